What follows belongs to an exercise in optimizing a design on an open flow for small area; a production flow would make more cautious choices.
RTL that was checked went through simulation tests only; none was proved equivalent to the original.
Runs are listed by start time; runs that overlapped did not see each other's results, and the first one shown may already differ from the original design.
Some runs may be left out. An edit can pass the tests and still lose a function that they never use.
No functional check of the RTL was part of runs 1 to 7.
No activity file was given, so power comes from the tool's default toggle rates.

`design.v`:
```
module alu #(
    parameter INT_W  = 3,
    parameter FRAC_W = 5,
    parameter INST_W = 3,
    parameter DATA_W = INT_W + FRAC_W
)(
    input                     i_clk,
    input                     i_rst_n,
    input                     i_valid,
    input signed [DATA_W-1:0] i_data_a,
    input signed [DATA_W-1:0] i_data_b,
    input        [INST_W-1:0] i_inst,
    output                    o_valid,
    output signed      [DATA_W-1:0] o_data
);
   parameter OP_ADD 	= 3'd0,
			 OP_SUB 	= 3'd1,
			 OP_MULT 	= 3'd2,
			 OP_NAND 	= 3'd3,
			 OP_XNOR	= 3'd4,
			 OP_SIGMOID = 3'd5,
			 OP_SHIFT 	= 3'd6,
			 OP_MIN 	= 3'd7;
integer i;
reg signed [DATA_W:0] o_data_w, o_data_r;
reg             o_valid_w, o_valid_r;
wire [DATA_W-2:0]	upper_limit;
wire [DATA_W-2:0]	bottom_limit;
wire signed [DATA_W*2-1:0] mult;
wire signed [DATA_W-1:0] signed_sigmoid;
wire signed [DATA_W-1:0] compare_positive;
wire signed [DATA_W-1:0] compare_negtive;
wire [DATA_W-1:0] 	unsigned_idatab;
wire [DATA_W-1:0] 	amount_shift;
wire [DATA_W-1:0] 	shift0, shift1, shift2, shift3, shift4, shift5, shift6, shift7;
assign o_valid = o_valid_r;
assign o_data = o_data_r;
assign upper_limit = ~i_data_a[6:0];
assign bottom_limit = i_data_a[6:0];
assign mult = i_data_a * i_data_b;
assign signed_sigmoid = (i_data_a >>> 2);
assign compare_positive = 8'b01100000 ;
assign compare_negtive = 8'b11000000 ;
assign unsigned_idatab = i_data_b;
assign amount_shift = unsigned_idatab % 8;
assign shift0 = i_data_a;
assign shift1 = {i_data_a[0],i_data_a[7:1]};
assign shift2 = {i_data_a[1:0],i_data_a[7:2]};
assign shift3 = {i_data_a[2:0],i_data_a[7:3]};
assign shift4 = {i_data_a[3:0],i_data_a[7:4]};
assign shift5 = {i_data_a[4:0],i_data_a[7:5]};
assign shift6 = {i_data_a[5:0],i_data_a[7:6]};
assign shift7 = {i_data_a[6:0],i_data_a[7]};
always@(*) o_valid_w = i_valid;
always@(*) begin	
	if( i_valid ) begin
		case( i_inst )
		OP_ADD : begin
			if( i_data_a[7] ) begin
				if( i_data_b[7] == 0 ) o_data_w = i_data_a + i_data_b;	
				else if( -i_data_b > bottom_limit ) o_data_w = -128;
				else o_data_w = i_data_a + i_data_b;	
			end
			else begin
				if( i_data_b[7] ) o_data_w = i_data_a + i_data_b;	
				else if( i_data_b > upper_limit ) o_data_w = 127;
				else o_data_w = i_data_a + i_data_b;	
			end
		end
		OP_SUB : begin
			if( i_data_a[7] ) begin
				if( i_data_b[7] ) o_data_w = i_data_a - i_data_b;	
				else if( i_data_b > bottom_limit ) o_data_w = -128;
				else o_data_w = i_data_a - i_data_b;	
			end
			else begin
				if( i_data_b[7] == 0 ) o_data_w = i_data_a - i_data_b;	
				else if( -i_data_b > upper_limit ) o_data_w = 127;
				else o_data_w = i_data_a - i_data_b;	
			end
		end
		OP_MULT : begin
			if( mult[15] == 0 ) begin
				if( mult[14:10] > 3 ) o_data_w = 127;
				else o_data_w = ( mult[4] )? mult[12:5] + 1 : mult[12:5];
			end
			else begin
				if( mult[14:10] < 5'b11100 ) o_data_w = -128;
				else o_data_w = ( mult[4] )? {1'b1,mult[11:5]+1'b1}: {1'b1,mult[11:5]};
			end
		end
		OP_NAND : o_data_w = ~(i_data_a & i_data_b);	
		OP_XNOR	: o_data_w = ~(i_data_a ^ i_data_b);
		OP_SIGMOID : begin 
			if( i_data_a >= compare_positive ) o_data_w = 8'b00100000;
			else if( i_data_a <= compare_negtive ) o_data_w = 0;
			else o_data_w = 8'b00010000 + signed_sigmoid;
		end
		OP_SHIFT : begin 
			case(amount_shift)
			0: o_data_w = shift0;	
			1: o_data_w = shift1;	
			2: o_data_w = shift2;	
			3: o_data_w = shift3;	
			4: o_data_w = shift4;	
			5: o_data_w = shift5;	
			6: o_data_w = shift6;	
			7: o_data_w = shift7;	
			default: o_data_w = shift0;
			endcase
		end
		OP_MIN : begin 
			if( i_data_a > i_data_b ) o_data_w = i_data_b;
			else o_data_w = i_data_a;
		end
		endcase
	end
	else 	o_data_w = 0;
end
always@(posedge i_clk or negedge i_rst_n) begin
    if(!i_rst_n) begin
        o_data_r  <= 0;
        o_valid_r <= 0;
    end 
	else begin
        o_data_r  <= o_data_w;
        o_valid_r <= o_valid_w;
    end
end
endmodule
```
`run.sh`:
```
#!/bin/bash
# synth_recipe.tcl (not shown) runs the flow's synth.tcl, then flattens the netlist and writes it again
# the make line also repeats each setting of config.mk as NAME=value (left out here)
make -C /OpenROAD-flow-scripts/flow DESIGN_CONFIG=/design/flow/config.mk WORK_HOME=/design/flow/orfs CLKGATE_MAP_FILE= SYNTH_SCRIPT=/design/flow/synth_recipe.tcl finish
```
`config.mk`:
```
export PLATFORM = sky130hd
export DESIGN_NAME = alu
export DESIGN_NICKNAME = alu
export VERILOG_FILES = /design/flow/design.v
export SDC_FILE = /design/flow/constraint.sdc
export NUM_CORES = 4
export LEC_CHECK = 0
export CAP_MARGIN = 20
export CORE_MARGIN = 2
export CORE_UTILIZATION = 40
export SLEW_MARGIN = 20
```
`constraint.sdc`:
```
create_clock -name core_clock -period 7.0 [get_ports {i_clk}]
set_input_delay 1.4000 -clock core_clock [delete_from_list [all_inputs] [get_ports {i_clk}]]
set_output_delay 1.4000 -clock core_clock [all_outputs]
set_load 0.01 [all_outputs]
```
==> summary.txt, run 1 <==
Outcome
  • Status: finished clean

Layout
  • Most common cell after layout, fill and taps aside: inv_1
  • Fill cell count: ~1,400
  • Area of the multi-input gates: ~0.0048 mm²
  • Final #Nets: between 800 and 900
  • Ratio of cells with drive above 1 in the final layout: under 10%
  • Most frequent cells in the layout: 90 x inv_1, 72 x ha_1, 62 x nor2_1
  • Syn-to-layout area delta: 14.1%
  • Fin util: 46.9%
  • Non-Filler Instances: ~900
  • ANT cells: 0
  • Reg area: ~230 µm²

Placement
  • Detailed Place HPWL: around 17,000 µm
  • Cells after DPL: 904
  • Routability Congestion: 0.938
  • Number of I/O port buffers: 30

GRT
  • Largest net degree at the start of global routing: 16
  • Vias in the first global route: between 5,000 and 6,000
  • First-pass GRT wire length: 31,800 µm
  • All-layer global routing usage: between 20 and 30%
  • Initial antenna violation count: 0
  • Remaining global-route overflow: 0

CTS
  • CTS resizes: 0
  • Cts hold-fix bufs: 0
  • H-tree depth: 1
  • Clock transition at path regs: 0.04 ns
  • CTS sink cnt: 9
  • Cts bufs inserted: 3
  • Post-CTS Setup Inserts: 0
  • CTS tree: yes
  • CTS max path bufs: 2
  • Clock root cell: clkbuf_16

Synthesis
  • Count of different cell masters after synthesis: 71
  • Synth async-reset ratio: between 90% and 100%
  • Seq cells post-synth: 9
  • Syn. warnings: 1
  • Syn_area_per_cell: 7.97 µm²
  • Dominant cells by area after synthesis: fa_1 20%, ha_1 16%, inv_1 6.2%, nor2_1 4.2%, dfrtp_1 4.1%
  • Yosys top cell by area: fa_1
  • Main flop type after synthesis: dfrtp_1
  • Syn Inst Count: approximately 690
  • Post-synth design cell area: between 0.005 and 0.006 mm²
  • Register area share after synthesis: under 10%
  • Post-synth EDFFs: 0
  • Synth top area share: between 20 and 25%

Timing
  • Final setup TNS: 0 ns
  • Worst rel slew slack: 38.8%
  • Unrepaired setup endpoints after global routing: false
  • Final min period: roughly 6.7 ns
  • Final hold vios: 0
  • Max Clock Freq: between 100 and 150 MHz
  • Final setup vio count: 0
  • Measured slew at the worst slew-check pin: roughly 0.91 ns
  • Slew Limit Fails: 0
  • Ratio of final minimum period to clock period: a little over nine tenths

Die
  • Rows: 42
  • Initial Utilization: 41.1%
  • DIE WIDTH: approximately 120 µm
  • Die ar.: around 0.015 mm²
  • Die Height: roughly 120 µm
  • Core area: about 0.013 mm²
  • Num ports: 31

Critical path
  • WP data arrival: 6.81 ns
  • Max FO, Critical Path: 8
  • Kind of critical path: primary input to flop
  • Worst EP required: between 7 and 8 ns
  • CP startpoint kind: primary input
  • Worst Setup End Kind: flop

Detailed routing
  • Vias: roughly 5,500
  • Vias per cell: about 6.1
  • Post-route ant nets: 0
  • DRT Wirelength: between 20,000 and 25,000 µm
  • DR WL/cell: about 23 µm
  • Number of remaining DRC errors: 0
  • Drt pass-1 iters: 8
  • Drt initial violations: around 530

Power
  • Worst vdd ir: 0.278 mV
  • Pleak: between 2 and 3 nW
  • Power per cell area: approximately 310 mW/mm²

Hold path
  • Hold Path Class: primary input to async pin

Job
  • Max-cap check violation count: 0
==> worst max path at each step <==
stage	slack (ns)	cells past startpoint	start	end
2_1_floorplan	0.81	18	i_data_b[2]	o_data_r[0]
3_3_place_gp	0.09	17	i_data_b[6]	o_data_r[7]
3_5_place_dp	-0.05	17	i_data_b[6]	o_data_r[7]
4_1_cts	0.16	17	i_data_b[6]	o_data_r[7]
5_1_grt	0.01	17	i_data_a[7]	o_data_r[7]
6_report	0.27	17	i_data_b[2]	o_data_r[7]
==> stage by stage <==
stage / cell area [µm²] / power, W / hold slack, ns / worst slack, ns
2_1_floorplan: 5490 / 0.00135 / 1.10 / 0.805
4_1_cts: 6230 / 0.00187 / 1.47 / 0.165
3_5_place_dp: 6150 / 0.00176 / 1.71 / -0.0539
3_3_place_gp: 6150 / 0.00173 / 1.71 / 0.0926
6_report: 6260 / 0.00195 / 1.46 / 0.270
5_1_grt: 6260 / 0.00212 / 1.49 / 0.0141
==> flip-flops by register name, indices dropped and copies added, names as in the netlist <==
signal / count
o_data_r: 8
o_valid_r: 1
==> critical path, stage by stage <==
cell and delay (ns):
clkdlybuf4s50_1 0.73, nand2_1 0.22, fa_1 0.57, inv_1 0.10
fa_1 0.54, inv_1 0.05, fa_1 0.49, fa_1 0.54
inv_1 0.05, ha_1 0.38, a21o_1 0.21, or3_1 0.32
a31oi_1 0.20, o21ai_1 0.20, and3_1 0.22, a2111oi_1 0.41
a221oi_1 0.17
==> report_power, final <==
group	internal, W	switching (W)
clock	0.0000759	0.0000223
combinational	0.000715	0.00106
sequential	0.0000681	0.00000376
total	0.000859	0.00109
==> synthesized netlist by cell type, types with 6 or more instances <==
| library cell | number |
|---|---|
| nand2_1 | 48 |
| and2_1 | 6 |
| nand2b_1 | 6 |
| nor2_1 | 62 |
| a21o_1 | 8 |
| nor2b_1 | 14 |
| clkbuf_1 | 18 |
| clkinv_1 | 7 |
| ha_1 | 72 |
| inv_1 | 90 |
| dfrtp_1 | 9 |
| nor3_1 | 9 |
| nand3_1 | 11 |
| fa_1 | 56 |
| a211oi_1 | 12 |
| nor4_1 | 12 |
| xnor2_1 | 16 |
| a22oi_1 | 6 |
| and3_1 | 6 |
| o211ai_1 | 7 |
| a221oi_1 | 15 |
| o21a_1 | 10 |
| a31oi_1 | 8 |
| o21ai_0 | 41 |
| buf_2 | 7 |
| a21oi_1 | 26 |
| xor2_1 | 10 |
==> cell type report <==
type / instances / area share [%]
Multi-Input combinational cell: 554 / 76.4
Inverter: 98 / 5.87
Tap cell: 176 / 3.52
Sequential cell: 9 / 3.60
Clock buffer: 4 / 1.26
Timing Repair Buffer: 67 / 9.31
==> cells by family after synthesis <==
| group | share of synthesized area, % |
|---|---|
| compound gates | 25.9 |
| fa+ha+maj | 36.8 |
| flops | 4.10 |
| buf+inv | 9.18 |
| xor+xnor | 4.56 |
| mux | 1.73 |
| simple gates | 17.7 |
==> routing by layer <==
layer | global-route usage (%) | vias up | wire length [µm]
met1 | 39.4 | 2712 | 9040
met3 | 3.24 | 49 | 1230
li1 | - | 2517 | -
met5 | 0 | - | 0
met2 | 46.1 | 235 | 9490
met4 | 8.98 | 0 | 701
==> run 2, diff against run 1 <==
==> design.v (replaced) <==
module alu_fa(input x, input y, input z, output s, output c);
    assign s = x ^ y ^ z;
    assign c = (x & y) | (x & z) | (y & z);
endmodule
module alu_ha(input x, input y, output s, output c);
    assign s = x ^ y;
    assign c = x & y;
endmodule
module alu #(
    parameter INT_W  = 3,
    parameter FRAC_W = 5,
    parameter INST_W = 3,
    parameter DATA_W = INT_W + FRAC_W
)(
    input                     i_clk,
    input                     i_rst_n,
    input                     i_valid,
    input signed [DATA_W-1:0] i_data_a,
    input signed [DATA_W-1:0] i_data_b,
    input        [INST_W-1:0] i_inst,
    output                    o_valid,
    output signed      [DATA_W-1:0] o_data
);
wire [7:0] a = i_data_a;
wire [7:0] b = i_data_b;
wire       sub = i_inst[0];
wire [7:0] bx  = b ^ {8{sub}};
wire [8:0] ac;
wire [7:0] sum;
assign ac[0] = sub;
genvar gi;
generate for (gi = 0; gi < 8; gi = gi + 1) begin : g_add
    alu_fa u_fa (.x(a[gi]), .y(bx[gi]), .z(ac[gi]), .s(sum[gi]), .c(ac[gi+1]));
end endgenerate
wire       ovf    = ac[7] ^ ac[8];
wire [7:0] addsub = ovf ? {~sum[7], {7{sum[7]}}} : sum;
wire       a_lt_b = sum[7] ^ ovf;
wire [7:0] minv   = a_lt_b ? a : b;
wire [15:4] q;
wire pp01_1 = a[0] & b[1];
wire pp02_2 = a[0] & b[2];
wire pp03_3 = a[0] & b[3];
wire pp04_4 = a[0] & b[4];
wire pp05_5 = a[0] & b[5];
wire pp06_6 = a[0] & b[6];
wire pp07_7 = ~(a[0] & b[7]);
wire pp10_8 = a[1] & b[0];
wire pp11_9 = a[1] & b[1];
wire pp12_10 = a[1] & b[2];
wire pp13_11 = a[1] & b[3];
wire pp14_12 = a[1] & b[4];
wire pp15_13 = a[1] & b[5];
wire pp16_14 = a[1] & b[6];
wire pp17_15 = ~(a[1] & b[7]);
wire pp20_16 = a[2] & b[0];
wire pp21_17 = a[2] & b[1];
wire pp22_18 = a[2] & b[2];
wire pp23_19 = a[2] & b[3];
wire pp24_20 = a[2] & b[4];
wire pp25_21 = a[2] & b[5];
wire pp26_22 = a[2] & b[6];
wire pp27_23 = ~(a[2] & b[7]);
wire pp30_24 = a[3] & b[0];
wire pp31_25 = a[3] & b[1];
wire pp32_26 = a[3] & b[2];
wire pp33_27 = a[3] & b[3];
wire pp34_28 = a[3] & b[4];
wire pp35_29 = a[3] & b[5];
wire pp36_30 = a[3] & b[6];
wire pp37_31 = ~(a[3] & b[7]);
wire pp40_32 = a[4] & b[0];
wire pp41_33 = a[4] & b[1];
wire pp42_34 = a[4] & b[2];
wire pp43_35 = a[4] & b[3];
wire pp44_36 = a[4] & b[4];
wire pp45_37 = a[4] & b[5];
wire pp46_38 = a[4] & b[6];
wire pp47_39 = ~(a[4] & b[7]);
wire pp50_40 = a[5] & b[0];
wire pp51_41 = a[5] & b[1];
wire pp52_42 = a[5] & b[2];
wire pp53_43 = a[5] & b[3];
wire pp54_44 = a[5] & b[4];
wire pp55_45 = a[5] & b[5];
wire pp56_46 = a[5] & b[6];
wire pp57_47 = ~(a[5] & b[7]);
wire pp60_48 = a[6] & b[0];
wire pp61_49 = a[6] & b[1];
wire pp62_50 = a[6] & b[2];
wire pp63_51 = a[6] & b[3];
wire pp64_52 = a[6] & b[4];
wire pp65_53 = a[6] & b[5];
wire pp66_54 = a[6] & b[6];
wire pp67_55 = ~(a[6] & b[7]);
wire pp70_56 = ~(a[7] & b[0]);
wire pp71_57 = ~(a[7] & b[1]);
wire pp72_58 = ~(a[7] & b[2]);
wire pp73_59 = ~(a[7] & b[3]);
wire pp74_60 = ~(a[7] & b[4]);
wire pp75_61 = ~(a[7] & b[5]);
wire pp76_62 = ~(a[7] & b[6]);
wire pp77_63 = a[7] & b[7];
wire s64, c65;
wire s66, c67;
wire s68, c69;
wire s70 = ~(pp17_15 ^ pp26_22);
wire c71 = pp17_15 | pp26_22;
wire s72, c73;
wire s74, c75;
wire s76 = ~(pp04_4 ^ pp13_11);
wire c77 = pp04_4 | pp13_11;
wire s78, c79;
wire s80, c81;
wire s82, c83;
wire s84, c85;
wire s86, c87;
wire s88, c89;
wire s90, c91;
wire s92, c93;
wire s94, c95;
wire s96, c97;
wire s98, c99;
wire s100, c101;
wire s102, c103;
wire s104, c105;
wire s106, c107;
wire s108, c109;
wire s110, c111;
wire s112, c113;
wire s114, c115;
wire s116, c117;
wire s118, c119;
wire s120, c121;
wire s122, c123;
wire s124, c125;
wire s126, c127;
wire s128, c129;
wire s130, c131;
wire s132, c133;
wire s134, c135;
wire s136, c137;
wire s138, c139;
wire s140, c141;
wire s142, c143;
wire s144, c145;
wire s146, c147;
wire c148 = pp01_1 & pp10_8;
wire c149 = (pp20_16 & s124) | (pp20_16 & c148) | (s124 & c148);
wire c150 = (s126 & c125) | (s126 & c149) | (c125 & c149);
wire s151, c152;
wire s153, c154;
wire s155, c156;
wire s157, c158;
wire s159, c160;
wire s161, c162;
wire s163, c164;
wire s165, c166;
wire s167, c168;
wire s169, c170;
wire s171, c172;
wire s173 = ~c172;
assign q[4] = s151;
assign q[5] = s153;
assign q[6] = s155;
assign q[7] = s157;
assign q[8] = s159;
assign q[9] = s161;
assign q[10] = s163;
assign q[11] = s165;
assign q[12] = s167;
assign q[13] = s169;
assign q[14] = s171;
assign q[15] = s173;
alu_ha u_s64 (.x(pp06_6), .y(pp15_13), .s(s64), .c(c65));
alu_fa u_s66 (.x(pp07_7), .y(pp16_14), .z(pp25_21), .s(s66), .c(c67));
alu_ha u_s68 (.x(pp34_28), .y(pp43_35), .s(s68), .c(c69));
alu_fa u_s72 (.x(pp35_29), .y(pp44_36), .z(pp53_43), .s(s72), .c(c73));
alu_fa u_s74 (.x(pp27_23), .y(pp36_30), .z(pp45_37), .s(s74), .c(c75));
alu_fa u_s78 (.x(pp05_5), .y(pp14_12), .z(pp23_19), .s(s78), .c(c79));
alu_ha u_s80 (.x(pp32_26), .y(pp41_33), .s(s80), .c(c81));
alu_fa u_s82 (.x(pp24_20), .y(pp33_27), .z(pp42_34), .s(s82), .c(c83));
alu_fa u_s84 (.x(pp51_41), .y(pp60_48), .z(s64), .s(s84), .c(c85));
alu_fa u_s86 (.x(pp52_42), .y(pp61_49), .z(pp70_56), .s(s86), .c(c87));
alu_fa u_s88 (.x(s66), .y(s68), .z(c65), .s(s88), .c(c89));
alu_fa u_s90 (.x(pp62_50), .y(pp71_57), .z(s70), .s(s90), .c(c91));
alu_fa u_s92 (.x(s72), .y(c67), .z(c69), .s(s92), .c(c93));
alu_fa u_s94 (.x(pp54_44), .y(pp63_51), .z(pp72_58), .s(s94), .c(c95));
alu_fa u_s96 (.x(s74), .y(c71), .z(c73), .s(s96), .c(c97));
alu_fa u_s98 (.x(pp37_31), .y(pp46_38), .z(pp55_45), .s(s98), .c(c99));
alu_fa u_s100 (.x(pp64_52), .y(pp73_59), .z(c75), .s(s100), .c(c101));
alu_fa u_s102 (.x(pp47_39), .y(pp56_46), .z(pp65_53), .s(s102), .c(c103));
alu_ha u_s104 (.x(pp03_3), .y(pp12_10), .s(s104), .c(c105));
alu_fa u_s106 (.x(pp22_18), .y(pp31_25), .z(pp40_32), .s(s106), .c(c107));
alu_fa u_s108 (.x(pp50_40), .y(s78), .z(s80), .s(s108), .c(c109));
alu_fa u_s110 (.x(s82), .y(s84), .z(c79), .s(s110), .c(c111));
alu_fa u_s112 (.x(s86), .y(s88), .z(c83), .s(s112), .c(c113));
alu_fa u_s114 (.x(s90), .y(s92), .z(c87), .s(s114), .c(c115));
alu_fa u_s116 (.x(s94), .y(s96), .z(c91), .s(s116), .c(c117));
alu_fa u_s118 (.x(s98), .y(s100), .z(c95), .s(s118), .c(c119));
alu_fa u_s120 (.x(pp74_60), .y(s102), .z(c99), .s(s120), .c(c121));
alu_fa u_s122 (.x(pp57_47), .y(pp66_54), .z(pp75_61), .s(s122), .c(c123));
alu_ha u_s124 (.x(pp02_2), .y(pp11_9), .s(s124), .c(c125));
alu_fa u_s126 (.x(pp21_17), .y(pp30_24), .z(s104), .s(s126), .c(c127));
alu_fa u_s128 (.x(s76), .y(s106), .z(c105), .s(s128), .c(c129));
alu_fa u_s130 (.x(c77), .y(s108), .z(c107), .s(s130), .c(c131));
alu_fa u_s132 (.x(c81), .y(s110), .z(c109), .s(s132), .c(c133));
alu_fa u_s134 (.x(c85), .y(s112), .z(c111), .s(s134), .c(c135));
alu_fa u_s136 (.x(c89), .y(s114), .z(c113), .s(s136), .c(c137));
alu_fa u_s138 (.x(c93), .y(s116), .z(c115), .s(s138), .c(c139));
alu_fa u_s140 (.x(c97), .y(s118), .z(c117), .s(s140), .c(c141));
alu_fa u_s142 (.x(c101), .y(s120), .z(c119), .s(s142), .c(c143));
alu_fa u_s144 (.x(c103), .y(s122), .z(c121), .s(s144), .c(c145));
alu_fa u_s146 (.x(pp67_55), .y(pp76_62), .z(c123), .s(s146), .c(c147));
alu_fa u_s151 (.x(s128), .y(c127), .z(c150), .s(s151), .c(c152));
alu_fa u_s153 (.x(s130), .y(c129), .z(c152), .s(s153), .c(c154));
alu_fa u_s155 (.x(s132), .y(c131), .z(c154), .s(s155), .c(c156));
alu_fa u_s157 (.x(s134), .y(c133), .z(c156), .s(s157), .c(c158));
alu_fa u_s159 (.x(s136), .y(c135), .z(c158), .s(s159), .c(c160));
alu_fa u_s161 (.x(s138), .y(c137), .z(c160), .s(s161), .c(c162));
alu_fa u_s163 (.x(s140), .y(c139), .z(c162), .s(s163), .c(c164));
alu_fa u_s165 (.x(s142), .y(c141), .z(c164), .s(s165), .c(c166));
alu_fa u_s167 (.x(s144), .y(c143), .z(c166), .s(s167), .c(c168));
alu_fa u_s169 (.x(s146), .y(c145), .z(c168), .s(s169), .c(c170));
alu_fa u_s171 (.x(pp77_63), .y(c147), .z(c170), .s(s171), .c(c172));
wire       z    = ~|q[11:4];
wire       sat  = q[15] ? ~&q[14:12] : (|q[14:13] | (q[12] & ~z));
wire [7:0] mulv = sat ? {q[15], {7{~q[15]}}} : {q[15] | z, q[11:5]};
wire       sg_hi  = ~a[7] & a[6] & a[5];
wire       sg_lo  = a[7] & (~a[6] | ~|a[5:0]);
wire       sg_mid = ~sg_hi & ~sg_lo;
wire [7:0] sigv   = {2'b00, ~a[7] & a[6], sg_mid & ~a[7] & ~a[6], a[5:2] & {4{sg_mid}}};
wire [7:0] r1   = b[0] ? {a[0], a[7:1]} : a;
wire [7:0] r2   = b[1] ? {r1[1:0], r1[7:2]} : r1;
wire [7:0] rotv = b[2] ? {r2[3:0], r2[7:4]} : r2;
reg [7:0] res;
always @(*) begin
    case (i_inst)
    3'd0, 3'd1: res = addsub;
    3'd2:       res = mulv;
    3'd3:       res = ~(a & b);
    3'd4:       res = ~(a ^ b);
    3'd5:       res = sigv;
    3'd6:       res = rotv;
    default:    res = minv;
    endcase
end
reg [7:0] o_data_r;
reg       o_valid_r;
always @(posedge i_clk or negedge i_rst_n) begin
    if (!i_rst_n) begin
        o_data_r  <= 8'd0;
        o_valid_r <= 1'b0;
    end else begin
        o_data_r  <= i_valid ? res : 8'd0;
        o_valid_r <= i_valid;
    end
end
assign o_valid = o_valid_r;
assign o_data  = o_data_r;
endmodule
--- a/config.mk
+++ b/config.mk
@@ -11 +11,2 @@
 export SLEW_MARGIN = 20
+export SYNTH_HIERARCHICAL = 1
==> run 2 against run 1 <==
The layout now fails its checks (setup timing). Synthesized cell count fell by 57%. Final cell count fell by 50%. Sequential cell count did not move. Maximum frequency fell by 12%. Power fell by 45%. Core utilization rose by 7.6 points. Setup slack got worse by 0.88 ns. Design area fell by 36%. Critical endpoint is now o_data_r[3]. Largest cell class unchanged.
==> summary.txt, run 2 <==
Outcome
  • Status: finished with violations
  • Layout Check Failures: setup timing

Synthesis
  • Yosys top cell by area: fa_1
  • Syn Inst Count: 295 (-57%)
  • Main flop type after synthesis: dfrtp_1
  • Synth async-reset ratio: 100% (unchanged)
  • Syn_area_per_cell: 10.3 µm² (+29%)
  • Post-synth EDFFs: 0 (unchanged)
  • Dominant cells by area after synthesis: fa_1 36%, and2_1 8.0%, dfrtp_1 7.4%, ha_1 6.2%, mux4_2 5.9%
  • Synth top area share: 35.5% (+15 points)
  • Count of different cell masters after synthesis: 56 (-21%)
  • Seq cells post-synth: 9 (unchanged)
  • Post-synth design cell area: 0.00304 mm² (-45%)
  • Count leader, synth: fa_1
  • Syn. warnings: 7 (+6)
  • Synth top cells by count: 54 x fa_1, 39 x and2_1, 26 x clkbuf_1
  • Register area share after synthesis: 7.40% (+3.3 points)

Power
  • P_int: 0.000585 W (-32%)
  • Power per cell area: 269 mW/mm² (-14%)
  • Clock power frac: 5.7% (+0.7 points)
  • Worst vdd ir: 0.172 mV (-38%)
  • Sw Share: 45.2% (-11 points)
  • Combinational Power Share: 88.3% (-3.0 points)
  • NetSw: 0.000483 W (-56%)
  • Pleak: 1.66 nW (-42%)
  • Sequential share of power: 6.0% (+2.3 points)

Layout
  • Non-Filler Instances: 453 (-50%)
  • Max reg flops: 8 (unchanged)
  • Syn-to-layout area delta: 30.8%
  • Final #Nets: 446 (-49%)
  • Most common cell after layout, fill and taps aside: buf_4
  • Reg area: 225 µm² (unchanged)
  • Most frequent cells in the layout: 54 x buf_4, 44 x fa_1, 31 x and2_1
  • Biggest regs: o_data_r: 8 flops, o_valid_r: 1 flops
  • Fill cell count: 675 (-50%)
  • Top reg by flops: o_data_r
  • Fin util: 54.5% (+7.6 points)
  • Ratio of cells with drive above 1 in the final layout: 33.6% (+24 points)
  • Area of the multi-input gates: 0.00283 mm² (-41%)
  • ANT cells: 0 (unchanged)
  • Final instance area: 0.00398 mm² (-36%)

Die
  • Core area: 0.00729 mm² (-45%)
  • Initial Utilization: 41.7% (+0.57 points)
  • Die ar.: 0.00832 mm² (-43%)
  • Num ports: 31 (unchanged)
  • Die Height: 91.2 µm (-25%)
  • DIE WIDTH: 91.2 µm (-25%)
  • Rows: 31 (-26%)

Timing
  • Slew Limit Fails: 0 (unchanged)
  • Max Clock Freq: 131 MHz (-12%)
  • Final setup vio count: 8 (+8)
  • Final min period: 7.61 ns (+0.878 ns)
  • Final WS setup: -0.608 ns (-0.878 ns)
  • Measured slew at the worst slew-check pin: 0.940 ns (+0.0279 ns)
  • Worst rel slew slack: 37.2% (-1.7 points)
  • Ratio of final minimum period to clock period: 109% (+13 points)
  • Unrepaired setup endpoints after global routing: true
  • Final hold vios: 0 (unchanged)

Detailed routing
  • Post-route ant nets: 0 (unchanged)
  • Drt initial violations: 164 (-69%)
  • Vias per cell: 6.06 (-0.27%)
  • Drt pass-1 iters: 5 (-3)
  • Vias: 2,743 (-50%)
  • DRT Wirelength: 9600 µm (-53%)
  • DR WL/cell: 21.2 µm (-5.9%)
  • Number of remaining DRC errors: 0 (unchanged)

CTS
  • Clock root cell: clkbuf_8
  • CTS max path bufs: 2 (unchanged)
  • CTS tree: yes
  • CTS sink cnt: 9 (unchanged)
  • Clock transition at path regs: 0.05 ns (about the same)
  • H-tree depth: 1 (unchanged)
  • Cts bufs inserted: 3 (unchanged)

GRT
  • All-layer global routing usage: 23.8% (-4.5 points)
  • First-pass GRT wire length: 15,300 µm (-52%)
  • Remaining global-route overflow: 0 (unchanged)
  • GRT busiest layer: met2
  • Initial antenna violation count: 0 (unchanged)
  • Met3 Usage GRT: 2.82% (-0.42 points)
  • Largest net degree at the start of global routing: 23 (+7)
  • Vias in the first global route: 2,849 (-49%)
  • M2 GR Usage: 39.9% (-6.2 points)
  • Met1 Track Usage GR: 32.9% (-6.5 points)

Critical path
  • Crit path max-delay cell type: fa_1
  • Kind of critical path: primary input to flop
  • CP startpoint kind: primary input
  • Worst Path Buf+Inv: 1 (-3)
  • Max stage delay on crit path: 0.54 ns (-0.19 ns)
  • Worst Setup End Kind: flop
  • Worst EP required: 7.11 ns (+0.03 ns)
  • WP data arrival: 7.72 ns (+0.91 ns)
  • Critical-path cell list: buf_12, and2_4, fa_1, fa_1, fa_1, fa_2, fa_2, fa_2, fa_2, fa_2, fa_2, fa_2, fa_2, fa_2, fa_1, or2_4, o311a_4, o31a_1
  • Max FO, Critical Path: 8 (unchanged)
  • Most used cell, CP: fa_2
  • CP top delay family: adder cells

Placement
  • Routability Congestion: 0.858 (-8.5%)
  • Cells after DPL: 446 (-51%)
  • Detailed Place HPWL: 7650 µm (-55%)
  • Placed Area: 0.00380 mm² (-38%)
  • Number of I/O port buffers: 30 (unchanged)

Job
  • Max-cap check violation count: 0 (unchanged)

Hold path
  • Hold Path Class: primary input to async pin
## run 2: changes by cell type after synthesis, sizes merged, moves of 10 or more
cell,before,now
inv,91,6
xnor2,16,1
nor4,12,0
nor2,62,5
a211oi,13,1
a21oi,26,5
nand2,48,21
nand3,11,1
and2,7,39
o21ai,44,7
nor2b,14,2
a221oi,17,1
ha,72,15
## run 2: per-stage QoR
step           TNS (ns)  total power [W]  hold slack, ns  setup WS, ns
2_1_floorplan     -5.81         0.000636            1.10        -0.824
3_3_place_gp     -10.35         0.000952            1.73         -1.46
3_5_place_dp     -10.48         0.000954            1.72         -1.42
4_1_cts           -4.16          0.00103            1.47        -0.586
5_1_grt           -5.63          0.00116            1.49        -0.742
6_report          -4.53          0.00107            1.46        -0.608
## run 2: cell families (layout without fill, tap and decap cells)
| logic type | Yosys count | in the layout | synth area share [%] |
|---|---|---|---|
| AOI/OAI and AO/OA | 58 | 58 | 14.8 |
| xor gates and xnor gates | 10 | 10 | 3.33 |
| adders and majority gates | 70 | 70 | 42.0 |
| buffers and inverters | 37 | 96 | 4.65 |
| DFF | 9 | 9 | 7.40 |
| muxes | 23 | 23 | 11.0 |
| and+or+nand+nor | 88 | 88 | 16.8 |
## run 2: area by class of cell
| cell class | count | share of cell area, % |
|---|---|---|
| tap | 99 | 3.11 |
| sequential | 9 | 5.66 |
| inverter | 6 | 0.566 |
| multi-input combinational | 249 | 71.0 |
| timing repair buffer | 86 | 18.5 |
| clock buffer | 4 | 1.13 |
## run 2: power groups by stage
stage               logic, W  registers, W  clock network, W
finish              0.000943     0.0000636         0.0000613
global route         0.00103     0.0000642         0.0000649
CTS                 0.000903     0.0000636         0.0000611
detailed placement  0.000890     0.0000644                 0
global placement    0.000887     0.0000646                 0
floorplan           0.000568     0.0000680                 0
## run 2: modules after synthesis (local to each module, per instance)
module | times used | flops+latches | cell area [µm²] | cells
alu | 1 | 9 | 1900 | 236
alu_fa | 54 | 0 | 20.0 | 1
alu_ha | 5 | 0 | 12.5 | 1
## run 2: worst max-delay path by stage
| stage | from | depth (start not counted) | to | slack [ns] |
|---|---|---|---|---|
| final | i_data_a[1] | 18 | o_data_r[3] | -0.61 |
| after global routing | i_data_a[1] | 20 | o_data_r[6] | -0.74 |
| after CTS | i_data_a[1] | 18 | o_data_r[0] | -0.59 |
| after detailed placement | i_data_a[1] | 21 | o_data_r[2] | -1.42 |
| after global placement | i_data_b[1] | 19 | o_data_r[2] | -1.46 |
| after floorplan | i_data_b[0] | 20 | o_data_r[0] | -0.82 |
## run 2: metal layers
layer  wire length, µm  vias to the layer above
li1                  -                     1177
met1              4230                     1442
met2              4750                      104
met3               421                       20
met4               198                        0
met5                 0                        -
## run 2: what timing repair did
action	in CTS	in global routing
buffers inserted	1	2
hold buffers	0	0
pin swaps	13	5
gates resized for setup	81	6
endpoints found under the setup margin	8	8
==> run 3, diff against run 2 <==
--- a/design.v
+++ b/design.v
@@ -3,2 +3,5 @@
     assign c = (x & y) | (x & z) | (y & z);
+endmodule
+module alu_ao(input g, input p, input c, output o);
+    assign o = g | (p & c);
 endmodule
@@ -31,5 +34,8 @@
 genvar gi;
+wire [7:0] ag, ap;
 generate for (gi = 0; gi < 8; gi = gi + 1) begin : g_add
-    alu_fa u_fa (.x(a[gi]), .y(bx[gi]), .z(ac[gi]), .s(sum[gi]), .c(ac[gi+1]));
+    alu_ha u_ha (.x(a[gi]), .y(bx[gi]), .s(ap[gi]), .c(ag[gi]));
+    alu_ao u_ao (.g(ag[gi]), .p(ap[gi]), .c(ac[gi]), .o(ac[gi+1]));
 end endgenerate
+assign sum = ap ^ ac[7:0];
 wire       ovf    = ac[7] ^ ac[8];
@@ -150,25 +156,47 @@
 wire s151, c152;
-wire s153, c154;
+wire s153 = s151 ^ c150;
+wire c154;
 wire s155, c156;
-wire s157, c158;
+wire s157 = s155 ^ c154;
+wire c158;
 wire s159, c160;
-wire s161, c162;
+wire s161 = s159 ^ c158;
+wire c162;
 wire s163, c164;
-wire s165, c166;
+wire s165 = s163 ^ c162;
+wire c166;
 wire s167, c168;
-wire s169, c170;
+wire s169 = s167 ^ c166;
+wire c170;
 wire s171, c172;
-wire s173 = ~c172;
-assign q[4] = s151;
-assign q[5] = s153;
-assign q[6] = s155;
-assign q[7] = s157;
-assign q[8] = s159;
-assign q[9] = s161;
-assign q[10] = s163;
-assign q[11] = s165;
-assign q[12] = s167;
-assign q[13] = s169;
-assign q[14] = s171;
-assign q[15] = s173;
+wire s173 = s171 ^ c170;
+wire c174;
+wire s175, c176;
+wire s177 = s175 ^ c174;
+wire c178;
+wire s179, c180;
+wire s181 = s179 ^ c178;
+wire c182;
+wire s183, c184;
+wire s185 = s183 ^ c182;
+wire c186;
+wire s187, c188;
+wire s189 = s187 ^ c186;
+wire c190;
+wire s191, c192;
+wire s193 = s191 ^ c190;
+wire c194;
+wire s195 = 1'b1 ^ c194;
+assign q[4] = s153;
+assign q[5] = s157;
+assign q[6] = s161;
+assign q[7] = s165;
+assign q[8] = s169;
+assign q[9] = s173;
+assign q[10] = s177;
+assign q[11] = s181;
+assign q[12] = s185;
+assign q[13] = s189;
+assign q[14] = s193;
+assign q[15] = s195;
 alu_ha u_s64 (.x(pp06_6), .y(pp15_13), .s(s64), .c(c65));
@@ -213,13 +241,24 @@
 alu_fa u_s146 (.x(pp67_55), .y(pp76_62), .z(c123), .s(s146), .c(c147));
-alu_fa u_s151 (.x(s128), .y(c127), .z(c150), .s(s151), .c(c152));
-alu_fa u_s153 (.x(s130), .y(c129), .z(c152), .s(s153), .c(c154));
-alu_fa u_s155 (.x(s132), .y(c131), .z(c154), .s(s155), .c(c156));
-alu_fa u_s157 (.x(s134), .y(c133), .z(c156), .s(s157), .c(c158));
-alu_fa u_s159 (.x(s136), .y(c135), .z(c158), .s(s159), .c(c160));
-alu_fa u_s161 (.x(s138), .y(c137), .z(c160), .s(s161), .c(c162));
-alu_fa u_s163 (.x(s140), .y(c139), .z(c162), .s(s163), .c(c164));
-alu_fa u_s165 (.x(s142), .y(c141), .z(c164), .s(s165), .c(c166));
-alu_fa u_s167 (.x(s144), .y(c143), .z(c166), .s(s167), .c(c168));
-alu_fa u_s169 (.x(s146), .y(c145), .z(c168), .s(s169), .c(c170));
-alu_fa u_s171 (.x(pp77_63), .y(c147), .z(c170), .s(s171), .c(c172));
+alu_ha u_s151 (.x(s128), .y(c127), .s(s151), .c(c152));
+alu_ao u_c154 (.g(c152), .p(s151), .c(c150), .o(c154));
+alu_ha u_s155 (.x(s130), .y(c129), .s(s155), .c(c156));
+alu_ao u_c158 (.g(c156), .p(s155), .c(c154), .o(c158));
+alu_ha u_s159 (.x(s132), .y(c131), .s(s159), .c(c160));
+alu_ao u_c162 (.g(c160), .p(s159), .c(c158), .o(c162));
+alu_ha u_s163 (.x(s134), .y(c133), .s(s163), .c(c164));
+alu_ao u_c166 (.g(c164), .p(s163), .c(c162), .o(c166));
+alu_ha u_s167 (.x(s136), .y(c135), .s(s167), .c(c168));
+alu_ao u_c170 (.g(c168), .p(s167), .c(c166), .o(c170));
+alu_ha u_s171 (.x(s138), .y(c137), .s(s171), .c(c172));
+alu_ao u_c174 (.g(c172), .p(s171), .c(c170), .o(c174));
+alu_ha u_s175 (.x(s140), .y(c139), .s(s175), .c(c176));
+alu_ao u_c178 (.g(c176), .p(s175), .c(c174), .o(c178));
+alu_ha u_s179 (.x(s142), .y(c141), .s(s179), .c(c180));
+alu_ao u_c182 (.g(c180), .p(s179), .c(c178), .o(c182));
+alu_ha u_s183 (.x(s144), .y(c143), .s(s183), .c(c184));
+alu_ao u_c186 (.g(c184), .p(s183), .c(c182), .o(c186));
+alu_ha u_s187 (.x(s146), .y(c145), .s(s187), .c(c188));
+alu_ao u_c190 (.g(c188), .p(s187), .c(c186), .o(c190));
+alu_ha u_s191 (.x(pp77_63), .y(c147), .s(s191), .c(c192));
+alu_ao u_c194 (.g(c192), .p(s191), .c(c190), .o(c194));
 wire       z    = ~|q[11:4];
==> run 3 against run 2 <==
The run now finishes clean. Global-route usage is 1.5 points lower. Synthesized cell count up 9.2%. Via count shrank 3.6%. Hold slack got worse by 0.0053 ns. Critical path depth rose by 1. Power fell by 24%. Clock-buffer cell count unchanged. Core utilization decreased by 3.5 points. Wire length decreased by 8.2%. Clock power down 5.7%. Sequential cell count unchanged. Critical endpoint is now o_data_r[2].
==> summary.txt, run 3 <==
CTS
  • CTS tree: yes
  • CTS sink cnt: 9 (unchanged)
  • Clock root cell: clkbuf_8
  • Clock transition at path regs: 0.04 ns (about the same)
  • H-tree depth: 1 (unchanged)
  • Cts bufs inserted: 3 (unchanged)
  • CTS resizes: 0 (-100%)
  • Cts hold-fix bufs: 0 (unchanged)
  • Post-CTS Setup Inserts: 0 (-1)
  • CTS max path bufs: 2 (unchanged)

Critical path
  • CP top delay family: adder cells
  • Worst Path Buf+Inv: 1 (unchanged)
  • Max stage delay on crit path: 0.55 ns (about the same)
  • Critical-path cell list: clkdlybuf4s50_1, and2_1, fa_1, fa_1, fa_1, fa_1, ha_1, a21o_1, a21o_1, a21o_1, a21o_1, a21o_1, a21o_1, a21o_1, xor2_1, nor4b_2, nand4_1, o2111a_2, o311a_1
  • WP data arrival: 6.84 ns (-0.88 ns)
  • Kind of critical path: primary input to flop
  • Crit path max-delay cell type: fa_1
  • Most used cell, CP: a21o_1
  • Worst EP required: 7.11 ns (about the same)
  • CP startpoint kind: primary input
  • Max FO, Critical Path: 7 (-1)
  • Worst Setup End Kind: flop

Synthesis
  • Dominant cells by area after synthesis: fa_1 23%, ha_1 14%, and2_1 7.7%, dfrtp_1 7.5%, mux4_2 6.0%
  • Syn_area_per_cell: 9.37 µm² (-9.1%)
  • Yosys top cell by area: fa_1
  • Post-synth EDFFs: 0 (unchanged)
  • Post-synth design cell area: 0.00302 mm² (-0.78%)
  • Count leader, synth: and2_1
  • Seq cells post-synth: 9 (unchanged)
  • Synth top cells by count: 37 x and2_1, 35 x fa_1, 34 x ha_1
  • Syn Inst Count: 322 (+9.2%)
  • Synth top area share: 23.2% (-12 points)
  • Syn. warnings: 7 (unchanged)
  • Count of different cell masters after synthesis: 49 (-13%)
  • Synth async-reset ratio: 100% (unchanged)
  • Main flop type after synthesis: dfrtp_1
  • Register area share after synthesis: 7.46% (+0.058 points)

Layout
  • Non-Filler Instances: 472 (+4.2%)
  • Syn-to-layout area delta: 23.4%
  • Biggest regs: o_data_r: 8 flops, o_valid_r: 1 flops
  • Ratio of cells with drive above 1 in the final layout: 16.6% (-17 points)
  • Max reg flops: 8 (unchanged)
  • Top reg by flops: o_data_r
  • Most common cell after layout, fill and taps aside: buf_4
  • Most frequent cells in the layout: 43 x buf_4, 37 x and2_1, 35 x fa_1
  • Final #Nets: 465 (+4.3%)
  • ANT cells: 0 (unchanged)
  • Final instance area: 0.00372 mm² (-6.4%)

Detailed routing
  • Drt pass-1 iters: 4 (-1)
  • Number of remaining DRC errors: 0 (unchanged)
  • DR WL/cell: 18.7 µm (-12%)
  • Post-route ant nets: 0 (unchanged)
  • DRT Wirelength: 8820 µm (-8.2%)
  • Vias: 2,645 (-3.6%)
  • Vias per cell: 5.60 (-7.5%)
  • Drt initial violations: 137 (-16%)

Die
  • Core area: 0.00729 mm² (unchanged)
  • Num ports: 31 (unchanged)
  • DIE WIDTH: 90.9 µm (-0.37%)
  • Die ar.: 0.00826 mm² (-0.74%)
  • Die Height: 90.9 µm (-0.37%)
  • Initial Utilization: 41.4% (-0.33 points)
  • Rows: 31 (unchanged)

Timing
  • Measured slew at the worst slew-check pin: 0.755 ns (-0.186 ns)
  • Final min period: 6.74 ns (-0.872 ns)
  • Hold Slack: 1.45 ns (-0.00526 ns)
  • Final setup vio count: 0 (-8)
  • Worst rel slew slack: 49.0% (+12 points)
  • Slew Limit Fails: 0 (unchanged)
  • Final hold vios: 0 (unchanged)
  • Unrepaired setup endpoints after global routing: false
  • Final setup TNS: 0 ns (+4.53 ns)
  • Ratio of final minimum period to clock period: 96.2% (-12 points)
  • Max Clock Freq: 148 MHz (+13%)

GRT
  • Largest net degree at the start of global routing: 20 (-13%)
  • Vias in the first global route: 2,694 (-5.4%)
  • All-layer global routing usage: 22.4% (-1.5 points)
  • Initial antenna violation count: 0 (unchanged)
  • First-pass GRT wire length: 14,300 µm (-6.7%)
  • Remaining global-route overflow: 0 (unchanged)

Power
  • Worst vdd ir: 0.104 mV (-40%)
  • Power per cell area: 218 mW/mm² (-19%)
  • Pwr Total: 0.000811 W (-24%)
  • Pleak: 1.75 nW (+5.3%)

Placement
  • Cells after DPL: 468 (+4.9%)
  • Detailed Place HPWL: 7250 µm (-5.3%)
  • Routability Congestion: 0.902 (+5.2%)
  • Placed Area: 0.00366 mm² (-3.8%)
  • Number of I/O port buffers: 30 (unchanged)

Outcome
  • Status: finished clean

Hold path
  • Hold Path Class: primary input to async pin

Job
  • Max-cap check violation count: 0 (unchanged)
run 3: changes by cell type after synthesis, sizes merged, moves of 12 or more:
cell	change
a21o	+19
fa	-19
ha	+19
xor2	+12
run 3: area by class of cell:
class / instances / area (µm²)
fillers: 725 / 3570
inverters: 6 / 22.5
clock buffers: 4 / 45.0
well taps: 99 / 124
multi-input cells: 281 / 2680
repair buffers: 73 / 631
flip-flops and latches: 9 / 225
run 3: final timing paths:
| kind | start | endpoint | slack (ns) | cells past startpoint |
|---|---|---|---|---|
| worst max-delay path | i_data_b[6] | o_data_r[2] | 0.26 | 19 |
| max in group asynchronous | i_rst_n | o_data_r[4] | 5.28 | 1 |
| worst min-delay path | i_rst_n | o_data_r[2] | 1.45 | 1 |
| min in group core_clock | i_valid | o_valid_r | 1.87 | 1 |
run 3: metal layers:
metal	vias up	GRT usage, %	wire, µm
met3	24	4.09	579
met2	93	35.8	4200
met4	0	7.95	228
li1	1244	-	-
met5	-	0	0
met1	1284	30.4	3810
run 3: power by group:
| group | internal (W) | switching, W |
|---|---|---|
| logic | 0.000358 | 0.000332 |
| clock network | 0.0000395 | 0.0000183 |
| registers | 0.0000610 | 0.00000259 |
run 3: through the flow:
stage               setup WS (ns)  utilization [%]
floorplan                   0.281                -
global placement          -0.0403             50.2
detailed placement         -0.116             50.2
CTS                        0.0965             50.8
global route               0.0239             51.1
finish                      0.264             51.1
run 3: cells by family after synthesis:
logic type | count (synthesis) | share of synthesized area [%]
flip-flops | 9 | 7.46
XOR/XNOR | 28 | 8.13
buffers and inverters | 32 | 4.23
adder cells (fa/ha/maj) | 70 | 37.7
AO/OA/AOI/OAI | 72 | 16.9
multiplexers | 14 | 8.04
AND/OR/NAND/NOR | 97 | 17.5
run 3: Yosys stat by module (local to each module, per instance):
module,copies in the design,cell area [µm²],flip-flops and latches
alu,1,1870,9
alu_ha,24,12.5,0
alu_fa,35,20.0,0
alu_ao,19,7.51,0
==> run 4, diff against run 3 <==
--- a/config.mk
+++ b/config.mk
@@ -10,2 +10,3 @@
 export CORE_UTILIZATION = 40
+export GPL_TIMING_DRIVEN = 0
 export SLEW_MARGIN = 20
==> run 4 against run 3 <==
Global-route usage fell by 0.89 points. Clock-buffer cell count did not move. Maximum frequency rose by 0.30%. Sequential share of layout area rose by 0.093 points. Non-clock buffer count fell by 13. Final cell count fell by 2.8%. Sequential power fell by 1%. Design area fell by 1.5%. Synthesized cell count did not move. Via count fell by 1.7%. Largest cell class unchanged.
==> summary.txt, run 4 <==
Synthesis
  • Syn_area_per_cell: 9.37 µm² (unchanged)
  • Register area share after synthesis: 7.46% (unchanged)
  • Post-synth EDFFs: 0 (unchanged)
  • Synth top cells by count: 37 x and2_1, 35 x fa_1, 34 x ha_1
  • Syn. warnings: 7 (unchanged)
  • Synth top area share: 23.2% (unchanged)
  • Synth async-reset ratio: 100% (unchanged)
  • Count of different cell masters after synthesis: 49 (unchanged)
  • Dominant cells by area after synthesis: fa_1 23%, ha_1 14%, and2_1 7.7%, dfrtp_1 7.5%, mux4_2 6.0%
  • Main flop type after synthesis: dfrtp_1
  • Yosys top cell by area: fa_1
  • Count leader, synth: and2_1
  • Post-synth design cell area: 0.00302 mm² (unchanged)
  • Syn Inst Count: 322 (unchanged)
  • Seq cells post-synth: 9 (unchanged)

GRT
  • First-pass GRT wire length: 14,000 µm (-2.4%)
  • Initial antenna violation count: 0 (unchanged)
  • All-layer global routing usage: 21.5% (-0.89 points)
  • Vias in the first global route: 2,549 (-5.4%)
  • Remaining global-route overflow: 0 (unchanged)
  • GRT busiest layer: met2
  • Met1 Track Usage GR: 32.2% (+1.8 points)
  • M2 GR Usage: 34.9% (-0.87 points)
  • Largest net degree at the start of global routing: 18 (-10%)
  • Met3 Usage GRT: 1.67% (-2.4 points)

Layout
  • Reg area: 225 µm² (unchanged)
  • Fill cell count: 718 (-0.97%)
  • Max reg flops: 8 (unchanged)
  • Most common cell after layout, fill and taps aside: and2_1
  • ANT cells: 0 (unchanged)
  • Most frequent cells in the layout: 37 x and2_1, 35 x fa_1, 32 x ha_1
  • Ratio of cells with drive above 1 in the final layout: 13.9% (-2.7 points)
  • Biggest regs: o_data_r: 8 flops, o_valid_r: 1 flops
  • Area of the multi-input gates: 0.00271 mm² (+1.1%)
  • Final #Nets: 452 (-2.8%)
  • Final instance area: 0.00367 mm² (-1.5%)
  • Syn-to-layout area delta: 21.6%
  • Top reg by flops: o_data_r

Critical path
  • Kind of critical path: primary input to flop
  • Max stage delay on crit path: 0.53 ns (-0.02 ns)
  • Most used cell, CP: a21o_1
  • CP Depth: 20 (+1)
  • WP data arrival: 6.82 ns (-0.02 ns)
  • CP startpoint kind: primary input
  • CP top delay family: adder cells
  • Worst Path Buf+Inv: 2 (+1)
  • Worst Setup End Kind: flop
  • Max FO, Critical Path: 10 (+3)
  • Critical-path cell list: clkbuf_2, clkbuf_8, and2_1, fa_1, fa_1, fa_1, fa_1, ha_1, a21o_1, a21o_1, a21o_1, a21o_1, a21o_1, a21o_1, a21o_1, xor2_2, nor4b_2, nand4_1, o2111a_2, o31a_1
  • Crit path max-delay cell type: fa_1
  • Worst EP required: 7.11 ns (about the same)

CTS
  • CTS tree: yes
  • CTS sink cnt: 9 (unchanged)
  • Clock transition at path regs: 0.04 ns (about the same)
  • Clock root cell: clkbuf_8
  • Cts bufs inserted: 3 (unchanged)
  • CTS max path bufs: 2 (unchanged)
  • H-tree depth: 1 (unchanged)
  • Cts hold-fix bufs: 0 (unchanged)

Detailed routing
  • Drt initial violations: 236 (+72%)
  • Vias per cell: 5.66 (+1.0%)
  • DR WL/cell: 18.9 µm (+0.94%)
  • Post-route ant nets: 0 (unchanged)
  • DRT Wirelength: 8660 µm (-1.8%)
  • Drt pass-1 iters: 4 (unchanged)
  • Number of remaining DRC errors: 0 (unchanged)
  • Vias: 2,599 (-1.7%)

Power
  • Sequential share of power: 8.4% (+0.6 points)
  • Combinational Power Share: 83.9% (-1.1 points)
  • Sw Share: 47.9% (+4.4 points)
  • Power per cell area: 205 mW/mm² (-5.7%)
  • P_int: 0.000392 W (-14%)
  • Clock power frac: 7.8% (+0.7 points)
  • NetSw: 0.000360 W (+2.3%)
  • Pleak: 1.73 nW (-1.4%)
  • Worst vdd ir: 0.120 mV (+15%)

Die
  • Die Height: 90.9 µm (unchanged)
  • DIE WIDTH: 90.9 µm (unchanged)
  • Rows: 31 (unchanged)
  • Num ports: 31 (unchanged)
  • Core area: 0.00729 mm² (unchanged)
  • Initial Utilization: 41.4% (unchanged)
  • Die ar.: 0.00826 mm² (unchanged)

Placement
  • Detailed Place HPWL: 6760 µm (-6.7%)
  • Placed Area: 0.00343 mm² (-6.2%)
  • Number of I/O port buffers: 29 (-3.3%)
  • Routability Congestion: 0.892 (-1.1%)
  • Pre-CTS setup slack: -0.875 ns (-0.758 ns)

Timing
  • Final setup vio count: 0 (unchanged)
  • Worst rel slew slack: 46.5% (-2.5 points)
  • Unrepaired setup endpoints after global routing: false
  • Final setup TNS: 0 ns (unchanged)
  • Max Clock Freq: 149 MHz (+0.30%)
  • Measured slew at the worst slew-check pin: 0.796 ns (+0.0410 ns)
  • Slew Limit Fails: 0 (unchanged)
  • Final hold vios: 0 (unchanged)
  • Ratio of final minimum period to clock period: 95.9% (-0.29 points)
  • Final min period: 6.72 ns (-0.0204 ns)
  • Final WS setup: 0.284 ns (+0.0204 ns)

Outcome
  • Status: finished clean

Hold path
  • Hold Path Class: primary input to async pin

Job
  • Max-cap check violation count: 0 (unchanged)
## run 4: cell count changes in the layout (fill, tap and decap cells not counted), sizes merged
cell,delta
buf,-22
clkbuf,+15
clkdlybuf4s50,-11
dlymetal6s2s,+5
## run 4: final timing paths
path | slack (ns) | end | startpoint
setup / recovery | 0.28 | o_data_r[4] | i_data_a[2]
hold / removal | 1.44 | o_data_r[2] | i_rst_n
min in group core_clock | 1.66 | o_valid_r | i_valid
max in group asynchronous | 5.30 | o_valid_r | i_rst_n
## run 4: power groups by stage
stage,combinational [W],sequential (W),clock [W]
finish,0.000631,0.0000629,0.0000584
global route,0.000696,0.0000645,0.0000620
CTS,0.000609,0.0000631,0.0000600
detailed placement,0.000597,0.0000638,0
global placement,0.000592,0.0000635,0
floorplan,0.000427,0.0000690,0
## run 4: area by class of cell
type,count,area share [%]
Multi-Input combinational cell,281,73.8
Timing Repair Buffer,36,9.07
Sequential cell,9,6.14
Buffer,24,5.76
Tap cell,99,3.38
Clock buffer,4,1.23
Inverter,6,0.614
## run 4: stage by stage
step / hold slack (ns) / total power [W] / cells / util (%)
after floorplan: 1.10 / 0.000496 / 322 / -
after global placement: 1.70 / 0.000655 / 450 / 47.1
after detailed placement: 1.70 / 0.000661 / 450 / 47.1
after CTS: 1.45 / 0.000732 / 453 / 48.7
after global routing: 1.46 / 0.000822 / 459 / 50.3
final: 1.44 / 0.000753 / 459 / 50.3
## run 4: cell families (layout without fill, tap and decap cells)
kind of cell,after synthesis,after routing,share of synthesized area [%]
simple gates,97,97,17.5
xor+xnor,28,28,8.13
compound gates,72,72,16.9
mux,14,14,8.04
flops,9,9,7.46
buf+inv,32,70,4.23
fa+ha+maj,70,70,37.7
## run 4: timing repair
item | in CTS | in global routing
buffers inserted | 0 | 6
pin swaps | 5 | 20
setup endpoints to repair | 8 | 8
gates resized for setup | 37 | 51
gates cloned | 0 | 1
endpoints found under the hold margin | 0 | 0
## run 4: routing by layer
layer  vias up  share of wire (%)
met3         7                7.5
met1      1269                 45
met5         -                  0
met2       103                 46
met4         0               0.79
li1       1220                  -
## run 4: Yosys stat by module, one instance, submodules excluded
| module | times used | flops+latches | area [µm²] |
|---|---|---|---|
| alu_ao | 19 | 0 | 7.51 |
| alu_fa | 35 | 0 | 20.0 |
| alu | 1 | 9 | 1870 |
| alu_ha | 24 | 0 | 12.5 |
==> run 5, diff against run 4 <==
==> design.v (replaced) <==
module alu_fa(input x, input y, input z, output s, output c);
    assign s = x ^ y ^ z;
    assign c = (x & y) | (x & z) | (y & z);
endmodule
module alu_ha(input x, input y, output s, output c);
    assign s = x ^ y;
    assign c = x & y;
endmodule
module alu_ao(input g, input p, input c, output o);
    assign o = g | (p & c);
endmodule
module alu #(
    parameter INT_W  = 3,
    parameter FRAC_W = 5,
    parameter INST_W = 3,
    parameter DATA_W = INT_W + FRAC_W
)(
    input                     i_clk,
    input                     i_rst_n,
    input                     i_valid,
    input signed [DATA_W-1:0] i_data_a,
    input signed [DATA_W-1:0] i_data_b,
    input        [INST_W-1:0] i_inst,
    output                    o_valid,
    output signed      [DATA_W-1:0] o_data
);
wire [7:0] a = i_data_a;
wire [7:0] b = i_data_b;
wire [2:0] op = i_inst;
wire       t  = op[2] | (op[0] & ~op[1]);
wire [7:0] bx = b ^ {8{t}};
wire [7:0] ag, ap;
wire [8:0] ac;
assign ac[0] = t;
genvar gi;
generate for (gi = 0; gi < 8; gi = gi + 1) begin : g_add
    alu_ha u_ha (.x(a[gi]), .y(bx[gi]), .s(ap[gi]), .c(ag[gi]));
    alu_ao u_ao (.g(ag[gi]), .p(ap[gi]), .c(ac[gi]), .o(ac[gi+1]));
end endgenerate
wire [7:0] sum = ap ^ ac[7:0];
wire       ovf    = ac[7] ^ ac[8];
wire       a_lt_b = sum[7] ^ ovf;
wire [15:4] q;
wire pp01_1 = a[0] & b[1];
wire pp02_2 = a[0] & b[2];
wire pp03_3 = a[0] & b[3];
wire pp04_4 = a[0] & b[4];
wire pp05_5 = a[0] & b[5];
wire pp06_6 = a[0] & b[6];
wire pp07_7 = ~(a[0] & b[7]);
wire pp10_8 = a[1] & b[0];
wire pp11_9 = a[1] & b[1];
wire pp12_10 = a[1] & b[2];
wire pp13_11 = a[1] & b[3];
wire pp14_12 = a[1] & b[4];
wire pp15_13 = a[1] & b[5];
wire pp16_14 = a[1] & b[6];
wire pp17_15 = ~(a[1] & b[7]);
wire pp20_16 = a[2] & b[0];
wire pp21_17 = a[2] & b[1];
wire pp22_18 = a[2] & b[2];
wire pp23_19 = a[2] & b[3];
wire pp24_20 = a[2] & b[4];
wire pp25_21 = a[2] & b[5];
wire pp26_22 = a[2] & b[6];
wire pp27_23 = ~(a[2] & b[7]);
wire pp30_24 = a[3] & b[0];
wire pp31_25 = a[3] & b[1];
wire pp32_26 = a[3] & b[2];
wire pp33_27 = a[3] & b[3];
wire pp34_28 = a[3] & b[4];
wire pp35_29 = a[3] & b[5];
wire pp36_30 = a[3] & b[6];
wire pp37_31 = ~(a[3] & b[7]);
wire pp40_32 = a[4] & b[0];
wire pp41_33 = a[4] & b[1];
wire pp42_34 = a[4] & b[2];
wire pp43_35 = a[4] & b[3];
wire pp44_36 = a[4] & b[4];
wire pp45_37 = a[4] & b[5];
wire pp46_38 = a[4] & b[6];
wire pp47_39 = ~(a[4] & b[7]);
wire pp50_40 = a[5] & b[0];
wire pp51_41 = a[5] & b[1];
wire pp52_42 = a[5] & b[2];
wire pp53_43 = a[5] & b[3];
wire pp54_44 = a[5] & b[4];
wire pp55_45 = a[5] & b[5];
wire pp56_46 = a[5] & b[6];
wire pp57_47 = ~(a[5] & b[7]);
wire pp60_48 = a[6] & b[0];
wire pp61_49 = a[6] & b[1];
wire pp62_50 = a[6] & b[2];
wire pp63_51 = a[6] & b[3];
wire pp64_52 = a[6] & b[4];
wire pp65_53 = a[6] & b[5];
wire pp66_54 = a[6] & b[6];
wire pp67_55 = ~(a[6] & b[7]);
wire pp70_56 = ~(a[7] & b[0]);
wire pp71_57 = ~(a[7] & b[1]);
wire pp72_58 = ~(a[7] & b[2]);
wire pp73_59 = ~(a[7] & b[3]);
wire pp74_60 = ~(a[7] & b[4]);
wire pp75_61 = ~(a[7] & b[5]);
wire pp76_62 = ~(a[7] & b[6]);
wire pp77_63 = a[7] & b[7];
wire s64, c65;
wire s66, c67;
wire s68, c69;
wire s70 = ~(pp04_4 ^ pp13_11);
wire c71 = pp04_4 | pp13_11;
wire s72, c73;
wire s74, c75;
wire s76, c77;
wire s78, c79;
wire s80, c81;
wire s82, c83;
wire s84, c85;
wire s86, c87;
wire s88, c89;
wire s90, c91;
wire s92, c93;
wire s94, c95;
wire s96, c97;
wire s98, c99;
wire s100, c101;
wire s102, c103;
wire s104, c105;
wire s106 = ~(pp17_15 ^ pp26_22);
wire c107 = pp17_15 | pp26_22;
wire s108, c109;
wire s110, c111;
wire s112, c113;
wire s114, c115;
wire s116, c117;
wire s118, c119;
wire s120, c121;
wire s122, c123;
wire s124, c125;
wire s126, c127;
wire s128, c129;
wire s130, c131;
wire s132, c133;
wire s134, c135;
wire s136, c137;
wire s138, c139;
wire s140, c141;
wire s142, c143;
wire s144, c145;
wire s146, c147;
wire c148 = pp01_1 & pp10_8;
wire c149 = s64 & c148;
wire c150 = s68 & c149;
wire s151, c152;
wire s153 = s151 ^ c150;
wire c154;
wire s155, c156;
wire s157, c158;
wire s159, c160;
wire s161, c162;
wire s163 = s161 ^ c160;
wire c164;
wire s165, c166;
wire s167 = s165 ^ c164;
wire c168;
wire s169, c170;
wire s171 = s169 ^ c168;
wire c172;
wire s173, c174;
wire s175 = s173 ^ c172;
wire c176;
wire s177, c178;
wire s179 = s177 ^ c176;
wire c180;
wire s181, c182;
wire s183 = s181 ^ c180;
wire c184;
wire s185, c186;
wire s187 = s185 ^ c184;
wire c188;
wire s189 = ~c188;
assign q[4] = s153;
assign q[5] = s155;
assign q[6] = s157;
assign q[7] = s159;
assign q[8] = s163;
assign q[9] = s167;
assign q[10] = s171;
assign q[11] = s175;
assign q[12] = s179;
assign q[13] = s183;
assign q[14] = s187;
assign q[15] = s189;
alu_fa u_s64 (.x(pp02_2), .y(pp11_9), .z(pp20_16), .s(s64), .c(c65));
alu_fa u_s66 (.x(pp03_3), .y(pp12_10), .z(pp21_17), .s(s66), .c(c67));
alu_fa u_s68 (.x(pp30_24), .y(c65), .z(s66), .s(s68), .c(c69));
alu_fa u_s72 (.x(pp22_18), .y(pp31_25), .z(pp40_32), .s(s72), .c(c73));
alu_fa u_s74 (.x(s70), .y(c67), .z(s72), .s(s74), .c(c75));
alu_fa u_s76 (.x(pp05_5), .y(pp14_12), .z(pp23_19), .s(s76), .c(c77));
alu_fa u_s78 (.x(pp32_26), .y(pp41_33), .z(pp50_40), .s(s78), .c(c79));
alu_fa u_s80 (.x(c71), .y(c73), .z(s76), .s(s80), .c(c81));
alu_fa u_s82 (.x(s78), .y(c75), .z(s80), .s(s82), .c(c83));
alu_fa u_s84 (.x(pp06_6), .y(pp15_13), .z(pp24_20), .s(s84), .c(c85));
alu_fa u_s86 (.x(pp33_27), .y(pp42_34), .z(pp51_41), .s(s86), .c(c87));
alu_fa u_s88 (.x(pp60_48), .y(c77), .z(c79), .s(s88), .c(c89));
alu_fa u_s90 (.x(s84), .y(s86), .z(c81), .s(s90), .c(c91));
alu_fa u_s92 (.x(s88), .y(c83), .z(s90), .s(s92), .c(c93));
alu_fa u_s94 (.x(pp07_7), .y(pp16_14), .z(pp25_21), .s(s94), .c(c95));
alu_fa u_s96 (.x(pp34_28), .y(pp43_35), .z(pp52_42), .s(s96), .c(c97));
alu_fa u_s98 (.x(pp61_49), .y(pp70_56), .z(c85), .s(s98), .c(c99));
alu_fa u_s100 (.x(c87), .y(s94), .z(s96), .s(s100), .c(c101));
alu_fa u_s102 (.x(c89), .y(s98), .z(s100), .s(s102), .c(c103));
alu_fa u_s104 (.x(c91), .y(s102), .z(c93), .s(s104), .c(c105));
alu_fa u_s108 (.x(pp35_29), .y(pp44_36), .z(pp53_43), .s(s108), .c(c109));
alu_fa u_s110 (.x(pp62_50), .y(pp71_57), .z(s106), .s(s110), .c(c111));
alu_fa u_s112 (.x(c95), .y(c97), .z(s108), .s(s112), .c(c113));
alu_fa u_s114 (.x(s110), .y(c99), .z(c101), .s(s114), .c(c115));
alu_fa u_s116 (.x(s112), .y(c103), .z(s114), .s(s116), .c(c117));
alu_fa u_s118 (.x(pp27_23), .y(pp36_30), .z(pp45_37), .s(s118), .c(c119));
alu_fa u_s120 (.x(pp54_44), .y(pp63_51), .z(pp72_58), .s(s120), .c(c121));
alu_fa u_s122 (.x(c107), .y(c109), .z(s118), .s(s122), .c(c123));
alu_fa u_s124 (.x(s120), .y(c111), .z(c113), .s(s124), .c(c125));
alu_fa u_s126 (.x(s122), .y(c115), .z(s124), .s(s126), .c(c127));
alu_fa u_s128 (.x(pp37_31), .y(pp46_38), .z(pp55_45), .s(s128), .c(c129));
alu_fa u_s130 (.x(pp64_52), .y(pp73_59), .z(c119), .s(s130), .c(c131));
alu_fa u_s132 (.x(c121), .y(s128), .z(c123), .s(s132), .c(c133));
alu_fa u_s134 (.x(s130), .y(c125), .z(s132), .s(s134), .c(c135));
alu_fa u_s136 (.x(pp47_39), .y(pp56_46), .z(pp65_53), .s(s136), .c(c137));
alu_fa u_s138 (.x(pp74_60), .y(c129), .z(s136), .s(s138), .c(c139));
alu_fa u_s140 (.x(c131), .y(s138), .z(c133), .s(s140), .c(c141));
alu_fa u_s142 (.x(pp57_47), .y(pp66_54), .z(pp75_61), .s(s142), .c(c143));
alu_fa u_s144 (.x(c137), .y(s142), .z(c139), .s(s144), .c(c145));
alu_fa u_s146 (.x(pp67_55), .y(pp76_62), .z(c143), .s(s146), .c(c147));
alu_ha u_s151 (.x(c69), .y(s74), .s(s151), .c(c152));
alu_ao u_c154 (.g(c152), .p(s151), .c(c150), .o(c154));
alu_ha u_s155 (.x(s82), .y(c154), .s(s155), .c(c156));
alu_ha u_s157 (.x(s92), .y(c156), .s(s157), .c(c158));
alu_ha u_s159 (.x(s104), .y(c158), .s(s159), .c(c160));
alu_ha u_s161 (.x(c105), .y(s116), .s(s161), .c(c162));
alu_ao u_c164 (.g(c162), .p(s161), .c(c160), .o(c164));
alu_ha u_s165 (.x(c117), .y(s126), .s(s165), .c(c166));
alu_ao u_c168 (.g(c166), .p(s165), .c(c164), .o(c168));
alu_ha u_s169 (.x(c127), .y(s134), .s(s169), .c(c170));
alu_ao u_c172 (.g(c170), .p(s169), .c(c168), .o(c172));
alu_ha u_s173 (.x(c135), .y(s140), .s(s173), .c(c174));
alu_ao u_c176 (.g(c174), .p(s173), .c(c172), .o(c176));
alu_ha u_s177 (.x(c141), .y(s144), .s(s177), .c(c178));
alu_ao u_c180 (.g(c178), .p(s177), .c(c176), .o(c180));
alu_ha u_s181 (.x(c145), .y(s146), .s(s181), .c(c182));
alu_ao u_c184 (.g(c182), .p(s181), .c(c180), .o(c184));
alu_ha u_s185 (.x(pp77_63), .y(c147), .s(s185), .c(c186));
alu_ao u_c188 (.g(c186), .p(s185), .c(c184), .o(c188));
wire       z    = ~|q[11:4];
wire       msat = q[15] ? ~&q[14:12] : (|q[14:13] | (q[12] & ~z));
wire       sg_hi  = ~a[7] & a[6] & a[5];
wire       sg_lo  = a[7] & (~a[6] | ~|a[5:0]);
wire       sg_mid = ~sg_hi & ~sg_lo;
wire [7:0] sigv   = {2'b00, ~a[7] & a[6], sg_mid & ~a[7] & ~a[6], a[5:2] & {4{sg_mid}}};
wire [7:0] r1   = b[0] ? {a[0], a[7:1]} : a;
wire [7:0] r2   = b[1] ? {r1[1:0], r1[7:2]} : r1;
wire [7:0] rotv = b[2] ? {r2[3:0], r2[7:4]} : r2;
wire       is_as = ~op[2] & ~op[1];
wire       is_mul = ~op[2] & op[1] & ~op[0];
wire       sat = (is_as & ovf) | (is_mul & msat);
wire       sgn = is_as ? ~sum[7] : q[15];
reg [7:0] base;
always @(*) begin
    case (op)
    3'd0, 3'd1: base = sum;
    3'd2:       base = {q[15] | z, q[11:5]};
    3'd3:       base = ~ag;
    3'd4:       base = ap;
    3'd5:       base = sigv;
    3'd6:       base = rotv;
    default:    base = a_lt_b ? a : b;
    endcase
end
wire [7:0] res = sat ? {sgn, {7{~sgn}}} : base;
reg [7:0] o_data_r;
reg       o_valid_r;
always @(posedge i_clk or negedge i_rst_n) begin
    if (!i_rst_n) begin
        o_data_r  <= 8'd0;
        o_valid_r <= 1'b0;
    end else begin
        o_data_r  <= i_valid ? res : 8'd0;
        o_valid_r <= i_valid;
    end
end
assign o_valid = o_valid_r;
assign o_data  = o_data_r;
endmodule
==> run 5 against run 4 <==
Core utilization down 3.0 points. Power up 1.3%. Area after synthesis increased by 3.1%. Via count increased by 5.3%. Sequential power grew about 10%. Synthesized cell count up 11%. Largest cell class unchanged. Largest power group unchanged. Highest routed layer unchanged.
==> summary.txt, run 5 <==
Outcome
  • Status: finished clean

Detailed routing
  • DR WL/cell: 17.7 µm (-6.3%)
  • Vias: 2,737 (+5.3%)
  • Vias per cell: 5.65 (-0.13%)
  • Drt pass-1 iters: 4 (unchanged)
  • Drt initial violations: 209 (-11%)
  • DRT Wirelength: 8550 µm (-1.2%)
  • Number of remaining DRC errors: 0 (unchanged)
  • Post-route ant nets: 0 (unchanged)

CTS
  • CTS max path bufs: 2 (unchanged)
  • CTS tree: yes
  • CTS sink cnt: 9 (unchanged)
  • Cts bufs inserted: 3 (unchanged)
  • Clock root cell: clkbuf_8
  • Clock transition at path regs: 0.04 ns (about the same)
  • H-tree depth: 1 (unchanged)
  • Cts hold-fix bufs: 0 (unchanged)

Timing
  • Slew Limit Fails: 0 (unchanged)
  • Final hold vios: 0 (unchanged)
  • Measured slew at the worst slew-check pin: 0.739 ns (-0.0564 ns)
  • Ratio of final minimum period to clock period: 97.0% (+1.1 points)
  • Worst rel slew slack: 50.7% (+4.2 points)
  • Max Clock Freq: 147 MHz (-1.1%)
  • Final min period: 6.79 ns (+0.0772 ns)
  • Final setup vio count: 0 (unchanged)
  • Hold Slack: 1.48 ns (+0.0319 ns)

Layout
  • Final #Nets: 466 (+3.1%)
  • Area of the multi-input gates: 0.00275 mm² (+1.4%)
  • Final instance area: 0.00362 mm² (-1.4%)
  • Top reg by flops: o_data_r
  • Max reg flops: 8 (unchanged)
  • Fin util: 47.3% (-3.0 points)
  • Most frequent cells in the layout: 40 x and2_1, 37 x fa_1, 32 x nand2_1
  • Fill cell count: 746 (+3.9%)
  • Biggest regs: o_data_r: 8 flops, o_valid_r: 1 flops
  • Syn-to-layout area delta: 16.2%
  • Reg area: 225 µm² (unchanged)
  • Ratio of cells with drive above 1 in the final layout: 11.8% (-2.1 points)
  • Most common cell after layout, fill and taps aside: and2_1
  • ANT cells: 0 (unchanged)

Power
  • Pleak: 1.61 nW (-6.6%)
  • Pwr Total: 0.000762 W (+1.3%)
  • Worst vdd ir: 0.164 mV (+37%)
  • Power per cell area: 211 mW/mm² (+2.7%)

Placement
  • Detailed Place HPWL: 6920 µm (+2.4%)
  • Number of I/O port buffers: 21 (-28%)
  • Routability Congestion: 0.920 (+3.1%)
  • Placed Area: 0.00345 mm² (+0.51%)

GRT
  • Initial antenna violation count: 0 (unchanged)
  • Remaining global-route overflow: 0 (unchanged)
  • All-layer global routing usage: 21.0% (-0.48 points)
  • Vias in the first global route: 2,771 (+8.7%)
  • First-pass GRT wire length: 14,200 µm (+1.5%)
  • Largest net degree at the start of global routing: 20 (+2)

Synthesis
  • Syn_area_per_cell: 8.72 µm² (-7.0%)
  • Yosys top cell by area: fa_1
  • Synth async-reset ratio: 100% (unchanged)
  • Syn Inst Count: 357 (+11%)
  • Syn. warnings: 7 (unchanged)
  • Post-synth design cell area: 0.00311 mm² (+3.1%)
  • Count of different cell masters after synthesis: 47 (-4.1%)
  • Seq cells post-synth: 9 (unchanged)
  • Register area share after synthesis: 7.24% (-0.23 points)
  • Main flop type after synthesis: dfrtp_1
  • Synth top cells by count: 40 x and2_1, 40 x fa_1, 32 x nand2_1
  • Dominant cells by area after synthesis: fa_1 26%, ha_1 8.4%, and2_1 8.0%, dfrtp_1 7.2%, a21o_1 4.6%
  • Post-synth EDFFs: 0 (unchanged)
  • Synth top area share: 25.7% (+2.5 points)

Hold path
  • Hold Path Class: primary input to async pin

Critical path
  • Worst EP required: 7.14 ns (+0.03 ns)
  • Crit path max-delay cell type: fa_1
  • Critical-path cell list: clkdlybuf4s50_1, buf_6, and2_1, fa_1, fa_2, fa_2, fa_1, fa_2, ha_2, a21o_1, a21o_1, a21o_1, a21o_1, a21o_1, a21o_1, a21o_1, nor4_2, o22ai_1, a21oi_1, o21ai_2, buf_4, o31ai_2
  • Kind of critical path: primary input to flop
  • Max FO, Critical Path: 10 (unchanged)
  • Max stage delay on crit path: 0.51 ns (-0.02 ns)
  • CP startpoint kind: primary input
  • Most used cell, CP: a21o_1
  • Worst Setup End Kind: flop
  • WP data arrival: 6.93 ns (+0.11 ns)

Die
  • Die ar.: 0.00850 mm² (+3.0%)
  • Core area: 0.00765 mm² (+4.9%)
  • Rows: 32 (+3.2%)
  • Die Height: 92.2 µm (+1.5%)
  • DIE WIDTH: 92.2 µm (+1.5%)
  • Num ports: 31 (unchanged)
  • Initial Utilization: 40.7% (-0.70 points)

Job
  • Max-cap check violation count: 0 (unchanged)
[run 5: modules after synthesis, one instance, submodules excluded]
module  area (µm²)  flops+latches
alu_fa        20.0              0
alu           1950              9
alu_ao        7.51              0
alu_ha        12.5              0
[run 5: timing repair]
action,in CTS,in global routing
setup buffers,1,1
endpoints found under the setup margin,8,8
resized for setup,21,16
pin swaps,3,3
gates cloned,0,0
[run 5: power by group]
part	total [W]	internal, W	switching [W]
Combinational	0.000632	0.000292	0.000341
Sequential	0.0000695	0.0000657	0.00000376
Clock	0.0000604	0.0000397	0.0000207
[run 5: how the worst max path moves through the flow]
stage / end / slack (ns) / start
6_report: o_data_r[1] / 0.21 / i_data_a[0]
2_1_floorplan: o_data_r[4] / 0.36 / i_data_b[1]
3_3_place_gp: o_data_r[4] / -0.86 / i_data_b[2]
5_1_grt: o_data_r[2] / -0.04 / i_data_a[0]
3_5_place_dp: o_data_r[3] / -0.88 / i_data_b[2]
4_1_cts: o_data_r[1] / 0.05 / i_data_a[1]
[run 5: cell type report]
| type | count | area share [%] |
|---|---|---|
| Timing Repair Buffer | 23 | 6.33 |
| Buffer | 25 | 5.43 |
| Inverter | 13 | 1.35 |
| Tap cell | 102 | 3.53 |
| Sequential cell | 9 | 6.23 |
| Multi-Input combinational cell | 308 | 75.9 |
| Clock buffer | 4 | 1.25 |
[run 5: cell families after synthesis]
family	share of synthesized area [%]
muxes	5.51
buffers and inverters	6.27
DFF	7.24
AOI/OAI and AO/OA	20.3
adders and majority gates	34.2
xor gates and xnor gates	6.76
and+or+nand+nor	19.8
[run 5: metal layers]
layer  share of wire [%]  wire, µm  global-route usage [%]  up-vias
li1                    -         -                       -     1278
met1                  48      4080                    31.2     1375
met2                  46      3950                    34.1       78
met3                 5.0       430                    2.22        6
met4                 1.1        94                    2.49        0
met5                   0         0                       0        -
[run 5: worst max-delay path, delay by kind of cell]
family                     cells  cell delay (ns)
buffers and inverters          3             0.78
AOI/OAI and AO/OA             11             1.91
adders and majority gates      6             2.45
and+or+nand+nor                2             0.39
[run 5: per-stage QoR]
stage          setup WS, ns  setup TNS (ns)  std cells
2_1_floorplan         0.356               0        357
3_3_place_gp         -0.855           -6.61        480
3_5_place_dp         -0.877           -6.86        480
4_1_cts              0.0451               0        484
6_report              0.207               0        484
5_1_grt             -0.0357         -0.0471        484
==> run 6, diff against run 5 <==
--- a/config.mk
+++ b/config.mk
@@ -10,2 +10,3 @@
 export CORE_UTILIZATION = 40
+export CTS_BUF_LIST = sky130_fd_sc_hd__clkbuf_2
 export GPL_TIMING_DRIVEN = 0
==> run 6 against run 5 <==
Critical endpoint unchanged. Largest cell class unchanged. Global-route usage stayed put. Still clean on timing, DRC and antenna. Hold slack lost 0.016 ns. Design area shrank 0.62%. Power shrank 3.6%.
==> summary.txt, run 6 <==
Layout
  • Syn-to-layout area delta: 15.5%
  • Max reg flops: 8 (unchanged)
  • Top reg by flops: o_data_r
  • ANT cells: 0 (unchanged)
  • Final instance area: 0.00359 mm² (-0.62%)
  • Final #Nets: 466 (unchanged)
  • Area of the multi-input gates: 0.00275 mm² (about the same)
  • Biggest regs: o_data_r: 8 flops, o_valid_r: 1 flops
  • Most frequent cells in the layout: 40 x and2_1, 38 x fa_1, 32 x nand2_1
  • Ratio of cells with drive above 1 in the final layout: 12.0% (+0.26 points)
  • Non-Filler Instances: 484 (unchanged)
  • Fill cell count: 752 (+0.80%)
  • Reg area: 225 µm² (unchanged)
  • Most common cell after layout, fill and taps aside: and2_1

GRT
  • Remaining global-route overflow: 0 (unchanged)
  • Largest net degree at the start of global routing: 20 (unchanged)
  • Initial antenna violation count: 0 (unchanged)
  • Vias in the first global route: 2,783 (+0.43%)
  • First-pass GRT wire length: 14,200 µm (+0.30%)
  • All-layer global routing usage: 21.0% (unchanged)

Timing
  • Ratio of final minimum period to clock period: 97.7% (+0.66 points)
  • Final min period: 6.84 ns (+0.0465 ns)
  • Final setup vio count: 0 (unchanged)
  • Final WS setup: 0.160 ns (-0.0465 ns)
  • Final setup TNS: 0 ns (unchanged)
  • Worst rel slew slack: 50.4% (-0.36 points)
  • Slew Limit Fails: 0 (unchanged)
  • Max Clock Freq: 146 MHz (-0.68%)
  • Final hold vios: 0 (unchanged)
  • Measured slew at the worst slew-check pin: 0.745 ns (+0.00538 ns)

Placement
  • Pre-CTS setup slack: -0.877 ns (unchanged)
  • Cells after DPL: 480 (unchanged)
  • Detailed Place HPWL: 6920 µm (unchanged)
  • Number of I/O port buffers: 21 (unchanged)
  • Routability Congestion: 0.920 (unchanged)
  • Placed Area: 0.00345 mm² (unchanged)

Die
  • Initial Utilization: 40.7% (unchanged)
  • Core area: 0.00765 mm² (unchanged)
  • DIE WIDTH: 92.2 µm (unchanged)
  • Rows: 32 (unchanged)
  • Num ports: 31 (unchanged)
  • Die Height: 92.2 µm (unchanged)
  • Die ar.: 0.00850 mm² (unchanged)

Detailed routing
  • DR WL/cell: 17.7 µm (+0.41%)
  • Drt initial violations: 198 (-5.3%)
  • Drt pass-1 iters: 4 (unchanged)
  • DRT Wirelength: 8590 µm (+0.41%)
  • Vias: 2,753 (+0.58%)
  • Max layer used: met4
  • DR WL met3: 553 µm (+29%)
  • DR WL met2: 4040 µm (+2.4%)
  • Vias per cell: 5.69 (+0.58%)
  • Number of remaining DRC errors: 0 (unchanged)
  • Wl on met1: 3940 µm (-3.4%)
  • Post-route ant nets: 0 (unchanged)

Critical path
  • CP top delay family: adder cells
  • Worst EP required: 7.15 ns (about the same)
  • Kind of critical path: primary input to flop
  • WP data arrival: 6.99 ns (+0.06 ns)
  • Worst Path Buf+Inv: 3 (unchanged)
  • Crit path max-delay cell type: fa_1
  • CP startpoint kind: primary input
  • Max stage delay on crit path: 0.51 ns (about the same)
  • Most used cell, CP: a21o_1
  • Critical-path cell list: clkdlybuf4s50_1, buf_6, and2_1, fa_1, fa_2, fa_2, fa_1, fa_1, ha_4, a21o_1, a21o_1, a21o_1, a21o_1, a21o_1, a21o_1, a21o_1, nor4_2, o22ai_1, a21oi_1, o21ai_2, buf_4, o31ai_2
  • Worst Setup End Kind: flop
  • Max FO, Critical Path: 10 (unchanged)

Power
  • Sequential share of power: 9.4% (+0.3 points)
  • Combinational Power Share: 86.0% (+3.0 points)
  • Worst vdd ir: 0.162 mV (-1.4%)
  • P_int: 0.000372 W (-6.3%)
  • Power per cell area: 204 mW/mm² (-3.0%)
  • NetSw: 0.000363 W (-0.56%)
  • Sw Share: 49.4% (+1.5 points)
  • Clock power frac: 4.6% (-3.3 points)
  • Pleak: 1.61 nW (-0.18%)
  • Pwr Total: 0.000735 W (-3.6%)

Synthesis
  • Yosys top cell by area: fa_1
  • Count of different cell masters after synthesis: 47 (unchanged)
  • Syn. warnings: 7 (unchanged)
  • Register area share after synthesis: 7.24% (unchanged)
  • Synth async-reset ratio: 100% (unchanged)
  • Main flop type after synthesis: dfrtp_1
  • Dominant cells by area after synthesis: fa_1 26%, ha_1 8.4%, and2_1 8.0%, dfrtp_1 7.2%, a21o_1 4.6%
  • Seq cells post-synth: 9 (unchanged)
  • Synth top area share: 25.7% (unchanged)
  • Syn Inst Count: 357 (unchanged)
  • Post-synth EDFFs: 0 (unchanged)
  • Post-synth design cell area: 0.00311 mm² (unchanged)
  • Synth top cells by count: 40 x and2_1, 40 x fa_1, 32 x nand2_1
  • Syn_area_per_cell: 8.72 µm² (unchanged)

Job
  • Max-cap check violation count: 0 (unchanged)

CTS
  • CTS max path bufs: 2 (unchanged)
  • Clock root cell: clkbuf_2
  • H-tree depth: 1 (unchanged)
  • Clock transition at path regs: 0.10 ns (+0.06 ns)
  • CTS tree: yes
  • CTS sink cnt: 9 (unchanged)
  • Cts bufs inserted: 3 (unchanged)

Outcome
  • Status: finished clean

Hold path
  • Hold Path Class: primary input to async pin
-- run 6: final timing paths --
path,start,end,slack (ns),depth (start not counted)
max,i_data_a[0],o_data_r[1],0.16,22
min in group core_clock,i_data_b[0],o_data_r[0],1.71,4
max in group asynchronous,i_rst_n,o_data_r[4],5.23,1
min,i_rst_n,o_valid_r,1.46,1
-- run 6: per-layer routing --
metal | vias to the layer above | global-route usage, %
met5 | - | 0
met4 | 0 | 3.11
met3 | 4 | 1.97
met2 | 97 | 33.9
met1 | 1372 | 31.2
li1 | 1280 | -
-- run 6: logic make-up (layout without fill, tap and decap cells) --
group | Yosys count | count (layout) | synth area share, %
XOR/XNOR | 24 | 24 | 6.76
flip-flops | 9 | 9 | 7.24
buffers and inverters | 40 | 65 | 6.27
AO/OA/AOI/OAI | 87 | 87 | 20.3
multiplexers | 14 | 14 | 5.51
AND/OR/NAND/NOR | 122 | 122 | 19.8
adder cells (fa/ha/maj) | 61 | 61 | 34.2
-- run 6: cell type report --
| class | instances | area share, % |
|---|---|---|
| Clock buffer | 4 | 0.557 |
| Multi-Input combinational cell | 308 | 76.4 |
| Buffer | 25 | 5.46 |
| Timing Repair Buffer | 23 | 6.37 |
| Tap cell | 102 | 3.55 |
| Sequential cell | 9 | 6.27 |
| Inverter | 13 | 1.36 |
-- run 6: per-stage QoR --
step | utilization, % | hold WS (ns)
after CTS | 46.1 | 1.46
final | 47.0 | 1.46
after floorplan | - | 1.10
after global routing | 47.0 | 1.45
after detailed placement | 45.1 | 1.74
after global placement | 45.1 | 1.71
-- run 6: modules after synthesis (local to each module, per instance) --
module	copies in the design	cell area [µm²]
alu	1	1950
alu_fa	40	20.0
alu_ha	19	12.5
alu_ao	16	7.51
-- run 6: what timing repair did --
item                       CTS  global route
setup endpoints to repair    8             8
gates resized for setup     21            16
pin swaps                    1             3
hold buffers                 0             0
setup buffers                0             2
-- run 6: power by group through the flow --
stage	clock network (W)	logic, W	registers (W)
finish	0.0000339	0.000632	0.0000690
global route	0.0000397	0.000710	0.0000701
CTS	0.0000352	0.000604	0.0000692
detailed placement	0	0.000593	0.0000705
global placement	0	0.000589	0.0000694
floorplan	0	0.000438	0.0000776
==> run 7, diff against run 6 <==
--- a/design.v
+++ b/design.v
@@ -43,65 +43,65 @@
 wire [15:4] q;
-wire pp01_1 = a[0] & b[1];
-wire pp02_2 = a[0] & b[2];
-wire pp03_3 = a[0] & b[3];
-wire pp04_4 = a[0] & b[4];
-wire pp05_5 = a[0] & b[5];
-wire pp06_6 = a[0] & b[6];
-wire pp07_7 = ~(a[0] & b[7]);
-wire pp10_8 = a[1] & b[0];
-wire pp11_9 = a[1] & b[1];
-wire pp12_10 = a[1] & b[2];
-wire pp13_11 = a[1] & b[3];
-wire pp14_12 = a[1] & b[4];
-wire pp15_13 = a[1] & b[5];
-wire pp16_14 = a[1] & b[6];
-wire pp17_15 = ~(a[1] & b[7]);
-wire pp20_16 = a[2] & b[0];
-wire pp21_17 = a[2] & b[1];
-wire pp22_18 = a[2] & b[2];
-wire pp23_19 = a[2] & b[3];
-wire pp24_20 = a[2] & b[4];
-wire pp25_21 = a[2] & b[5];
-wire pp26_22 = a[2] & b[6];
-wire pp27_23 = ~(a[2] & b[7]);
-wire pp30_24 = a[3] & b[0];
-wire pp31_25 = a[3] & b[1];
-wire pp32_26 = a[3] & b[2];
-wire pp33_27 = a[3] & b[3];
-wire pp34_28 = a[3] & b[4];
-wire pp35_29 = a[3] & b[5];
-wire pp36_30 = a[3] & b[6];
-wire pp37_31 = ~(a[3] & b[7]);
-wire pp40_32 = a[4] & b[0];
-wire pp41_33 = a[4] & b[1];
-wire pp42_34 = a[4] & b[2];
-wire pp43_35 = a[4] & b[3];
-wire pp44_36 = a[4] & b[4];
-wire pp45_37 = a[4] & b[5];
-wire pp46_38 = a[4] & b[6];
-wire pp47_39 = ~(a[4] & b[7]);
-wire pp50_40 = a[5] & b[0];
-wire pp51_41 = a[5] & b[1];
-wire pp52_42 = a[5] & b[2];
-wire pp53_43 = a[5] & b[3];
-wire pp54_44 = a[5] & b[4];
-wire pp55_45 = a[5] & b[5];
-wire pp56_46 = a[5] & b[6];
-wire pp57_47 = ~(a[5] & b[7]);
-wire pp60_48 = a[6] & b[0];
-wire pp61_49 = a[6] & b[1];
-wire pp62_50 = a[6] & b[2];
-wire pp63_51 = a[6] & b[3];
-wire pp64_52 = a[6] & b[4];
-wire pp65_53 = a[6] & b[5];
-wire pp66_54 = a[6] & b[6];
-wire pp67_55 = ~(a[6] & b[7]);
-wire pp70_56 = ~(a[7] & b[0]);
-wire pp71_57 = ~(a[7] & b[1]);
-wire pp72_58 = ~(a[7] & b[2]);
-wire pp73_59 = ~(a[7] & b[3]);
-wire pp74_60 = ~(a[7] & b[4]);
-wire pp75_61 = ~(a[7] & b[5]);
-wire pp76_62 = ~(a[7] & b[6]);
-wire pp77_63 = a[7] & b[7];
+wire pp01_1 = ~(a[0] & b[1]);
+wire pp02_2 = ~(a[0] & b[2]);
+wire pp03_3 = ~(a[0] & b[3]);
+wire pp04_4 = ~(a[0] & b[4]);
+wire pp05_5 = ~(a[0] & b[5]);
+wire pp06_6 = ~(a[0] & b[6]);
+wire pp07_7 = a[0] & b[7];
+wire pp10_8 = ~(a[1] & b[0]);
+wire pp11_9 = ~(a[1] & b[1]);
+wire pp12_10 = ~(a[1] & b[2]);
+wire pp13_11 = ~(a[1] & b[3]);
+wire pp14_12 = ~(a[1] & b[4]);
+wire pp15_13 = ~(a[1] & b[5]);
+wire pp16_14 = ~(a[1] & b[6]);
+wire pp17_15 = a[1] & b[7];
+wire pp20_16 = ~(a[2] & b[0]);
+wire pp21_17 = ~(a[2] & b[1]);
+wire pp22_18 = ~(a[2] & b[2]);
+wire pp23_19 = ~(a[2] & b[3]);
+wire pp24_20 = ~(a[2] & b[4]);
+wire pp25_21 = ~(a[2] & b[5]);
+wire pp26_22 = ~(a[2] & b[6]);
+wire pp27_23 = a[2] & b[7];
+wire pp30_24 = ~(a[3] & b[0]);
+wire pp31_25 = ~(a[3] & b[1]);
+wire pp32_26 = ~(a[3] & b[2]);
+wire pp33_27 = ~(a[3] & b[3]);
+wire pp34_28 = ~(a[3] & b[4]);
+wire pp35_29 = ~(a[3] & b[5]);
+wire pp36_30 = ~(a[3] & b[6]);
+wire pp37_31 = a[3] & b[7];
+wire pp40_32 = ~(a[4] & b[0]);
+wire pp41_33 = ~(a[4] & b[1]);
+wire pp42_34 = ~(a[4] & b[2]);
+wire pp43_35 = ~(a[4] & b[3]);
+wire pp44_36 = ~(a[4] & b[4]);
+wire pp45_37 = ~(a[4] & b[5]);
+wire pp46_38 = ~(a[4] & b[6]);
+wire pp47_39 = a[4] & b[7];
+wire pp50_40 = ~(a[5] & b[0]);
+wire pp51_41 = ~(a[5] & b[1]);
+wire pp52_42 = ~(a[5] & b[2]);
+wire pp53_43 = ~(a[5] & b[3]);
+wire pp54_44 = ~(a[5] & b[4]);
+wire pp55_45 = ~(a[5] & b[5]);
+wire pp56_46 = ~(a[5] & b[6]);
+wire pp57_47 = a[5] & b[7];
+wire pp60_48 = ~(a[6] & b[0]);
+wire pp61_49 = ~(a[6] & b[1]);
+wire pp62_50 = ~(a[6] & b[2]);
+wire pp63_51 = ~(a[6] & b[3]);
+wire pp64_52 = ~(a[6] & b[4]);
+wire pp65_53 = ~(a[6] & b[5]);
+wire pp66_54 = ~(a[6] & b[6]);
+wire pp67_55 = a[6] & b[7];
+wire pp70_56 = a[7] & b[0];
+wire pp71_57 = a[7] & b[1];
+wire pp72_58 = a[7] & b[2];
+wire pp73_59 = a[7] & b[3];
+wire pp74_60 = a[7] & b[4];
+wire pp75_61 = a[7] & b[5];
+wire pp76_62 = a[7] & b[6];
+wire pp77_63 = ~(a[7] & b[7]);
 wire s64, c65;
@@ -109,4 +109,3 @@
 wire s68, c69;
-wire s70 = ~(pp04_4 ^ pp13_11);
-wire c71 = pp04_4 | pp13_11;
+wire s70, c71;
 wire s72, c73;
@@ -128,4 +127,3 @@
 wire s104, c105;
-wire s106 = ~(pp17_15 ^ pp26_22);
-wire c107 = pp17_15 | pp26_22;
+wire s106, c107;
 wire s108, c109;
@@ -150,5 +148,5 @@
 wire s146, c147;
-wire c148 = pp01_1 & pp10_8;
-wire c149 = s64 & c148;
-wire c150 = s68 & c149;
+wire c148 = pp01_1 | pp10_8;
+wire c149 = s64 | c148;
+wire c150 = s68 | c149;
 wire s151, c152;
@@ -156,5 +154,8 @@
 wire c154;
-wire s155, c156;
-wire s157, c158;
-wire s159, c160;
+wire s155 = ~(s82 ^ c154);
+wire c156 = s82 | c154;
+wire s157 = ~(s92 ^ c156);
+wire c158 = s92 | c156;
+wire s159 = ~(s104 ^ c158);
+wire c160 = s104 | c158;
 wire s161, c162;
@@ -181,14 +182,14 @@
 wire s189 = ~c188;
-assign q[4] = s153;
-assign q[5] = s155;
-assign q[6] = s157;
-assign q[7] = s159;
-assign q[8] = s163;
-assign q[9] = s167;
-assign q[10] = s171;
-assign q[11] = s175;
-assign q[12] = s179;
-assign q[13] = s183;
-assign q[14] = s187;
-assign q[15] = s189;
+assign q[4] = ~s153;
+assign q[5] = ~s155;
+assign q[6] = ~s157;
+assign q[7] = ~s159;
+assign q[8] = ~s163;
+assign q[9] = ~s167;
+assign q[10] = ~s171;
+assign q[11] = ~s175;
+assign q[12] = ~s179;
+assign q[13] = ~s183;
+assign q[14] = ~s187;
+assign q[15] = ~s189;
 alu_fa u_s64 (.x(pp02_2), .y(pp11_9), .z(pp20_16), .s(s64), .c(c65));
@@ -196,2 +197,3 @@
 alu_fa u_s68 (.x(pp30_24), .y(c65), .z(s66), .s(s68), .c(c69));
+alu_ha u_s70 (.x(pp04_4), .y(pp13_11), .s(s70), .c(c71));
 alu_fa u_s72 (.x(pp22_18), .y(pp31_25), .z(pp40_32), .s(s72), .c(c73));
@@ -213,2 +215,3 @@
 alu_fa u_s104 (.x(c91), .y(s102), .z(c93), .s(s104), .c(c105));
+alu_ha u_s106 (.x(pp17_15), .y(pp26_22), .s(s106), .c(c107));
 alu_fa u_s108 (.x(pp35_29), .y(pp44_36), .z(pp53_43), .s(s108), .c(c109));
@@ -235,5 +238,2 @@
 alu_ao u_c154 (.g(c152), .p(s151), .c(c150), .o(c154));
-alu_ha u_s155 (.x(s82), .y(c154), .s(s155), .c(c156));
-alu_ha u_s157 (.x(s92), .y(c156), .s(s157), .c(c158));
-alu_ha u_s159 (.x(s104), .y(c158), .s(s159), .c(c160));
 alu_ha u_s161 (.x(c105), .y(s116), .s(s161), .c(c162));
@@ -265,15 +265,21 @@
 wire       sgn = is_as ? ~sum[7] : q[15];
-reg [7:0] base;
-always @(*) begin
-    case (op)
-    3'd0, 3'd1: base = sum;
-    3'd2:       base = {q[15] | z, q[11:5]};
-    3'd3:       base = ~ag;
-    3'd4:       base = ap;
-    3'd5:       base = sigv;
-    3'd6:       base = rotv;
-    default:    base = a_lt_b ? a : b;
-    endcase
-end
-wire [7:0] res = sat ? {sgn, {7{~sgn}}} : base;
+wire       v      = i_valid;
+wire       e_as   = v & is_as & ~ovf;
+wire       e_mul  = v & is_mul & ~msat;
+wire       e_sat1 = v & ((is_as & ovf & ~sum[7]) | (is_mul & msat & q[15]));
+wire       e_sat0 = v & ((is_as & ovf & sum[7]) | (is_mul & msat & ~q[15]));
+wire       e_nand = v & (op == 3'd3);
+wire       e_xnor = v & (op == 3'd4);
+wire       e_sig  = v & (op == 3'd5);
+wire       e_rot  = v & (op == 3'd6);
+wire       e_min  = v & (op == 3'd7);
+wire       e_r0   = e_rot & ~b[2];
+wire       e_r1   = e_rot & b[2];
+wire       e_ma   = e_min & a_lt_b;
+wire       e_mb   = e_min & ~a_lt_b;
+wire [7:0] mulb   = {q[15] | z, q[11:5]};
+wire [7:0] res    = ({8{e_as}} & sum) | ({8{e_mul}} & mulb) | ({8{e_nand}} & ~ag) |
+                    ({8{e_xnor}} & ap) | ({8{e_sig}} & sigv) |
+                    ({8{e_r0}} & r2) | ({8{e_r1}} & {r2[3:0], r2[7:4]}) |
+                    ({8{e_ma}} & a) | ({8{e_mb}} & b) | {e_sat1, {7{e_sat0}}};
 reg [7:0] o_data_r;
@@ -285,3 +291,3 @@
     end else begin
-        o_data_r  <= i_valid ? res : 8'd0;
+        o_data_r  <= res;
         o_valid_r <= i_valid;
==> run 7 against run 6 <==
Core utilization up 2.1 points. Area after synthesis is 5.3% lower. Combinational power is 12% higher. Hold slack worse by 0.029 ns. Design area decreased by 2.0%. Die area shrank 5.1%. Synthesized cell count shrank 8.1%. Largest cell class unchanged. Clock-buffer cell count did not move.
==> summary.txt, run 7 <==
Outcome
  • Status: finished clean

Synthesis
  • Largest family of logic cells by synthesized area: adder cells
  • Synth async-reset ratio: 100% (unchanged)
  • Dominant cells by area after synthesis: fa_1 27%, ha_1 8.9%, dfrtp_1 7.6%, mux2i_1 7.1%, nand2_1 6.8%
  • Post-Synth XOR/XNOR Area: 5.90% (-0.85 points)
  • Post-synth EDFFs: 0 (unchanged)
  • Synthesized-area fraction occupied by adder cells: 36.1% (+1.9 points)
  • Post-synth design cell area: 0.00295 mm² (-5.3%)
  • Count of different cell masters after synthesis: 52 (+11%)
  • Syn. warnings: 7 (unchanged)
  • Syn_area_per_cell: 8.98 µm² (+3.0%)
  • Post-synthesis compound-gate area fraction: 15.8% (-4.4 points)
  • Count leader, synth: nand2_1
  • Synth top cells by count: 53 x nand2_1, 40 x fa_1, 21 x ha_1, 21 x mux2i_1
  • Syn Inst Count: 328 (-8.1%)
  • Synth top area share: 27.2% (+1.5 points)
  • Post-synthesis mux area share: 8.28% (+2.8 points)
  • Main flop type after synthesis: dfrtp_1
  • Simple-Gate Fraction of Synth Area: 20.5% (+0.69 points)
  • Seq cells post-synth: 9 (unchanged)
  • Yosys top cell by area: fa_1
  • Register area share after synthesis: 7.65% (+0.41 points)

Die
  • Core area: 0.00718 mm² (-6.2%)
  • Die ar.: 0.00807 mm² (-5.1%)
  • Rows: 31 (-3.1%)
  • Initial Utilization: 41.0% (+0.36 points)
  • DIE WIDTH: 89.8 µm (-2.6%)
  • Num ports: 31 (unchanged)
  • Die Height: 89.8 µm (-2.6%)

Detailed routing
  • DRT Wirelength: 8300 µm (-3.3%)
  • Drt initial violations: 130 (-34%)
  • Number of remaining DRC errors: 0 (unchanged)
  • Post-route ant nets: 0 (unchanged)
  • DR WL/cell: 18.0 µm (+1.3%)
  • Vias: 2,629 (-4.5%)
  • Drt pass-1 iters: 4 (unchanged)
  • Vias per cell: 5.69 (about the same)

Placement
  • Detailed Place HPWL: 6230 µm (-10%)
  • Routability Congestion: 0.931 (+1.1%)
  • Number of I/O port buffers: 22 (+4.8%)
  • Cells after DPL: 449 (-6.5%)

GRT
  • All-layer global routing usage: 20.4% (-0.60 points)
  • Remaining global-route overflow: 0 (unchanged)
  • Initial antenna violation count: 0 (unchanged)
  • Vias in the first global route: 2,610 (-6.2%)
  • Largest net degree at the start of global routing: 18 (-10%)
  • First-pass GRT wire length: 13,500 µm (-4.9%)

Timing
  • Worst rel slew slack: 42.6% (-7.8 points)
  • Final min period: 6.78 ns (-0.0590 ns)
  • Unrepaired setup endpoints after global routing: false
  • Max Clock Freq: 147 MHz (+0.87%)
  • Slew Limit Fails: 0 (unchanged)
  • Final hold vios: 0 (unchanged)
  • Measured slew at the worst slew-check pin: 0.850 ns (+0.105 ns)
  • Ratio of final minimum period to clock period: 96.9% (-0.84 points)
  • Final setup vio count: 0 (unchanged)

Layout
  • Final #Nets: 447 (-4.1%)
  • Most frequent cells in the layout: 53 x nand2_1, 37 x fa_1, 21 x mux2i_1
  • Most common cell after layout, fill and taps aside: nand2_1
  • Max reg flops: 8 (unchanged)
  • Top reg by flops: o_data_r
  • Syn-to-layout area delta: 19.6%
  • Ratio of cells with drive above 1 in the final layout: 15.2% (+3.1 points)
  • Biggest regs: o_data_r: 8 flops, o_valid_r: 1 flops
  • ANT cells: 0 (unchanged)
  • Non-Filler Instances: 462 (-4.5%)

Critical path
  • CP startpoint kind: primary input
  • Worst EP required: 7.17 ns (+0.02 ns)
  • Kind of critical path: primary input to flop
  • Max FO, Critical Path: 6 (-4)
  • WP data arrival: 6.95 ns (-0.04 ns)
  • Worst Setup End Kind: flop

Hold path
  • Hold Path Class: primary input to async pin

CTS
  • Cts bufs inserted: 3 (unchanged)
  • Cts hold-fix bufs: 0 (unchanged)
  • Clock root cell: clkbuf_2
  • CTS sink cnt: 9 (unchanged)
  • CTS tree: yes
  • CTS max path bufs: 2 (unchanged)
  • H-tree depth: 1 (unchanged)
  • Clock transition at path regs: 0.10 ns (about the same)

Power
  • Pleak: 1.49 nW (-7.1%)
  • Pwr Total: 0.000812 W (+11%)
  • Worst vdd ir: 0.177 mV (+9.4%)
  • Power per cell area: 231 mW/mm² (+13%)

Job
  • Max-cap check violation count: 0 (unchanged)
## run 7: kinds of logic (layout without fill, tap and decap cells)
family | Yosys count | count (layout)
and+or+nand+nor | 115 | 115
adders and majority gates | 61 | 61
muxes | 24 | 24
xor gates and xnor gates | 19 | 19
DFF | 9 | 9
buffers and inverters | 39 | 74
AOI/OAI and AO/OA | 61 | 61
## run 7: layer usage
metal	GRT usage [%]	part of all wire (%)	up-vias
li1	-	-	1221
met1	30.0	47	1343
met2	33.8	49	63
met3	2.26	4.3	2
met4	1.92	0.23	0
met5	0	0	-
## run 7: repair_timing
item	in CTS	in global routing
setup endpoints to repair	8	8
gates resized for setup	38	15
pin swaps	9	6
setup buffers	9	1
## run 7: Yosys stat by module, one instance, submodules excluded
module | flops+latches | cell area, µm²
alu_ha | 0 | 12.5
alu | 9 | 1800
alu_fa | 0 | 20.0
alu_ao | 0 | 7.51
## run 7: worst max-delay path, stage by stage
cell and delay (ns):
clkdlybuf4s15_1 0.28, clkbuf_8 0.17, nand2_1 0.07, fa_1 0.46, fa_1 0.53, fa_2 0.42
fa_2 0.39, fa_1 0.45, inv_1 0.07, ha_2 0.18, inv_1 0.04, a21o_1 0.16
a21o_1 0.18, a21o_1 0.18, a21o_1 0.18, a21o_1 0.18, a21o_1 0.18, a21o_1 0.21
or4_4 0.56, nor4_4 0.25, o21ai_4 0.15, o2111ai_2 0.25
## run 7: final cells by class
type	count	area, µm²
sequential	9	225
timing repair buffer	32	289
tap	99	124
buffer	24	176
fill	719	3650
inverter	14	52.6
clock buffer	4	20.0
multi-input combinational	280	2640
## run 7: worst paths after layout
path | from | endpoint | slack [ns] | depth (start not counted)
setup / recovery | i_data_a[3] | o_data_r[4] | 0.22 | 22
hold / removal | i_rst_n | o_data_r[3] | 1.43 | 1
max in group asynchronous | i_rst_n | o_data_r[2] | 5.27 | 1
min in group core_clock | i_valid | o_valid_r | 1.63 | 1
## run 7: stage by stage
step | util [%] | setup slack (ns) | TNS (ns) | hold slack [ns] | area, µm²
6_report | 49.1 | 0.219 | 0 | 1.43 | 3520
5_1_grt | 49.1 | 0.000202 | 0 | 1.43 | 3520
4_1_cts | 48.7 | 0.00226 | 0 | 1.43 | 3500
3_5_place_dp | 45.8 | -1.00 | -7.33 | 1.72 | 3290
3_3_place_gp | 45.8 | -0.987 | -7.23 | 1.71 | 3290
2_1_floorplan | - | 0.0638 | 0 | 1.10 | 2950
## run 7: where the power goes
part | internal [W] | switching [W] | total, W
registers | 0.0000660 | 0.00000339 | 0.0000694
logic | 0.000318 | 0.000390 | 0.000708
clock network | 0.0000152 | 0.0000196 | 0.0000347
total | 0.000399 | 0.000413 | 0.000812
==> run 8, diff against run 7 <==
--- a/design.v
+++ b/design.v
@@ -152,44 +152,42 @@
 wire s151, c152;
-wire s153 = s151 ^ c150;
-wire c154;
-wire s155 = ~(s82 ^ c154);
-wire c156 = s82 | c154;
-wire s157 = ~(s92 ^ c156);
-wire c158 = s92 | c156;
-wire s159 = ~(s104 ^ c158);
-wire c160 = s104 | c158;
-wire s161, c162;
-wire s163 = s161 ^ c160;
-wire c164;
-wire s165, c166;
-wire s167 = s165 ^ c164;
-wire c168;
-wire s169, c170;
-wire s171 = s169 ^ c168;
-wire c172;
-wire s173, c174;
-wire s175 = s173 ^ c172;
-wire c176;
-wire s177, c178;
-wire s179 = s177 ^ c176;
-wire c180;
-wire s181, c182;
-wire s183 = s181 ^ c180;
-wire c184;
-wire s185, c186;
-wire s187 = s185 ^ c184;
-wire c188;
-wire s189 = ~c188;
-assign q[4] = ~s153;
-assign q[5] = ~s155;
-assign q[6] = ~s157;
-assign q[7] = ~s159;
-assign q[8] = ~s163;
-assign q[9] = ~s167;
-assign q[10] = ~s171;
-assign q[11] = ~s175;
-assign q[12] = ~s179;
-assign q[13] = ~s183;
-assign q[14] = ~s187;
-assign q[15] = ~s189;
+wire s153 = ~(s82 ^ c152);
+wire c154 = s82 | c152;
+wire s155 = ~(s92 ^ c154);
+wire c156 = s92 | c154;
+wire s157 = ~(s104 ^ c156);
+wire c158 = s104 | c156;
+wire s159, c160;
+wire s161 = s159 ^ c158;
+wire c162;
+wire s163, c164;
+wire s165 = s163 ^ c162;
+wire c166;
+wire s167, c168;
+wire s169 = s167 ^ c166;
+wire c170;
+wire s171, c172;
+wire s173 = s171 ^ c170;
+wire c174;
+wire s175, c176;
+wire s177 = s175 ^ c174;
+wire c178;
+wire s179, c180;
+wire s181 = s179 ^ c178;
+wire c182;
+wire s183, c184;
+wire s185 = s183 ^ c182;
+wire c186;
+wire s187 = ~c186;
+assign q[4] = ~s151;
+assign q[5] = ~s153;
+assign q[6] = ~s155;
+assign q[7] = ~s157;
+assign q[8] = ~s161;
+assign q[9] = ~s165;
+assign q[10] = ~s169;
+assign q[11] = ~s173;
+assign q[12] = ~s177;
+assign q[13] = ~s181;
+assign q[14] = ~s185;
+assign q[15] = ~s187;
 alu_fa u_s64 (.x(pp02_2), .y(pp11_9), .z(pp20_16), .s(s64), .c(c65));
@@ -236,18 +234,17 @@
 alu_fa u_s146 (.x(pp67_55), .y(pp76_62), .z(c143), .s(s146), .c(c147));
-alu_ha u_s151 (.x(c69), .y(s74), .s(s151), .c(c152));
-alu_ao u_c154 (.g(c152), .p(s151), .c(c150), .o(c154));
-alu_ha u_s161 (.x(c105), .y(s116), .s(s161), .c(c162));
-alu_ao u_c164 (.g(c162), .p(s161), .c(c160), .o(c164));
-alu_ha u_s165 (.x(c117), .y(s126), .s(s165), .c(c166));
-alu_ao u_c168 (.g(c166), .p(s165), .c(c164), .o(c168));
-alu_ha u_s169 (.x(c127), .y(s134), .s(s169), .c(c170));
-alu_ao u_c172 (.g(c170), .p(s169), .c(c168), .o(c172));
-alu_ha u_s173 (.x(c135), .y(s140), .s(s173), .c(c174));
-alu_ao u_c176 (.g(c174), .p(s173), .c(c172), .o(c176));
-alu_ha u_s177 (.x(c141), .y(s144), .s(s177), .c(c178));
-alu_ao u_c180 (.g(c178), .p(s177), .c(c176), .o(c180));
-alu_ha u_s181 (.x(c145), .y(s146), .s(s181), .c(c182));
-alu_ao u_c184 (.g(c182), .p(s181), .c(c180), .o(c184));
-alu_ha u_s185 (.x(pp77_63), .y(c147), .s(s185), .c(c186));
-alu_ao u_c188 (.g(c186), .p(s185), .c(c184), .o(c188));
+alu_fa u_s151 (.x(c69), .y(s74), .z(c150), .s(s151), .c(c152));
+alu_ha u_s159 (.x(c105), .y(s116), .s(s159), .c(c160));
+alu_ao u_c162 (.g(c160), .p(s159), .c(c158), .o(c162));
+alu_ha u_s163 (.x(c117), .y(s126), .s(s163), .c(c164));
+alu_ao u_c166 (.g(c164), .p(s163), .c(c162), .o(c166));
+alu_ha u_s167 (.x(c127), .y(s134), .s(s167), .c(c168));
+alu_ao u_c170 (.g(c168), .p(s167), .c(c166), .o(c170));
+alu_ha u_s171 (.x(c135), .y(s140), .s(s171), .c(c172));
+alu_ao u_c174 (.g(c172), .p(s171), .c(c170), .o(c174));
+alu_ha u_s175 (.x(c141), .y(s144), .s(s175), .c(c176));
+alu_ao u_c178 (.g(c176), .p(s175), .c(c174), .o(c178));
+alu_ha u_s179 (.x(c145), .y(s146), .s(s179), .c(c180));
+alu_ao u_c182 (.g(c180), .p(s179), .c(c178), .o(c182));
+alu_ha u_s183 (.x(pp77_63), .y(c147), .s(s183), .c(c184));
+alu_ao u_c186 (.g(c184), .p(s183), .c(c182), .o(c186));
 wire       z    = ~|q[11:4];
==> run 8 against run 7 <==
Still clean. Wire length is 4.3% lower. Non-clock buffer count down 11. Critical path depth is 1 lower. Largest power group unchanged.
==> summary.txt, run 8 <==
Power
  • Worst vdd ir: 0.136 mV (-23%)
  • Combinational Power Share: 86.8% (-0.4 points)
  • Pleak: 1.46 nW (-2.5%)
  • Power per cell area: 218 mW/mm² (-5.5%)
  • Clock power frac: 4.2% (about the same)
  • NetSw: 0.000376 W (-8.9%)
  • Sw Share: 51.0% (+0.11 points)
  • P_int: 0.000362 W (-9.3%)
  • Pwr Total: 0.000738 W (-9.1%)
  • Sequential share of power: 8.9% (+0.4 points)

CTS
  • Cts hold-fix bufs: 0 (unchanged)
  • CTS tree: yes
  • CTS sink cnt: 9 (unchanged)
  • CTS max path bufs: 2 (unchanged)
  • Cts bufs inserted: 3 (unchanged)
  • Clock root cell: clkbuf_2
  • H-tree depth: 1 (unchanged)
  • Clock transition at path regs: 0.09 ns (about the same)

Critical path
  • Max FO, Critical Path: 10 (+4)
  • CP startpoint kind: primary input
  • Kind of critical path: primary input to flop
  • WP data arrival: 6.92 ns (-0.03 ns)
  • Worst Setup End Kind: flop
  • Worst EP required: 7.17 ns (about the same)

Die
  • DIE WIDTH: 90.0 µm (+0.16%)
  • Die ar.: 0.00809 mm² (+0.32%)
  • Die Height: 90.0 µm (+0.16%)
  • Rows: 31 (unchanged)
  • Core area: 0.00721 mm² (+0.54%)
  • Num ports: 31 (unchanged)
  • Initial Utilization: 41.0% (-0.082 points)

Synthesis
  • Syn Inst Count: 323 (-1.5%)
  • Synth async-reset ratio: 100% (unchanged)
  • Synth top cells by count: 53 x nand2_1, 41 x fa_1, 20 x ha_1
  • Seq cells post-synth: 9 (unchanged)
  • Post-Synth XOR/XNOR Area: 5.84% (-0.062 points)
  • Simple-Gate Fraction of Synth Area: 19.1% (-1.4 points)
  • Post-synth design cell area: 0.00296 mm² (+0.34%)
  • Dominant cells by area after synthesis: fa_1 28%, ha_1 8.5%, dfrtp_1 7.6%, nand2_1 6.7%, mux2i_1 4.4%
  • Yosys top cell by area: fa_1
  • Syn_area_per_cell: 9.15 µm² (+1.9%)
  • Synthesized-area fraction occupied by adder cells: 36.2% (+0.13 points)
  • Main flop type after synthesis: dfrtp_1
  • Count of different cell masters after synthesis: 57 (+9.6%)
  • Register area share after synthesis: 7.62% (-0.026 points)
  • Post-synth EDFFs: 0 (unchanged)
  • Count leader, synth: nand2_1
  • Synth top area share: 27.8% (+0.59 points)
  • Post-synthesis compound-gate area fraction: 15.0% (-0.82 points)
  • Largest family of logic cells by synthesized area: adder cells
  • Post-synthesis mux area share: 8.98% (+0.69 points)
  • Syn. warnings: 7 (unchanged)

Layout
  • ANT cells: 0 (unchanged)
  • Most common cell after layout, fill and taps aside: nand2_1
  • Syn-to-layout area delta: 14.7%
  • Max reg flops: 8 (unchanged)
  • Most frequent cells in the layout: 53 x nand2_1, 41 x fa_1, 19 x ha_1
  • Fill cell count: 740 (+2.9%)
  • Ratio of cells with drive above 1 in the final layout: 12.7% (-2.4 points)
  • Final instance area: 0.00339 mm² (-3.8%)
  • Biggest regs: o_data_r: 8 flops, o_valid_r: 1 flops
  • Fin util: 47.0% (-2.1 points)
  • Top reg by flops: o_data_r
  • Final #Nets: 430 (-3.8%)

Job
  • Max-cap check violation count: 0 (unchanged)

GRT
  • First-pass GRT wire length: 13,400 µm (-0.97%)
  • Largest net degree at the start of global routing: 11 (-7)
  • Vias in the first global route: 2,619 (+0.34%)
  • Initial antenna violation count: 0 (unchanged)
  • All-layer global routing usage: 20.3% (-0.057 points)
  • Remaining global-route overflow: 0 (unchanged)

Timing
  • Unrepaired setup endpoints after global routing: false
  • Max Clock Freq: 148 MHz (+0.42%)
  • Worst rel slew slack: 42.0% (-0.60 points)
  • Final hold vios: 0 (unchanged)
  • Hold Slack: 1.43 ns (+0.00244 ns)
  • Final WS setup: 0.248 ns (+0.0285 ns)
  • Slew Limit Fails: 0 (unchanged)
  • Final setup vio count: 0 (unchanged)
  • Ratio of final minimum period to clock period: 96.5% (-0.41 points)
  • Measured slew at the worst slew-check pin: 0.858 ns (+0.00848 ns)
  • Final min period: 6.75 ns (-0.0285 ns)

Detailed routing
  • DR WL/cell: 17.9 µm (-0.66%)
  • Drt pass-1 iters: 4 (unchanged)
  • DRT Wirelength: 7940 µm (-4.3%)
  • Drt initial violations: 181 (+39%)
  • Number of remaining DRC errors: 0 (unchanged)
  • Vias: 2,518 (-4.2%)
  • Vias per cell: 5.66 (-0.56%)
  • Post-route ant nets: 0 (unchanged)

Hold path
  • Hold Path Class: primary input to async pin

Placement
  • Detailed Place HPWL: 6270 µm (+0.71%)
  • Placed Area: 0.00328 mm² (-0.30%)
  • Routability Congestion: 0.930 (about the same)
  • Number of I/O port buffers: 20 (-9.1%)
  • Pre-CTS setup slack: -0.671 ns (+0.329 ns)

Outcome
  • Status: finished clean
-- run 8: cell types whose count changed after synthesis, sizes merged, moves of 3 or more --
cell,delta
mux2i,-8
mux4,+5
nor3,+5
o22ai,-5
xnor2,-5
a211oi,-4
xor2,+4
a221oi,-3
inv,+3
nand3,+3
-- run 8: how the worst max path moves through the flow --
stage / from / to / slack, ns / cells after the start
3_5_place_dp: i_data_a[3] / o_data_r[4] / -0.67 / 22
6_report: i_data_a[5] / o_data_r[3] / 0.25 / 21
5_1_grt: i_data_a[5] / o_data_r[3] / 0.03 / 21
3_3_place_gp: i_data_a[3] / o_data_r[6] / -0.70 / 22
2_1_floorplan: i_data_b[0] / o_data_r[3] / 0.39 / 20
4_1_cts: i_data_a[1] / o_data_r[4] / 0.001 / 22
-- run 8: power by group through the flow --
stage | logic (W) | clock network, W | registers (W)
detailed placement | 0.000611 | 0 | 0.0000672
CTS | 0.000638 | 0.0000327 | 0.0000661
global route | 0.000724 | 0.0000345 | 0.0000674
global placement | 0.000604 | 0 | 0.0000670
finish | 0.000641 | 0.0000314 | 0.0000659
floorplan | 0.000458 | 0 | 0.0000742
-- run 8: per-module statistics from Yosys (local to each module, per instance) --
module / copies in the design / flops+latches
alu: 1 / 9
alu_fa: 41 / 0
alu_ha: 17 / 0
alu_ao: 15 / 0
-- run 8: cell type report --
cell class / instances / area [µm²] / share of cell area (%)
Multi-Input combinational cell: 271 / 2550 / 75.3
Tap cell: 99 / 124 / 3.65
Sequential cell: 9 / 225 / 6.64
Inverter: 17 / 63.8 / 1.88
Clock buffer: 4 / 20.0 / 0.591
Timing Repair Buffer: 20 / 193 / 5.68
Buffer: 25 / 210 / 6.20
-- run 8: worst max-delay path, cell delays in order --
cell and delay, ns:
clkdlybuf4s50_1 0.62, clkbuf_4 0.29, nand2_1 0.10, fa_1 0.49, fa_1 0.56, fa_1 0.45, fa_1 0.50, inv_1 0.07
ha_2 0.21, inv_1 0.05, a21o_1 0.17, a21o_1 0.18, a21o_1 0.18, a21o_1 0.17, a21o_1 0.18, a21o_1 0.18
xor2_1 0.16, nand2_1 0.13, o2bb2ai_2 0.17, or4bb_1 0.52, nand4_1 0.13
-- run 8: logic make-up after synthesis --
kind of cell	Yosys count
compound gates	58
xor+xnor	18
fa+ha+maj	61
buf+inv	43
flops	9
mux	20
simple gates	114
-- run 8: layer usage --
metal	track usage, %	part of all wire, %	vias to the layer above
met3	1.51	5.3	6
met2	35.0	49	76
li1	-	-	1174
met4	2.82	0.45	0
met1	29.0	45	1262
met5	0	0	-
-- run 8: repair_timing --
action	4_1_cts	5_1_grt
setup endpoints to repair	8	8
gates resized for setup	25	19
setup buffers	0	0
pin swaps	0	2
endpoints found under the hold margin	0	0
-- run 8: stage by stage --
stage,std cells,TNS [ns]
floorplan,323,0
detailed placement,442,-4.68
global route,445,0
CTS,446,0
global placement,442,-4.86
finish,445,0
==> run 9, diff against run 8 <==
==> flow/run.sh (new file) <==
#!/bin/bash
# Own layout flow: the standard ORFS flow (standard.sh, which runs the
# standard synthesis unchanged), with three ORFS settings changed:
#   - port buffers are the smallest buffer cell (every port still gets one),
#   - the buffers ABC adds during synthesis are removed at floorplan,
#   - non-critical cells are downsized after global routing (ORFS's
#     power-recovery step).
# The make output goes to flow_make.log; ORFS writes each step's log under
# orfs/logs/.
set -euo pipefail
export BUFFER_PORTS_ARGS="-buffer_cell sky130_fd_sc_hd__buf_1"
export REMOVE_ABC_BUFFERS=1
export RECOVER_POWER=100
bash standard.sh > flow_make.log 2>&1
==> standard.sh (new file) <==
#!/bin/bash
# synth_recipe.tcl (not shown) runs the flow's synth.tcl, then flattens the netlist and writes it again
# the make line also repeats each setting of config.mk as NAME=value (left out here)
make -C /OpenROAD-flow-scripts/flow DESIGN_CONFIG=/design/flow/config.mk WORK_HOME=/design/flow/orfs CLKGATE_MAP_FILE= SYNTH_SCRIPT=/design/flow/synth_recipe.tcl "${@:-finish}"
removed: run.sh
==> run 9 against run 8 <==
Still clean. Hold slack got worse by 0.35 ns. Die area did not move. Via count rose by 0.20%. Clock power rose by 2%. Sequential share of layout area rose by 0.67 points. Synthesized cell count did not move. Power fell by 7.0%. Maximum frequency rose by 2.2%. Highest routed layer unchanged.
==> summary.txt, run 9 <==
GRT
  • Vias in the first global route: 2,652 (+1.3%)
  • Initial antenna violation count: 0 (unchanged)
  • Largest net degree at the start of global routing: 19 (+8)
  • First-pass GRT wire length: 13,700 µm (+2.2%)
  • Remaining global-route overflow: 0 (unchanged)
  • All-layer global routing usage: 20.8% (+0.49 points)

Synthesis
  • Main flop type after synthesis: dfrtp_1
  • Count of different cell masters after synthesis: 57 (unchanged)
  • Post-synth design cell area: 0.00296 mm² (unchanged)
  • Synth top cells by count: 53 x nand2_1, 41 x fa_1, 20 x ha_1
  • Syn. warnings: 7 (unchanged)
  • Syn Inst Count: 323 (unchanged)
  • Synth async-reset ratio: 100% (unchanged)
  • Syn_area_per_cell: 9.15 µm² (unchanged)
  • Synth top area share: 27.8% (unchanged)
  • Register area share after synthesis: 7.62% (unchanged)
  • Seq cells post-synth: 9 (unchanged)
  • Post-synth EDFFs: 0 (unchanged)
  • Yosys top cell by area: fa_1
  • Count leader, synth: nand2_1
  • Dominant cells by area after synthesis: fa_1 28%, ha_1 8.5%, dfrtp_1 7.6%, nand2_1 6.7%, mux2i_1 4.4%

Critical path
  • Worst EP required: 7.13 ns (-0.04 ns)
  • Worst Setup End Kind: flop
  • CP top delay family: adder cells
  • Max stage delay on crit path: 0.53 ns (-0.09 ns)
  • Worst Path Buf+Inv: 3 (-1)
  • CP Launch Point: i_data_b[5]
  • CP startpoint kind: primary input
  • Kind of critical path: primary input to flop
  • Max FO, Critical Path: 10 (unchanged)
  • Most used cell, CP: a21o_1
  • WP data arrival: 6.74 ns (-0.18 ns)
  • Crit path max-delay cell type: fa_1
  • Critical-path cell list: buf_1, nand2_1, fa_1, fa_1, fa_1, fa_1, fa_1, inv_1, ha_1, inv_1, a21o_1, a21o_1, a21o_1, a21o_1, a21o_1, a21o_1, xor2_1, nand2_1, o2bb2ai_1, nand3_1, o2111ai_1

Layout
  • Syn-to-layout area delta: 4.15%
  • Area of the multi-input gates: 0.00252 mm² (-1.3%)
  • Fill cell count: 750 (+1.4%)
  • Final instance area: 0.00308 mm² (-9.2%)
  • Ratio of cells with drive above 1 in the final layout: 8.46% (-4.3 points)
  • Fin util: 42.7% (-4.3 points)
  • Biggest regs: o_data_r: 8 flops, o_valid_r: 1 flops
  • ANT cells: 0 (unchanged)
  • Reg area: 225 µm² (unchanged)
  • Max reg flops: 8 (unchanged)
  • Most frequent cells in the layout: 53 x nand2_1, 41 x fa_1, 20 x ha_1
  • Most common cell after layout, fill and taps aside: nand2_1
  • Top reg by flops: o_data_r
  • Non-Filler Instances: 430 (-3.4%)
  • Final #Nets: 415 (-3.5%)

Die
  • Die Height: 90.0 µm (unchanged)
  • Core area: 0.00721 mm² (unchanged)
  • Initial Utilization: 41.0% (unchanged)
  • Die ar.: 0.00809 mm² (unchanged)
  • DIE WIDTH: 90.0 µm (unchanged)
  • Rows: 31 (unchanged)
  • Num ports: 31 (unchanged)

Detailed routing
  • DR WL/cell: 18.2 µm (+2.2%)
  • Vias: 2,523 (+0.20%)
  • Drt pass-1 iters: 5 (+1)
  • Post-route ant nets: 0 (unchanged)
  • Drt initial violations: 228 (+26%)
  • Number of remaining DRC errors: 0 (unchanged)
  • DRT Wirelength: 7840 µm (-1.3%)
  • Vias per cell: 5.87 (+3.7%)

Placement
  • Number of I/O port buffers: 30 (+50%)
  • Placed Area: 0.00305 mm² (-7.1%)
  • Routability Congestion: 0.871 (-6.3%)
  • Pre-CTS setup slack: -0.350 ns (+0.321 ns)
  • Detailed Place HPWL: 5730 µm (-8.7%)
  • Cells after DPL: 426 (-3.6%)

Power
  • Pleak: 1.29 nW (-11%)
  • Worst vdd ir: 0.164 mV (+20%)
  • Pwr Total: 0.000686 W (-7.0%)
  • Power per cell area: 223 mW/mm² (+2.4%)

Timing
  • Final hold vios: 0 (unchanged)
  • Unrepaired setup endpoints after global routing: false
  • Slew Limit Fails: 0 (unchanged)
  • Final WS setup: 0.391 ns (+0.143 ns)
  • Max Clock Freq: 151 MHz (+2.2%)
  • Final min period: 6.61 ns (-0.143 ns)
  • Final setup vio count: 0 (unchanged)
  • Worst rel slew slack: 39.3% (-2.7 points)
  • Ratio of final minimum period to clock period: 94.4% (-2.0 points)
  • Measured slew at the worst slew-check pin: 0.910 ns (+0.0520 ns)

CTS
  • CTS tree: yes
  • Cts hold-fix bufs: 0 (unchanged)
  • CTS sink cnt: 9 (unchanged)
  • Clock transition at path regs: 0.08 ns (about the same)
  • H-tree depth: 1 (unchanged)
  • CTS max path bufs: 2 (unchanged)
  • Clock root cell: clkbuf_2
  • Cts bufs inserted: 3 (unchanged)

Outcome
  • Status: finished clean

Job
  • Max-cap check violation count: 0 (unchanged)

Hold path
  • Hold Path Class: primary input to async pin
==> run 9: power by group <==
group	internal (W)	switching (W)
Combinational	0.000253	0.000336
Clock	0.0000152	0.0000168
Sequential	0.0000635	0.00000275
==> run 9: layout make-up <==
class	instances	area share, %
clock buffers	4	0.650
flip-flops and latches	9	7.32
inverters	17	2.07
multi-input cells	271	81.9
well taps	99	4.02
repair buffers	30	4.07
==> run 9: worst max-delay path by stage <==
| stage | slack [ns] | depth (start not counted) | end |
|---|---|---|---|
| 2_1_floorplan | 0.88 | 18 | o_data_r[3] |
| 6_report | 0.39 | 21 | o_data_r[4] |
| 5_1_grt | 0.001 | 21 | o_data_r[5] |
| 3_3_place_gp | -0.33 | 21 | o_data_r[4] |
| 4_1_cts | 0.02 | 21 | o_data_r[5] |
| 3_5_place_dp | -0.35 | 19 | o_data_r[5] |
==> run 9: cells by family (layout without fill, tap and decap cells) <==
family                   after synthesis  after routing  synth area share (%)
AND/OR/NAND/NOR                      114            114                  19.1
adder cells (fa/ha/maj)               61             61                  36.2
AO/OA/AOI/OAI                         58             58                  15.0
buffers and inverters                 43             51                  7.24
multiplexers                          20             20                  8.98
XOR/XNOR                              18             18                  5.84
flip-flops                             9              9                  7.62
==> run 9: layer usage <==
metal / part of all wire (%) / GRT usage, % / up-vias
met1: 44 / 29.4 / 1268
met3: 6.2 / 2.77 / 6
met4: 0.34 / 1.79 / 0
li1: - / - / 1145
met2: 49 / 35.7 / 104
met5: 0 / 0 / -
==> run 9: Yosys stat by module (local to each module, per instance) <==
module	flops+latches	cells inside
alu_fa	0	1
alu_ha	0	1
alu	9	250
alu_ao	0	1
==> run 9: timing repair <==
action | 4_1_cts | 5_1_grt
pin swaps | 0 | 0
hold endpoints to repair | 0 | 0
buffers inserted | 0 | 0
gates resized for setup | 3 | 13
endpoints found under the setup margin | 6 | 8
==> run 9: per-stage QoR <==
step	setup TNS, ns	hold slack [ns]
after global routing	0	1.10
after global placement	-2.12	1.33
after CTS	0	1.08
after detailed placement	-2.25	1.36
final	0	1.08
after floorplan	0	1.10

## what the ideal ports hide
Ports are ideal in the flow. The routed layouts listed here were re-timed in OpenROAD. Step 1 sets driving cells, clkbuf_16 on the clock port and buf_2 on the other inputs (assumed; they add their load-dependent delay and slew). Step 2 also shifts input and output timing later by t, the mid clock arrival at the registers, as if the neighbouring blocks saw the same clock. Three values: no drivers, after step 1, after step 2; two values: the first two.
run	shift t [ns]	slack for setup (ns)	worst setup path after step 2	worst slew at a driven data input, ns	cell pins on the clock port's net
run 1	0.259	0.270 / 0.273 / 0.015	input to register	0.06	1
run 2	0.259	-0.608 / -0.629 / -0.888	input to register	0.06	1
run 3	0.248	0.264 / 0.265 / 0.017	input to register	0.05	1
run 4	0.253	0.284 / 0.285 / 0.032	input to register	0.04	1
run 5	0.252	0.207 / 0.205 / -0.047	input to register	0.04	1
run 6	0.258	0.160 / 0.155 / -0.103	input to register	0.04	1
run 7	0.273	0.219 / 0.207 / -0.066	input to register	0.04	1
run 8	0.249	0.248 / 0.239 / -0.010	input to register	0.06	1
run 9	0.255	0.391 / 0.384 / 0.130	input to register	0.03	1
With both steps, setup timing fails in run 5, run 6, run 7 and run 8, where it was met with ideal ports. The setup slack of run 7, which loses most, moves by -0.012 ns with the drivers and by -0.285 ns with both steps.
